Source: an optimization exercise on an open RTL-to-GDS flow (aim: small area). Production flows keep margins and buffers that such runs may drop. In this exercise RTL edits were held to simulation tests only and were not proved equivalent to the original. Order is by start time. A run may have started before the one above it ended, and the first run may already hold edits. Some runs may be left out. An edit can pass the tests and still lose a function that they never use. Power figures rest on the tool's default switching activity, not on a simulated workload.

## design/flow/design.v

```verilog
`timescale 1ns / 1ps
module argminmax4(
    input wire signed [31:0] q0, q1, q2, q3,
    output wire [1:0] amax, amin
    );
    wire l01 = q0 < q1, l02 = q0 < q2, l03 = q0 < q3;
    wire l12 = q1 < q2, l13 = q1 < q3, l23 = q2 < q3;
    wire g01 = q0 > q1, g02 = q0 > q2, g03 = q0 > q3;
    wire g12 = q1 > q2, g13 = q1 > q3, g23 = q2 > q3;
    wire mx1 =  l01 & ~l12 & ~l13;
    wire mx2 =  l02 &  l12 & ~l23;
    wire mx3 =  l03 &  l13 &  l23;
    assign amax = {mx2 | mx3, mx1 | mx3};
    wire mn1 =  g01 & ~g12 & ~g13;
    wire mn2 =  g02 &  g12 & ~g23;
    wire mn3 =  g03 &  g13 &  g23;
    assign amin = {mn2 | mn3, mn1 | mn3};
endmodule
`timescale 1ns / 1ps
module PG(
    input wire clk, rst,
    input wire [31:0] Q0_A, Q1_A, Q2_A, Q3_A,
    input wire [31:0] Q0_B, Q1_B, Q2_B, Q3_B,
    input wire [1:0] Arand_A, Arand_B,
    input wire Asel_A, Asel_B,
    input wire learning,
    output wire [1:0] Amax_A, Amax_B,
    output wire [1:0] Amin_A, Amin_B,
    output wire [1:0] A_A, A_B
    );
    wire [1:0] amax_A, amin_A, amax_B, amin_B;
    argminmax4 amm0(.q0(Q0_A), .q1(Q1_A), .q2(Q2_A), .q3(Q3_A), .amax(amax_A), .amin(amin_A));
    argminmax4 amm1(.q0(Q0_B), .q1(Q1_B), .q2(Q2_B), .q3(Q3_B), .amax(amax_B), .amin(amin_B));
    reg [1:0] Amax_reg_A, Amin_reg_A, Agreed_A, Arand_reg_A;
    reg [1:0] Amax_reg_B, Amin_reg_B, Agreed_B, Arand_reg_B;
    reg Asel_reg_A, Asel_reg_B;
    always @(posedge clk) begin
        if (rst) begin
            Amax_reg_A <= 2'd0;
            Amin_reg_A <= 2'd0;
            Agreed_A   <= 2'd0;
            Amax_reg_B <= 2'd0;
            Amin_reg_B <= 2'd0;
            Agreed_B   <= 2'd0;
        end else begin
            Amax_reg_A <= amax_A;
            Amin_reg_A <= amin_A;
            Agreed_A   <= Amax_reg_A;
            Amax_reg_B <= amax_B;
            Amin_reg_B <= amin_B;
            Agreed_B   <= Amax_reg_B;
        end
        Asel_reg_A  <= Asel_A;
        Asel_reg_B  <= Asel_B;
        Arand_reg_A <= Arand_A;
        Arand_reg_B <= Arand_B;
    end
    assign Amax_A = Amax_reg_A;
    assign Amin_A = Amin_reg_A;
    assign Amax_B = Amax_reg_B;
    assign Amin_B = Amin_reg_B;
    assign A_A = (Asel_reg_A & learning) ? Agreed_A : Arand_reg_A;
    assign A_B = (Asel_reg_B & learning) ? Agreed_B : Arand_reg_B;
endmodule
```

## design/flow/run.sh

```bash
#!/bin/bash
# synth_recipe.tcl (not shown) runs the flow's synth.tcl, then flattens the netlist and writes it again
# the make line also repeats each setting of config.mk as NAME=value (left out here)
make -C /OpenROAD-flow-scripts/flow DESIGN_CONFIG=/design/flow/config.mk WORK_HOME=/design/flow/orfs CLKGATE_MAP_FILE= SYNTH_SCRIPT=/design/flow/synth_recipe.tcl finish
```

## design/flow/config.mk

```make
export PLATFORM = sky130hd
export DESIGN_NAME = PG
export DESIGN_NICKNAME = PG
export VERILOG_FILES = /design/flow/design.v
export SDC_FILE = /design/flow/constraint.sdc
export NUM_CORES = 4
export LEC_CHECK = 0
export CAP_MARGIN = 20
export CORE_MARGIN = 2
export CORE_UTILIZATION = 40
export SLEW_MARGIN = 20
```

## design/flow/constraint.sdc

```tcl
create_clock -name core_clock -period 9.0 [get_ports {clk}]
set_input_delay 1.8000 -clock core_clock [delete_from_list [all_inputs] [get_ports {clk}]]
set_output_delay 1.8000 -clock core_clock [all_outputs]
set_load 0.01 [all_outputs]
```

==> impl_results.md, run 1 <==
- Syn Inst Count: approximately 1.2k
- Antenna Violating Nets Remaining: 0
- Most frequent cells after synthesis: 384 x sky130_fd_sc_hd__ha_1, 209 x sky130_fd_sc_hd__inv_1, 136 x sky130_fd_sc_hd__a21oi_1
- Tot Pwr: ~770 µW
- Synthesized flop and latch total: 18
- Pleak: 6.64 nW
- Max-cap check violation count: 0
- Clock tree from TritonCTS: done
- Path class of the lowest-slack min-delay path: reg2reg
- Endpoints failing hold: 0
- Class of the most critical setup path: in2out
- Max Fanout on Critical Path: 2
- Largest buffer count on any clock path: 2
- Minimum clock period: 4.97 ns
- Post-synthesis average cell area: 7.86 µm²
- Most frequent cell after synthesis: sky130_fd_sc_hd__ha_1
- Die height: ~160 µm
- Status: complete, no violations
- HPWL after detailed placement: 30700 µm
- Detailed Route Iter0 Violations: between 500 and 600
- Initial antenna violation count: 2
- First drt pass iteration count: 5
- Number of nets in the finished design: 2163
- Die Span X: ~160 µm
- Number of placed instances, taps included: around 1.8k
- Final period utilization: about 55%
- Category of the worst setup path capture point: output pin
- Total wire length: approximately 34000 µm
- Pre-CTS setup slack: 4.04 ns
- First-pass GRT wire length: between 50000 and 60000 µm
- I/O pins: approximately 280
- Total congestion overflow: 0
- H-tree level count: 1
- Met2 GRT Util: 45.7%
- Post-CTS setup buffer count: 0
- Cell types with the largest area share after synthesis: sky130_fd_sc_hd__ha_1 50%, sky130_fd_sc_hd__inv_1 8.1%, sky130_fd_sc_hd__a21oi_1 7.0%
- Met1 routing resource usage after global routing: between 30% and 40%
- Setup repair after global routing missed its margin: no
- Sinks on the clock net: 18
- Standard-cell rows: 56
- Cell at the root of the clock tree: sky130_fd_sc_hd__clkbuf_16
- Number of enable-type register cells in the synthesized netlist: 0
- CTS Hold Bufs: 0
- Starting utilization of the core area: around 41%
- Vias per Instance: between 5 and 6
- Routed via count: ~10k
- Placed inst area: 12900 µm²
- Sequential fraction of the synthesis area: roughly 3.7%
- Final-layout worst hold slack: 0.461 ns
- Count of pins over their slew limit: 0
- Post-layout worst setup margin: 4.03 ns
- Final non-filler cell total: ~1.8k
- TNS Setup: 0 ns
- Routability cong.: 0.932
- Setup-failing EPs final: 0
- Area inside the core boundary: roughly 24000 µm²
- Ys flop type: sky130_fd_sc_hd__dfxtp_1
- Number of distinct standard cells referenced by the synthesized netlist: 70
- Count of warnings emitted by yosys: 1
- Area added between synthesis and finish: 33.5%
- Slew headroom: 39.9%
- Worst skew pair latency: 0.26 ns
- Worst path arrival time: 3.17 ns
- Max VDD drop: a little under 60 µV
- Fraction of layout instances using a drive strength above 1: 1.19%
- Final routed wire length divided by cell count: about 18 µm
- PwrDens: roughly 60 nW/µm²
- Finished layout cell area: roughly 13000 µm²
- Number of antenna diodes: 0
- CTS Buf Count: 3
- Highest clock rate: between 200 and 250 MHz
- Utilization after layout: 54.8%
- Number of nets in the synthesized netlist: ~1.9k
- Vias in the first global route: a little over 10k
- Worst Skew: between 0.006 and 0.007 ns
- All-Layer GR Usage: between 20% and 30%
- Resize count post-CTS: 0
- DRC violations left: 0
- Slew at the pin with the worst max-slew slack: between 0.8 and 0.9 ns
- Clock transition at path regs: about 0.05 ns
- Pin count of the biggest net entering global routing: 16
- Fraction of post-synthesis cell area in the top cell type by area: just under 50%
- Area of the die: between 20000 and 30000 µm²
- Mapped cell area: between 9000 and 10000 µm²
- Most used routing layer in global routing: met2
- Cell type with the highest aggregate area in the netlist: sky130_fd_sc_hd__ha_1
- FFs w/ async S/R, synth: 0%
- Filler cell count in the final layout: between 2k and 2.5k
- Met3 global-route usage: 3.92%
- Critical path launch point type: primary input
- CP required: 7.20 ns
- Buffers on Ports: approximately 280
layout make-up:
| cell class | instances | area [µm²] | area share, % |
|---|---|---|---|
| clock buffer | 4 | 88.8 | 0.686 |
| timing repair buffer | 276 | 2760 | 21.3 |
| sequential | 18 | 360 | 2.78 |
| multi-input combinational | 1006 | 8550 | 66.1 |
| inverter | 209 | 785 | 6.06 |
| tap | 319 | 399 | 3.08 |
logic make-up after synthesis:
kind of cell               count (synthesis)  synth area share, %
DFF                                       18                 3.71
buffers and inverters                    210                 8.12
muxes                                      8                0.903
and+or+nand+nor                          291                 16.5
adders and majority gates                384                 49.5
AOI/OAI and AO/OA                        323                 21.3
cells in the final DEF, fill, tap and decap left out, drive strengths merged, types with 8 or more instances in the layout:
cell           synthesis  routed
nor3                  11      11
nand4                 82      82
a211oi                13      13
a21o                  50      50
nor4                  16      16
ha                   384     384
nand2                 65      65
nor2                  28      28
o21ai                 36      36
nor2b                 16      16
and4                   8       8
inv                  209     209
a21oi                137     137
clkdlybuf4s50          0     276
o211ai                16      16
dfxtp                 18      18
nand2b                12      12
nand3                 32      32
layer usage:
layer  vias to the layer above  wire (µm)
li1                       5193          -
met1                      4592      15100
met2                       318      15900
met3                        44       2030
met4                         4        661
met5                         -         26
state kept, by name, summed over array words and instances, names as in the netlist:
register	cells
Agreed_B	2
Amax_reg_A	2
Arand_reg_A	2
Asel_reg_A	1
Asel_reg_B	1
Agreed_A	2
Amin_reg_B	2
Arand_reg_B	2
Amin_reg_A	2
Amax_reg_B	2
worst max-delay path: stages:
cell                              delay [ns]
sky130_fd_sc_hd__clkdlybuf4s50_1        0.43
sky130_fd_sc_hd__nand2_1                0.11
sky130_fd_sc_hd__mux2_2                 0.34
sky130_fd_sc_hd__clkdlybuf4s50_1        0.48
power by group:
| group | switching, mW | leakage, nW | internal, mW | total [mW] |
|---|---|---|---|---|
| logic | 0.292 | 6.44 | 0.288 | 0.580 |
| registers | 0.00378 | 0.149 | 0.0864 | 0.0901 |
| clock network | 0.0338 | 0.0442 | 0.0678 | 0.102 |
worst paths after layout:
check | from | endpoint | slack [ns] | depth (start not counted)
hold / removal | Amax_reg_A[0]$_SDFF_PP0_ | Agreed_A[0]$_SDFF_PP0_ | 0.46 | 1
setup reg to reg | Amax_reg_B[0]$_SDFF_PP0_ | Agreed_B[0]$_SDFF_PP0_ | 8.39 | 1
hold reg to reg | Amax_reg_A[0]$_SDFF_PP0_ | Agreed_A[0]$_SDFF_PP0_ | 0.46 | 1
setup / recovery | learning | A_A[0] | 4.03 | 4
==> run 2, diff against run 1 <==
--- a/design/flow/design.v
+++ b/design/flow/design.v
@@ -1,11 +1,49 @@
 `timescale 1ns / 1ps
+module cmp3_32(
+    input wire [31:0] a, b,
+    output wire lt, gt
+    );
+    wire [31:0] x = {~a[31], a[30:0]};
+    wire [31:0] y = {~b[31], b[30:0]};
+    wire [31:0] l0 = ~x & y;
+    wire [31:0] e0 = ~(x ^ y);
+    wire [15:0] l1, e1;
+    wire [7:0]  l2, e2;
+    wire [3:0]  l3, e3;
+    wire [1:0]  l4, e4;
+    genvar k;
+    generate
+        for (k = 0; k < 16; k = k + 1) begin : s1
+            assign l1[k] = l0[2*k+1] | (e0[2*k+1] & l0[2*k]);
+            assign e1[k] = e0[2*k+1] & e0[2*k];
+        end
+        for (k = 0; k < 8; k = k + 1) begin : s2
+            assign l2[k] = l1[2*k+1] | (e1[2*k+1] & l1[2*k]);
+            assign e2[k] = e1[2*k+1] & e1[2*k];
+        end
+        for (k = 0; k < 4; k = k + 1) begin : s3
+            assign l3[k] = l2[2*k+1] | (e2[2*k+1] & l2[2*k]);
+            assign e3[k] = e2[2*k+1] & e2[2*k];
+        end
+        for (k = 0; k < 2; k = k + 1) begin : s4
+            assign l4[k] = l3[2*k+1] | (e3[2*k+1] & l3[2*k]);
+            assign e4[k] = e3[2*k+1] & e3[2*k];
+        end
+    endgenerate
+    assign lt = l4[1] | (e4[1] & l4[0]);
+    assign gt = ~lt & ~(e4[1] & e4[0]);
+endmodule
 module argminmax4(
-    input wire signed [31:0] q0, q1, q2, q3,
+    input wire [31:0] q0, q1, q2, q3,
     output wire [1:0] amax, amin
     );
-    wire l01 = q0 < q1, l02 = q0 < q2, l03 = q0 < q3;
-    wire l12 = q1 < q2, l13 = q1 < q3, l23 = q2 < q3;
-    wire g01 = q0 > q1, g02 = q0 > q2, g03 = q0 > q3;
-    wire g12 = q1 > q2, g13 = q1 > q3, g23 = q2 > q3;
+    wire l01, l02, l03, l12, l13, l23;
+    wire g01, g02, g03, g12, g13, g23;
+    cmp3_32 c01(.a(q0), .b(q1), .lt(l01), .gt(g01));
+    cmp3_32 c02(.a(q0), .b(q2), .lt(l02), .gt(g02));
+    cmp3_32 c03(.a(q0), .b(q3), .lt(l03), .gt(g03));
+    cmp3_32 c12(.a(q1), .b(q2), .lt(l12), .gt(g12));
+    cmp3_32 c13(.a(q1), .b(q3), .lt(l13), .gt(g13));
+    cmp3_32 c23(.a(q2), .b(q3), .lt(l23), .gt(g23));
     wire mx1 =  l01 & ~l12 & ~l13;
     wire mx2 =  l02 &  l12 & ~l23;
==> design/flow/flow/run.sh (new file) <==
#!/bin/bash
# Own layout flow. The standard synthesis runs first, unchanged. Then remap.tcl synthesizes the
# same RTL again with an area-oriented ABC script (the comparator module on its own), keeping the
# standard synthesis's register names and cells; its netlist replaces the standard one and the
# standard layout runs on it, with sky130_fd_sc_hd__buf_1 as the port buffers.
set -euo pipefail
W=$(pwd)
R=$W/orfs/results/$FLOW_PLATFORM/PG/base
export LIB=$FLOW_HOME/platforms/$FLOW_PLATFORM/lib/sky130_fd_sc_hd__tt_025C_1v80.lib
export DEEPSYN_T=${DEEPSYN_T:-60}
export DONT_USE_CELLS=$(sed -n '/^export DONT_USE_CELLS/,/^[^ ]/p' $FLOW_HOME/platforms/$FLOW_PLATFORM/config.mk | grep -o 'sky130_fd_sc_hd__[a-z0-9_]*' | tr '\n' ' ')

bash standard.sh synth > std_synth.log 2>&1
cp $R/1_2_yosys.v std_1_2_yosys.v

yosys -c flow/remap.tcl > remap.log 2>&1

grep -o 'sky130_fd_sc_hd__df[a-z0-9_]* [^ ]*' std_1_2_yosys.v | sort > regs_std.txt
grep -o 'sky130_fd_sc_hd__df[a-z0-9_]* [^ ]*' remap.v | sort > regs_remap.txt
if ! diff regs_std.txt regs_remap.txt > regs_diff.txt; then
  echo "register mismatch with the standard synthesis" >&2
  cat regs_diff.txt >&2
  exit 1
fi

cp remap.v $R/1_2_yosys.v
rm -f $R/1_synth.odb $R/1_synth.sdc
export BUFFER_PORTS_ARGS="-buffer_cell sky130_fd_sc_hd__buf_1"
bash standard.sh finish > layout.log 2>&1
==> design/flow/flow/remap.tcl (new file) <==
# Area-oriented synthesis of design.v: the same coarse synthesis as the standard flow, then the
# comparator module optimised on its own with ABC's deepsyn and mapped with amap.
set lib $::env(LIB)
set dont_use {}
foreach c $::env(DONT_USE_CELLS) { lappend dont_use -dont_use $c }
yosys read_liberty -lib $lib
yosys read_verilog -defer $::env(FLOW_DESIGN)
yosys hierarchy -check -top $::env(FLOW_TOP)
yosys setattr -mod -set keep_hierarchy 1 argminmax4
yosys synth -top $::env(FLOW_TOP) -flatten -nofsm -noshare
yosys rename -wire
yosys opt -purge
yosys dfflibmap -liberty $lib {*}$dont_use
yosys opt
yosys setundef -zero
yosys abc -script "+strash;&get -n;&deepsyn -T $::env(DEEPSYN_T);&put;amap;topo;stime -p" -liberty $lib {*}$dont_use
# left out here: clear keep_hierarchy, flatten
yosys splitnets
yosys opt_clean -purge
yosys hilomap -singleton -hicell sky130_fd_sc_hd__conb_1 HI -locell sky130_fd_sc_hd__conb_1 LO
yosys insbuf -buf sky130_fd_sc_hd__buf_4 A X
yosys stat -liberty $lib
yosys check -assert -mapped
yosys write_verilog -noattr -nohex -nodec remap.v
==> design/flow/standard.sh (new file) <==
#!/bin/bash
# synth_recipe.tcl (not shown) runs the flow's synth.tcl, then flattens the netlist and writes it again
# the make line also repeats each setting of config.mk as NAME=value (left out here)
make -C /OpenROAD-flow-scripts/flow DESIGN_CONFIG=/design/flow/config.mk WORK_HOME=/design/flow/orfs CLKGATE_MAP_FILE= SYNTH_SCRIPT=/design/flow/synth_recipe.tcl "${@:-finish}"
removed: design/flow/run.sh
==> run 2 against run 1 <==
Clock power decreased by 18%. Sequential share of layout area increased by 2.4 points. Die area decreased by 41%. Largest power group unchanged. Still clean on timing, DRC and antenna. Utilization decreased by 4.3 points. Final area decreased by 46%. Synthesized cell count decreased by 26%.
==> impl_results.md, run 2 <==
- Status: complete, no violations
- Count of warnings emitted by yosys: 1
- PwrDens: a little under 80 nW/µm²
- Minimum clock period: around 4.8 ns
- Setup-failing EPs final: 0
- HPWL after detailed placement: 22400 µm
- First drt pass iteration count: 7
- Standard-cell rows: 43
- First-pass GRT wire length: between 40000 and 50000 µm
- Pleak: slightly above 2 nW
- Antenna Violating Nets Remaining: 0
- Category of the worst setup path capture point: flop
- Met1 routed wirelength after detailed routing: between 10000 and 15000 µm
- Detailed Route Iter0 Violations: 1319
- Crit-path cells: buf_1 > clkinv_1 > o22ai_1 > nand2b_1 > o221ai_1 > nand2b_1 > o221ai_1 > nand2b_1 > o221ai_1 > a222oi_1 > nor2_1 > a211o_1 > nand2_1 > o221a_1 > or2_0 > o211ai_1 > and2_0 > a221oi_1 > o21ai_0 > o21ai_0 > nor2b_1
- Setup repair after global routing missed its margin: no
- Routability cong.: around 1
- Routed via count: 9052
- TNS Setup: 0 ns
- Cell at the root of the clock tree: sky130_fd_sc_hd__clkbuf_16
- Number of nets in the synthesized netlist: between 1k and 1.5k
- Clock transition at path regs: around 0.05 ns
- Worst path arrival time: 4.97 ns
- Die height: roughly 120 µm
- Highest clock rate: 208 MHz
- Worst Skew: 0.000493 ns
- CTS Hold Bufs: 0
- Die Span X: around 120 µm
- Number of antenna diodes: 0
- Endpoints failing hold: 0
- Class of the most critical setup path: in2reg
- Buffers on Ports: 276
- Max-cap check violation count: 0
- CTS Buf Count: 3
- Largest buffer count on any clock path: 2
- Slowest cell on crit path: sky130_fd_sc_hd__a222oi_1
- Vias in the first global route: ~8k
- Clock tree from TritonCTS: done
- Filler cell count in the final layout: approximately 1.6k
- Critical path launch point type: primary input
- Number of nets in the finished design: roughly 1.5k
- Total wire length: about 26000 µm
- Fraction of layout instances using a drive strength above 1: less than 1%
- Routed met2 length: 11000 µm
- Initial antenna violation count: 0
- I/O pins: between 200 and 300
- Commonest non-fill, non-tap cell in the layout: sky130_fd_sc_hd__buf_1
- Post-synthesis average cell area: about 6.2 µm²
- Starting utilization of the core area: slightly above 40%
- All-Layer GR Usage: 32.5%
- H-tree level count: 1
- Path class of the lowest-slack min-delay path: reg2reg
- Slew headroom: between 50% and 60%
- Final-layout worst hold slack: approximately 0.46 ns
- Sinks on the clock net: 18
- Pin count of the biggest net entering global routing: 13
- Syn Inst Count: approximately 900
- Commonest cells after routing, fill and taps aside: 276 x sky130_fd_sc_hd__buf_1, 240 x sky130_fd_sc_hd__clkinv_1, 136 x sky130_fd_sc_hd__o22ai_1, 66 x sky130_fd_sc_hd__o221ai_1, 58 x sky130_fd_sc_hd__a222oi_1
- Max VDD drop: 51.2 µV
- Area of the die: 15100 µm²
- Post-CTS setup buffer count: 0
- Utilization after layout: between 50% and 60%
- Max Fanout on Critical Path: 5
- Area added between synthesis and finish: 23.7%
- Resize count post-CTS: 0
- Total congestion overflow: 0
- CP required: 9.18 ns
- Slew at the pin with the worst max-slew slack: 0.667 ns
- Met3 Routed Length: about 3000 µm
- Largest delay contributor family on the critical path: compound AO/OA/AOI/OAI gates
- DRC violations left: 0
- Area inside the core boundary: 13800 µm²
- Largest stage delay on the critical path: roughly 0.3 ns
- Mapped cell area: between 5000 and 6000 µm²
- Vias per Instance: about 6.6
- Worst skew pair latency: ~0.24 ns
- Final period utilization: between 50% and 60%
- Sum of buffers and inverters on the critical path: 2
- Count of pins over their slew limit: 0
- Top layer reached by signal wires: met4
- Final routed wire length divided by cell count: between 15 and 20 µm
run 2: path summary, 6_finish.rpt:
kind / cells past startpoint / slack, ns / end / from
max: 21 / 4.20 / Amin_reg_A[0]$_SDFF_PP0_ / Q0_A[1]
min: 1 / 0.46 / Agreed_A[1]$_SDFF_PP0_ / Amax_reg_A[1]$_SDFF_PP0_
max reg2reg: 1 / 8.41 / Agreed_A[0]$_SDFF_PP0_ / Amax_reg_A[0]$_SDFF_PP0_
min reg2reg: 1 / 0.46 / Agreed_A[1]$_SDFF_PP0_ / Amax_reg_A[1]$_SDFF_PP0_
run 2: layer usage:
metal,up-vias,GRT usage (%)
met3,79,5.16
li1,4248,-
met5,-,0
met2,647,49.9
met4,0,9.91
met1,4078,46.5
run 2: cell type report:
| class | count | area [µm²] | area share, % |
|---|---|---|---|
| Multi-Input combinational cell | 650 | 4390 | 62.8 |
| Timing Repair Buffer | 276 | 1040 | 14.8 |
| Inverter | 240 | 901 | 12.9 |
| Sequential cell | 18 | 360 | 5.16 |
| Tap cell | 180 | 225 | 3.22 |
| Clock buffer | 3 | 75.1 | 1.07 |
run 2: stage by stage:
stage          instances  area [µm²]  setup slack (ns)  total power [mW]
2_1_floorplan        908        5650              4.77             0.304
3_3_place_gp        1364        6910              4.16             0.464
3_5_place_dp        1364        6910              4.08             0.459
4_1_cts             1367        6980              4.30             0.546
5_1_grt             1367        6980              3.90             0.597
6_report            1367        6980              4.20             0.555
run 2: power breakdown:
group / total, mW / switching, mW / internal (mW)
Combinational: 0.382 / 0.238 / 0.143
Sequential: 0.0894 / 0.00254 / 0.0869
Clock: 0.0841 / 0.0259 / 0.0582
Total: 0.555 / 0.267 / 0.289
==> run 3, diff against run 2 <==
==> design/flow/flow/run.sh (replaced) <==
#!/bin/bash
# Own layout flow. The standard synthesis runs first, unchanged. Then remap.tcl synthesizes the
# same RTL again with an area-oriented ABC script (the comparator module on its own, with deepsyn
# from a few random seeds in parallel; the smallest result is kept), keeping the standard
# synthesis's register names and cells. Its netlist replaces the standard one and the standard
# layout runs on it, with sky130_fd_sc_hd__buf_1 as the port buffers.
set -euo pipefail
W=$(pwd)
R=$W/orfs/results/$FLOW_PLATFORM/PG/base
export LIB=$FLOW_HOME/platforms/$FLOW_PLATFORM/lib/sky130_fd_sc_hd__tt_025C_1v80.lib
export DEEPSYN_T=${DEEPSYN_T:-90}
export DONT_USE_CELLS=$(sed -n '/^export DONT_USE_CELLS/,/^[^ ]/p' $FLOW_HOME/platforms/$FLOW_PLATFORM/config.mk | grep -o 'sky130_fd_sc_hd__[a-z0-9_]*' | tr '\n' ' ')

bash standard.sh synth > std_synth.log 2>&1
cp $R/1_2_yosys.v std_1_2_yosys.v

pids=()
for s in 1 2 3 4; do
  DEEPSYN_S=$s REMAP_OUT=remap_$s.v yosys -c flow/remap.tcl > remap_$s.log 2>&1 &
  pids+=($!)
done
for p in "${pids[@]}"; do wait $p; done
best=
best_area=
for s in 1 2 3 4; do
  a=$(grep "Chip area for module '\\\\PG'" remap_$s.log | tail -1 | awk '{print $NF}')
  echo "seed $s area $a" >> remap_choice.log
  if [[ -z "$best" ]] || awk -v a="$a" -v b="$best_area" 'BEGIN{exit !(a < b)}'; then
    best=$s; best_area=$a
  fi
done
echo "kept seed $best" >> remap_choice.log
cp remap_$best.v remap.v

grep -o 'sky130_fd_sc_hd__df[a-z0-9_]* [^ ]*' std_1_2_yosys.v | sort > regs_std.txt
grep -o 'sky130_fd_sc_hd__df[a-z0-9_]* [^ ]*' remap.v | sort > regs_remap.txt
if ! diff regs_std.txt regs_remap.txt > regs_diff.txt; then
  echo "register mismatch with the standard synthesis" >&2
  cat regs_diff.txt >&2
  exit 1
fi

cp remap.v $R/1_2_yosys.v
rm -f $R/1_synth.odb $R/1_synth.sdc
export BUFFER_PORTS_ARGS="-buffer_cell sky130_fd_sc_hd__buf_1"
bash standard.sh finish > layout.log 2>&1
--- a/design/flow/flow/remap.tcl
+++ b/design/flow/flow/remap.tcl
@@ -14,5 +14,6 @@
 yosys opt
 yosys setundef -zero
-yosys abc -script "+strash;&get -n;&deepsyn -T $::env(DEEPSYN_T);&put;amap;topo;stime -p" -liberty $lib {*}$dont_use
+yosys abc -script "+strash;&get -n;&deepsyn -T $::env(DEEPSYN_T) -S $::env(DEEPSYN_S);&put;amap;topo;stime -p" -liberty $lib {*}$dont_use argminmax4
+yosys abc -script "+strash;dch;amap;topo;stime -p" -liberty $lib {*}$dont_use $::env(FLOW_TOP)
 # left out here: clear keep_hierarchy, flatten
 yosys splitnets
@@ -22,3 +23,3 @@
 yosys stat -liberty $lib
 yosys check -assert -mapped
-yosys write_verilog -noattr -nohex -nodec remap.v
+yosys write_verilog -noattr -nohex -nodec $::env(REMAP_OUT)
--- a/design/flow/config.mk
+++ b/design/flow/config.mk
@@ -9,3 +9,4 @@
 export CORE_MARGIN = 2
 export CORE_UTILIZATION = 40
+export CTS_BUF_LIST = sky130_fd_sc_hd__clkbuf_4
 export SLEW_MARGIN = 20
==> run 3 against run 2 <==
Final cell count decreased by 2.1%. Critical path depth decreased by 7. Final area decreased by 2.8%. Clock skew increased by 0.0062 ns. First-iteration DRC count increased by 11%. Fmax increased by 11%. Wire length increased by 6.2%. Clock-buffer cell count unchanged. Critical endpoint is now Amin_reg_B[0]$_SDFF_PP0_.
==> impl_results.md, run 3 <==
- Utilization after layout: between 50% and 60%
- First drt pass iteration count: 13
- Met3 Routed Length: approximately 3800 µm
- Initial antenna violation count: 0
- Finished layout cell area: ~6800 µm²
- TNS Setup: 0 ns
- Top layer reached by signal wires: met4
- Die Span X: 121 µm
- Buffers on Ports: 276
- Crit-path cells: buf_1 > clkinv_1 > o22ai_1 > clkinv_1 > a222oi_1 > o21ai_0 > a222oi_1 > o221ai_1 > a222oi_1 > clkinv_1 > a31oi_1 > clkinv_1 > a31o_1 > nor2b_1
- Worst path arrival time: around 4.5 ns
- Count of warnings emitted by yosys: 1
- Highest clock rate: 231 MHz
- Largest stage delay on the critical path: roughly 0.39 ns
- Slew at the pin with the worst max-slew slack: around 0.86 ns
- Critical register-to-register path endpoint: Agreed_B[1]$_SDFF_PP0_
- Pin count of the biggest net entering global routing: 13
- Class of the most critical setup path: in2reg
- Minimum setup slack among reg-to-reg paths: about 8.4 ns
- Minimum clock period: ~4.3 ns
- Number of antenna diodes: 0
- Total congestion overflow: 0
- Path class of the lowest-slack min-delay path: reg2reg
- Fraction of layout instances using a drive strength above 1: less than 1%
- Source of the worst hold timing path: Amax_reg_A[0]$_SDFF_PP0_
- Routed via count: 9104
- Final period utilization: between 40% and 50%
- Number of nets in the finished design: about 1.4k
- Standard-cell rows: 42
- Setup-failing EPs final: 0
- CTS Buf Count: 3
- Count of pins over their slew limit: 0
- Vias in the first global route: ~8.2k
- Routability cong.: approximately 1.0
- Cell occurring most often along the worst timing path: sky130_fd_sc_hd__clkinv_1
- Met1 routed wirelength after detailed routing: 11800 µm
- Max VDD drop: 33.2 µV
- Antenna Violating Nets Remaining: 0
- Sinks on the clock net: 18
- Syn Inst Count: 880
- Cell at the root of the clock tree: sky130_fd_sc_hd__clkbuf_4
- Max-cap check violation count: 0
- All-Layer GR Usage: between 30% and 40%
- Max Fanout on Critical Path: 4
- PwrDens: between 70 and 80 nW/µm²
- DRC violations left: 0
- Worst skew pair latency: about 0.29 ns
- Clock transition at path regs: 0.10 ns
- Slowest cell on crit path: sky130_fd_sc_hd__a222oi_1
- Post-synthesis average cell area: 6.24 µm²
- Detailed Route Iter0 Violations: around 1.5k
- Hold EP: Agreed_A[0]$_SDFF_PP0_
- Starting utilization of the core area: approximately two fifths
- CP required: between 9 and 10 ns
- I/O pins: ~280
- Largest buffer count on any clock path: 2
- R2r worst-path depth: 1
- CTS Hold Bufs: 0
- Worst Skew: about 0.0067 ns
- Die height: around 120 µm
- Mapped cell area: 5490 µm²
- Post-CTS setup buffer count: 0
- Commonest cells after routing, fill and taps aside: 276 x sky130_fd_sc_hd__buf_1, 251 x sky130_fd_sc_hd__clkinv_1, 128 x sky130_fd_sc_hd__o22ai_1, 84 x sky130_fd_sc_hd__o221ai_1, 74 x sky130_fd_sc_hd__a222oi_1
- Number of nets in the synthesized netlist: ~1.1k
- Final routed wire length divided by cell count: 20.6 µm
- Tot Pwr: ~510 µW
- Placed inst area: between 6000 and 7000 µm²
- Vias per Instance: 6.80
- Setup repair after global routing missed its margin: no
- Hold Path Cell Cnt: 1
- Category of the worst setup path capture point: flop
- Resize count post-CTS: 0
- H-tree level count: 1
- Total wire length: ~28000 µm
- Critical path launch point type: primary input
- HPWL after detailed placement: 23600 µm
- Area of the die: ~15000 µm²
- Area inside the core boundary: 13300 µm²
- Pleak: 1.94 nW
- Routed met2 length: ~12000 µm
- Area added between synthesis and finish: 23.6%
- Endpoints failing hold: 0
- R2r startpoint: Amax_reg_B[1]$_SDFF_PP0_
- Clock tree from TritonCTS: done
- Slew headroom: a little over two fifths
- Status: complete, no violations
- First-pass GRT wire length: ~43000 µm
- Commonest non-fill, non-tap cell in the layout: sky130_fd_sc_hd__buf_1
[run 3: cell types whose count changed in the layout (fill, tap and decap cells not counted), moves of 10 or more]
cell	previous run	this run
sky130_fd_sc_hd__a222oi_1	58	74
sky130_fd_sc_hd__clkinv_1	240	251
sky130_fd_sc_hd__nand2b_1	28	10
sky130_fd_sc_hd__nand3_1	14	4
sky130_fd_sc_hd__nor4_1	8	18
sky130_fd_sc_hd__o221ai_1	66	84
sky130_fd_sc_hd__o22a_1	12	0
sky130_fd_sc_hd__or4_1	14	2
[run 3: through the flow]
stage | std cells | hold slack (ns) | worst slack, ns
4_1_cts | 1338 | 0.499 | 4.71
6_report | 1338 | 0.490 | 4.66
3_3_place_gp | 1334 | 0.475 | 4.39
3_5_place_dp | 1334 | 0.483 | 4.39
2_1_floorplan | 880 | 0.488 | 4.99
5_1_grt | 1338 | 0.506 | 4.34
[run 3: layer usage]
metal / vias up / GRT usage, %
met5: - / 0
met1: 4122 / 50.9
met4: 0 / 5.24
met2: 731 / 54.6
li1: 4195 / -
met3: 56 / 8.18
[run 3: how the worst max path moves through the flow]
| stage | startpoint | to | cells after the start |
|---|---|---|---|
| 6_report | Q1_B[11] | Amin_reg_B[0]$_SDFF_PP0_ | 14 |
| 5_1_grt | Q1_B[11] | Amin_reg_B[0]$_SDFF_PP0_ | 14 |
| 4_1_cts | Q1_B[11] | Amin_reg_B[0]$_SDFF_PP0_ | 14 |
| 3_5_place_dp | Q1_B[11] | Amin_reg_B[0]$_SDFF_PP0_ | 14 |
| 3_3_place_gp | Q1_B[11] | Amin_reg_B[0]$_SDFF_PP0_ | 14 |
| 2_1_floorplan | learning | A_A[0] | 3 |
[run 3: power breakdown]
part           total (mW)  internal, mW  switching [mW]  leakage (nW)
Clock              0.0397        0.0161          0.0236        0.0154
Combinational       0.381         0.139           0.243          1.77
Sequential         0.0910        0.0867         0.00429         0.150
[run 3: critical path: cells and delay by family]
family	cells	cell delay, ns
AND/OR/NAND/NOR	1	0.12
AO/OA/AOI/OAI	8	1.89
buffers and inverters	5	0.67
[run 3: layout make-up]
| cell class | instances | area, µm² |
|---|---|---|
| Multi-Input combinational cell | 612 | 4190 |
| Sequential cell | 18 | 360 |
| Fill cell | 1507 | 6560 |
| Timing Repair Buffer | 278 | 1050 |
| Inverter | 250 | 938 |
| Clock buffer | 3 | 22.5 |
| Tap cell | 176 | 220 |
| Clock inverter | 1 | 3.75 |
==> run 4, diff against run 3 <==
--- a/design/flow/flow/run.sh
+++ b/design/flow/flow/run.sh
@@ -2,5 +2,5 @@
 # Own layout flow. The standard synthesis runs first, unchanged. Then remap.tcl synthesizes the
 # same RTL again with an area-oriented ABC script (the comparator module on its own, with deepsyn
-# from a few random seeds in parallel; the smallest result is kept), keeping the standard
+# from eight random seeds, four at a time; the smallest result is kept), keeping the standard
 # synthesis's register names and cells. Its netlist replaces the standard one and the standard
 # layout runs on it, with sky130_fd_sc_hd__buf_1 as the port buffers.
@@ -9,5 +9,5 @@
 R=$W/orfs/results/$FLOW_PLATFORM/PG/base
 export LIB=$FLOW_HOME/platforms/$FLOW_PLATFORM/lib/sky130_fd_sc_hd__tt_025C_1v80.lib
-export DEEPSYN_T=${DEEPSYN_T:-90}
+export DEEPSYN_T=${DEEPSYN_T:-45}
 export DONT_USE_CELLS=$(sed -n '/^export DONT_USE_CELLS/,/^[^ ]/p' $FLOW_HOME/platforms/$FLOW_PLATFORM/config.mk | grep -o 'sky130_fd_sc_hd__[a-z0-9_]*' | tr '\n' ' ')
 
@@ -15,13 +15,16 @@
 cp $R/1_2_yosys.v std_1_2_yosys.v
 
-pids=()
-for s in 1 2 3 4; do
-  DEEPSYN_S=$s REMAP_OUT=remap_$s.v yosys -c flow/remap.tcl > remap_$s.log 2>&1 &
-  pids+=($!)
+SEEDS="1 2 3 4 5 6 7 8"
+for round in "1 2 3 4" "5 6 7 8"; do
+  pids=()
+  for s in $round; do
+    DEEPSYN_S=$s REMAP_OUT=remap_$s.v yosys -c flow/remap.tcl > remap_$s.log 2>&1 &
+    pids+=($!)
+  done
+  for p in "${pids[@]}"; do wait $p; done
 done
-for p in "${pids[@]}"; do wait $p; done
 best=
 best_area=
-for s in 1 2 3 4; do
+for s in $SEEDS; do
   a=$(grep "Chip area for module '\\\\PG'" remap_$s.log | tail -1 | awk '{print $NF}')
   echo "seed $s area $a" >> remap_choice.log
==> run 4 against run 3 <==
Global-route usage decreased by 0.82 points. Largest cell class unchanged. Critical path depth down 2. Synthesized cell count shrank 0.68%. Combinational power decreased by 1%. Highest routed layer unchanged. Worst hold slack improved by 0.029 ns.
==> impl_results.md, run 4 <==
- Setup-failing EPs final: 0
- Largest buffer count on any clock path: 2
- Pin count of the biggest net entering global routing: 13
- Routed via count: 9087
- Internal power: 239 µW
- Slew headroom: 52.1%
- Setup repair after global routing missed its margin: no
- Class of the most critical setup path: in2reg
- HPWL after detailed placement: around 23000 µm
- Finished layout cell area: between 6000 and 7000 µm²
- Pre-CTS setup slack: 4.32 ns
- Top layer reached by signal wires: met4
- Final routed wire length divided by cell count: between 20 and 25 µm
- Number of nets in the synthesized netlist: ~1.1k
- Area added between synthesis and finish: 23.3%
- Highest clock rate: ~220 MHz
- Placed inst area: a little under 7000 µm²
- Worst skew pair latency: ~0.28 ns
- CTS Buf Count: 3
- Post-synthesis average cell area: about 6.3 µm²
- Slew at the pin with the worst max-slew slack: approximately 0.7 ns
- Buffers on Ports: between 200 and 300
- Minimum setup slack among reg-to-reg paths: around 8.4 ns
- Antenna Violating Nets Remaining: 0
- Minimum clock period: ~4.5 ns
- Logic depth of the worst path, buffers included: 12
- Count of pins over their slew limit: 0
- Mapped cell area: between 5000 and 6000 µm²
- All-Layer GR Usage: approximately 35%
- Starting utilization of the core area: roughly two fifths
- Number of nets in the finished design: 1420
- Utilization after layout: between 50% and 60%
- Category of the worst setup path capture point: flop
- Final period utilization: about half
- Largest stage delay on the critical path: 0.50 ns
- Vias in the first global route: slightly above 8k
- Post-layout worst setup margin: around 4.5 ns
- Met3 Routed Length: about 3700 µm
- Vias per Instance: between 6 and 7
- Filler cell count in the final layout: around 1.5k
- Fraction of power spent switching nets: 52.6%
- Final-layout worst hold slack: 0.519 ns
- H-tree level count: 1
- Path class of the lowest-slack min-delay path: reg2reg
- Met1 routed wirelength after detailed routing: 10900 µm
- CP required: about 9.2 ns
- Clock transition at path regs: 0.09 ns
- DRC violations left: 0
- Post-CTS setup buffer count: 0
- Max Fanout on Critical Path: 4
- Total wire length: between 20000 and 30000 µm
- PwrDens: between 70 and 80 nW/µm²
- Area of the die: 14700 µm²
- Proportion of power drawn by the clock network: approximately 7.5%
- Initial antenna violation count: 0
- I/O pins: about 280
- First drt pass iteration count: 9
- Clock tree from TritonCTS: done
- Hold Path Cell Cnt: 1
- Total congestion overflow: 0
- Syn Inst Count: slightly below 900
- Combinational group share of total power: between 70% and 80%
- Detailed Route Iter0 Violations: approximately 1.4k
- Die Span X: around 120 µm
- Worst Skew: 0.00492 ns
- Worst path arrival time: between 4 and 5 ns
- Final non-filler cell total: roughly 1.3k
- R2r worst-path depth: 1
- Max VDD drop: 32.4 µV
- Commonest cells after routing, fill and taps aside: 276 x sky130_fd_sc_hd__buf_1, 247 x sky130_fd_sc_hd__clkinv_1, 142 x sky130_fd_sc_hd__o22ai_1, 84 x sky130_fd_sc_hd__o221ai_1, 66 x sky130_fd_sc_hd__a222oi_1
- Die height: 121 µm
- First-pass GRT wire length: between 40000 and 50000 µm
- Fraction of layout instances using a drive strength above 1: less than 1%
- Count of warnings emitted by yosys: 1
- CTS Hold Bufs: 0
- Sinks on the clock net: 18
- Resize count post-CTS: 0
- Pleak: around 1.9 nW
- Number of placed instances, taps included: 1326
- Crit-path cells: buf_1 > clkinv_1 > a22oi_1 > o221ai_1 > nor4_1 > o221ai_1 > or4_1 > nor2_1 > nor2_1 > or3b_1 > o21ai_0 > nor2b_1
- Area inside the core boundary: 13300 µm²
- Cell at the root of the clock tree: sky130_fd_sc_hd__clkbuf_4
- Slowest cell on crit path: sky130_fd_sc_hd__or4_1
- Max-cap check violation count: 0
- Commonest non-fill, non-tap cell in the layout: sky130_fd_sc_hd__buf_1
- Endpoints failing hold: 0
- Critical path launch point type: primary input
- Seq pwr share: between 10% and 20%
- Sum of buffers and inverters on the critical path: 2
- Number of antenna diodes: 0
- Tot Pwr: between 500 and 600 µW
- Largest delay contributor family on the critical path: simple AND/OR/NAND/NOR gates
- TNS Setup: 0 ns
- Routability cong.: approximately 1.0
- Power dissipated by switching net loads: approximately 270 µW
- Status: complete, no violations
- Routed met2 length: approximately 12000 µm
- Standard-cell rows: 42
[run 4: final cells by class]
cell class	count	area [µm²]	area share, %
Sequential cell	18	360	5.32
Inverter	246	923	13.6
Multi-Input combinational cell	610	4210	62.1
Clock buffer	3	22.5	0.332
Tap cell	176	220	3.25
Timing Repair Buffer	276	1040	15.3
Clock inverter	1	3.75	0.0554
[run 4: power by group through the flow]
stage	registers [mW]	clock network (mW)	logic, mW
final	0.0909	0.0379	0.376
after global routing	0.0917	0.0455	0.406
after CTS	0.0909	0.0406	0.363
after detailed placement	0.0928	0	0.361
after global placement	0.0930	0	0.368
after floorplan	0.0925	0	0.202
[run 4: worst paths after layout]
check,from,end
worst max register to register,Amax_reg_B[0]$_SDFF_PP0_,Agreed_B[0]$_SDFF_PP0_
worst max-delay path,Q3_B[21],Amax_reg_B[0]$_SDFF_PP0_
worst min register to register,Amax_reg_A[0]$_SDFF_PP0_,Agreed_A[0]$_SDFF_PP0_
worst min-delay path,Amax_reg_A[0]$_SDFF_PP0_,Agreed_A[0]$_SDFF_PP0_
[run 4: routing by layer]
metal / vias to the layer above / GRT usage, %
met1: 4135 / 46.2
met4: 0 / 9.70
met3: 59 / 8.08
li1: 4174 / -
met2: 719 / 55.4
met5: - / 0
==> run 5, diff against run 4 <==
==> design/flow/design.v (replaced) <==
`timescale 1ns / 1ps
module argminmax4(q0, q1, q2, q3, amax, amin);
  input [31:0] q0;
  wire [31:0] q0;
  input [31:0] q1;
  wire [31:0] q1;
  input [31:0] q2;
  wire [31:0] q2;
  input [31:0] q3;
  wire [31:0] q3;
  output [1:0] amax;
  wire [1:0] amax;
  output [1:0] amin;
  wire [1:0] amin;
  wire _0000_;
  wire _0001_;
  wire _0002_;
  wire _0003_;
  wire _0004_;
  wire _0005_;
  wire _0006_;
  wire _0007_;
  wire _0008_;
  wire _0009_;
  wire _0010_;
  wire _0011_;
  wire _0012_;
  wire _0013_;
  wire _0014_;
  wire _0015_;
  wire _0016_;
  wire _0017_;
  wire _0018_;
  wire _0019_;
  wire _0020_;
  wire _0021_;
  wire _0022_;
  wire _0023_;
  wire _0024_;
  wire _0025_;
  wire _0026_;
  wire _0027_;
  wire _0028_;
  wire _0029_;
  wire _0030_;
  wire _0031_;
  wire _0032_;
  wire _0033_;
  wire _0034_;
  wire _0035_;
  wire _0036_;
  wire _0037_;
  wire _0038_;
  wire _0039_;
  wire _0040_;
  wire _0041_;
  wire _0042_;
  wire _0043_;
  wire _0044_;
  wire _0045_;
  wire _0046_;
  wire _0047_;
  wire _0048_;
  wire _0049_;
  wire _0050_;
  wire _0051_;
  wire _0052_;
  wire _0053_;
  wire _0054_;
  wire _0055_;
  wire _0056_;
  wire _0057_;
  wire _0058_;
  wire _0059_;
  wire _0060_;
  wire _0061_;
  wire _0062_;
  wire _0063_;
  wire _0064_;
  wire _0065_;
  wire _0066_;
  wire _0067_;
  wire _0068_;
  wire _0069_;
  wire _0070_;
  wire _0071_;
  wire _0072_;
  wire _0073_;
  wire _0074_;
  wire _0075_;
  wire _0076_;
  wire _0077_;
  wire _0078_;
  wire _0079_;
  wire _0080_;
  wire _0081_;
  wire _0082_;
  wire _0083_;
  wire _0084_;
  wire _0085_;
  wire _0086_;
  wire _0087_;
  wire _0088_;
  wire _0089_;
  wire _0090_;
  wire _0091_;
  wire _0092_;
  wire _0093_;
  wire _0094_;
  wire _0095_;
  wire _0096_;
  wire _0097_;
  wire _0098_;
  wire _0099_;
  wire _0100_;
  wire _0101_;
  wire _0102_;
  wire _0103_;
  wire _0104_;
  wire _0105_;
  wire _0106_;
  wire _0107_;
  wire _0108_;
  wire _0109_;
  wire _0110_;
  wire _0111_;
  wire _0112_;
  wire _0113_;
  wire _0114_;
  wire _0115_;
  wire _0116_;
  wire _0117_;
  wire _0118_;
  wire _0119_;
  wire _0120_;
  wire _0121_;
  wire _0122_;
  wire _0123_;
  wire _0124_;
  wire _0125_;
  wire _0126_;
  wire _0127_;
  wire _0128_;
  wire _0129_;
  wire _0130_;
  wire _0131_;
  wire _0132_;
  wire _0133_;
  wire _0134_;
  wire _0135_;
  wire _0136_;
  wire _0137_;
  wire _0138_;
  wire _0139_;
  wire _0140_;
  wire _0141_;
  wire _0142_;
  wire _0143_;
  wire _0144_;
  wire _0145_;
  wire _0146_;
  wire _0147_;
  wire _0148_;
  wire _0149_;
  wire _0150_;
  wire _0151_;
  wire _0152_;
  wire _0153_;
  wire _0154_;
  wire _0155_;
  wire _0156_;
  wire _0157_;
  wire _0158_;
  wire _0159_;
  wire _0160_;
  wire _0161_;
  wire _0162_;
  wire _0163_;
  wire _0164_;
  wire _0165_;
  wire _0166_;
  wire _0167_;
  wire _0168_;
  wire _0169_;
  wire _0170_;
  wire _0171_;
  wire _0172_;
  wire _0173_;
  wire _0174_;
  wire _0175_;
  wire _0176_;
  wire _0177_;
  wire _0178_;
  wire _0179_;
  wire _0180_;
  wire _0181_;
  wire _0182_;
  wire _0183_;
  wire _0184_;
  wire _0185_;
  wire _0186_;
  wire _0187_;
  wire _0188_;
  wire _0189_;
  wire _0190_;
  wire _0191_;
  wire _0192_;
  wire _0193_;
  wire _0194_;
  wire _0195_;
  wire _0196_;
  wire _0197_;
  wire _0198_;
  wire _0199_;
  wire _0200_;
  wire _0201_;
  wire _0202_;
  wire _0203_;
  wire _0204_;
  wire _0205_;
  wire _0206_;
  wire _0207_;
  wire _0208_;
  wire _0209_;
  wire _0210_;
  wire _0211_;
  wire _0212_;
  wire _0213_;
  wire _0214_;
  wire _0215_;
  wire _0216_;
  wire _0217_;
  wire _0218_;
  wire _0219_;
  wire _0220_;
  wire _0221_;
  wire _0222_;
  wire _0223_;
  wire _0224_;
  wire _0225_;
  wire _0226_;
  wire _0227_;
  wire _0228_;
  wire _0229_;
  wire _0230_;
  wire _0231_;
  wire _0232_;
  wire _0233_;
  wire _0234_;
  wire _0235_;
  wire _0236_;
  wire _0237_;
  wire _0238_;
  wire _0239_;
  wire _0240_;
  wire _0241_;
  wire _0242_;
  wire _0243_;
  wire _0244_;
  wire _0245_;
  wire _0246_;
  wire _0247_;
  wire _0248_;
  wire _0249_;
  wire _0250_;
  wire _0251_;
  wire _0252_;
  wire _0253_;
  wire _0254_;
  wire _0255_;
  wire _0256_;
  wire _0257_;
  wire _0258_;
  wire _0259_;
  wire _0260_;
  wire _0261_;
  wire _0262_;
  wire _0263_;
  wire _0264_;
  wire _0265_;
  wire _0266_;
  wire _0267_;
  wire _0268_;
  wire _0269_;
  wire _0270_;
  wire _0271_;
  wire _0272_;
  wire _0273_;
  wire _0274_;
  wire _0275_;
  wire _0276_;
  wire _0277_;
  wire _0278_;
  wire _0279_;
  wire _0280_;
  wire _0281_;
  wire _0282_;
  wire _0283_;
  wire _0284_;
  wire _0285_;
  wire _0286_;
  wire _0287_;
  wire _0288_;
  wire _0289_;
  wire _0290_;
  wire _0291_;
  wire _0292_;
  wire _0293_;
  wire _0294_;
  wire _0295_;
  wire _0296_;
  wire _0297_;
  wire _0298_;
  wire _0299_;
  wire _0300_;
  wire _0301_;
  wire _0302_;
  wire _0303_;
  wire _0304_;
  wire _0305_;
  wire _0306_;
  wire _0307_;
  wire _0308_;
  wire _0309_;
  wire _0310_;
  wire _0311_;
  wire _0312_;
  wire _0313_;
  wire _0314_;
  wire _0315_;
  wire _0316_;
  wire _0317_;
  wire _0318_;
  wire _0319_;
  wire _0320_;
  wire _0321_;
  wire _0322_;
  wire _0323_;
  wire _0324_;
  wire _0325_;
  wire _0326_;
  wire _0327_;
  wire _0328_;
  wire _0329_;
  wire _0330_;
  wire _0331_;
  wire _0332_;
  wire _0333_;
  wire _0334_;
  wire _0335_;
  wire _0336_;
  wire _0337_;
  wire _0338_;
  wire _0339_;
  wire _0340_;
  wire _0341_;
  wire _0342_;
  wire _0343_;
  wire _0344_;
  wire _0345_;
  wire _0346_;
  wire _0347_;
  wire _0348_;
  wire _0349_;
  wire _0350_;
  wire _0351_;
  wire _0352_;
  wire _0353_;
  wire _0354_;
  wire _0355_;
  wire _0356_;
  wire _0357_;
  wire _0358_;
  wire _0359_;
  wire _0360_;
  wire _0361_;
  wire _0362_;
  wire _0363_;
  wire _0364_;
  wire _0365_;
  wire _0366_;
  wire _0367_;
  wire _0368_;
  wire _0369_;
  wire _0370_;
  wire _0371_;
  wire _0372_;
  wire _0373_;
  wire _0374_;
  wire _0375_;
  wire _0376_;
  wire _0377_;
  wire _0378_;
  wire _0379_;
  wire _0380_;
  wire _0381_;
  wire _0382_;
  wire _0383_;
  wire _0384_;
  wire _0385_;
  wire _0386_;
  wire _0387_;
  wire _0388_;
  wire _0389_;
  wire _0390_;
  wire _0391_;
  wire _0392_;
  wire _0393_;
  wire _0394_;
  wire _0395_;
  wire _0396_;
  wire _0397_;
  wire _0398_;
  wire _0399_;
  wire _0400_;
  wire _0401_;
  wire _0402_;
  wire _0403_;
  wire _0404_;
  wire _0405_;
  wire _0406_;
  wire _0407_;
  wire _0408_;
  wire _0409_;
  wire _0410_;
  wire _0411_;
  wire _0412_;
  wire _0413_;
  wire _0414_;
  wire _0415_;
  wire _0416_;
  wire _0417_;
  wire _0418_;
  wire _0419_;
  wire _0420_;
  wire _0421_;
  wire _0422_;
  wire _0423_;
  wire _0424_;
  wire _0425_;
  wire _0426_;
  wire _0427_;
  wire _0428_;
  wire _0429_;
  wire _0430_;
  wire _0431_;
  wire _0432_;
  wire _0433_;
  wire _0434_;
  wire _0435_;
  wire _0436_;
  wire _0437_;
  wire _0438_;
  wire _0439_;
  wire _0440_;
  wire _0441_;
  wire _0442_;
  wire _0443_;
  wire _0444_;
  wire _0445_;
  wire _0446_;
  wire _0447_;
  wire _0448_;
  wire _0449_;
  wire _0450_;
  wire _0451_;
  wire _0452_;
  wire _0453_;
  wire _0454_;
  wire _0455_;
  wire _0456_;
  wire _0457_;
  wire _0458_;
  wire _0459_;
  wire _0460_;
  wire _0461_;
  wire _0462_;
  wire _0463_;
  wire _0464_;
  wire _0465_;
  wire _0466_;
  wire _0467_;
  wire _0468_;
  wire _0469_;
  wire _0470_;
  wire _0471_;
  wire _0472_;
  wire _0473_;
  wire _0474_;
  wire _0475_;
  wire _0476_;
  wire _0477_;
  wire _0478_;
  wire _0479_;
  wire _0480_;
  wire _0481_;
  wire _0482_;
  wire _0483_;
  wire _0484_;
  wire _0485_;
  wire _0486_;
  wire _0487_;
  wire _0488_;
  wire _0489_;
  wire _0490_;
  wire _0491_;
  wire _0492_;
  wire _0493_;
  wire _0494_;
  wire _0495_;
  wire _0496_;
  wire _0497_;
  wire _0498_;
  wire _0499_;
  wire _0500_;
  wire _0501_;
  wire _0502_;
  wire _0503_;
  wire _0504_;
  wire _0505_;
  wire _0506_;
  wire _0507_;
  wire _0508_;
  wire _0509_;
  wire _0510_;
  wire _0511_;
  wire _0512_;
  wire _0513_;
  wire _0514_;
  wire _0515_;
  wire _0516_;
  wire _0517_;
  wire _0518_;
  wire _0519_;
  wire _0520_;
  wire _0521_;
  wire _0522_;
  wire _0523_;
  wire _0524_;
  wire _0525_;
  wire _0526_;
  wire _0527_;
  wire _0528_;
  wire _0529_;
  wire _0530_;
  wire _0531_;
  wire _0532_;
  wire _0533_;
  wire _0534_;
  wire _0535_;
  wire _0536_;
  wire _0537_;
  wire _0538_;
  wire _0539_;
  wire _0540_;
  wire _0541_;
  wire _0542_;
  wire _0543_;
  wire _0544_;
  wire _0545_;
  wire _0546_;
  wire _0547_;
  wire _0548_;
  wire _0549_;
  wire _0550_;
  wire _0551_;
  wire _0552_;
  wire _0553_;
  wire _0554_;
  wire _0555_;
  wire _0556_;
  wire _0557_;
  wire _0558_;
  wire _0559_;
  wire _0560_;
  wire _0561_;
  wire _0562_;
  wire _0563_;
  wire _0564_;
  wire _0565_;
  wire _0566_;
  wire _0567_;
  wire _0568_;
  wire _0569_;
  wire _0570_;
  wire _0571_;
  wire _0572_;
  wire _0573_;
  wire _0574_;
  wire _0575_;
  wire _0576_;
  wire _0577_;
  wire _0578_;
  wire _0579_;
  wire _0580_;
  wire _0581_;
  wire _0582_;
  wire _0583_;
  wire _0584_;
  wire _0585_;
  wire _0586_;
  wire _0587_;
  wire _0588_;
  wire _0589_;
  wire _0590_;
  wire _0591_;
  wire _0592_;
  wire _0593_;
  wire _0594_;
  wire _0595_;
  wire _0596_;
  wire _0597_;
  wire _0598_;
  wire _0599_;
  wire _0600_;
  wire [31:0] \c01.a ;
  wire [31:0] \c01.b ;
  wire [31:0] \c01.x ;
  wire [31:0] \c01.y ;
  wire [31:0] \c02.a ;
  wire [31:0] \c02.b ;
  wire [31:0] \c02.x ;
  wire [31:0] \c02.y ;
  wire [31:0] \c03.a ;
  wire [31:0] \c03.b ;
  wire [31:0] \c03.x ;
  wire [31:0] \c03.y ;
  wire [31:0] \c12.a ;
  wire [31:0] \c12.b ;
  wire [31:0] \c12.x ;
  wire [31:0] \c12.y ;
  wire [31:0] \c13.a ;
  wire [31:0] \c13.b ;
  wire [31:0] \c13.x ;
  wire [31:0] \c13.y ;
  wire [31:0] \c23.a ;
  wire [31:0] \c23.b ;
  wire [31:0] \c23.x ;
  wire [31:0] \c23.y ;
  assign _0000_ = q3[31] & ~(q0[31]);
  assign _0001_ = ~_0000_;
  assign _0002_ = ~q0[30];
  assign _0003_ = ~q0[29];
  assign _0004_ = ~((q3[29] | _0003_) & (q3[30] | _0002_));
  assign _0005_ = _0001_ & ~(_0004_);
  assign _0006_ = ~q3[28];
  assign _0007_ = ~q3[27];
  assign _0008_ = ~((_0007_ & q0[27]) | (_0006_ & q0[28]));
  assign _0009_ = ~(_0008_ & _0005_);
  assign _0010_ = ~q3[26];
  assign _0011_ = ~q3[25];
  assign _0012_ = ~((_0011_ & q0[25]) | (_0010_ & q0[26]));
  assign _0013_ = ~q3[24];
  assign _0014_ = ~q3[23];
  assign _0015_ = ~((_0014_ & q0[23]) | (_0013_ & q0[24]));
  assign _0016_ = ~q3[22];
  assign _0017_ = ~q3[21];
  assign _0018_ = ~((_0017_ & q0[21]) | (_0016_ & q0[22]));
  assign _0019_ = ~(_0018_ & _0015_);
  assign _0020_ = ~q3[20];
  assign _0021_ = ~q3[19];
  assign _0022_ = ~((_0021_ & q0[19]) | (_0020_ & q0[20]));
  assign _0023_ = ~q0[18];
  assign _0024_ = ~q0[17];
  assign _0025_ = ~((q3[17] | _0024_) & (q3[18] | _0023_));
  assign _0026_ = _0022_ & ~(_0025_);
  assign _0027_ = ~q0[16];
  assign _0028_ = ~q0[15];
  assign _0029_ = ~((q3[15] | _0028_) & (q3[16] | _0027_));
  assign _0030_ = ~q0[14];
  assign _0031_ = ~((q3[14] & _0030_) | (q3[15] & _0028_));
  assign _0032_ = ~((q3[16] & _0027_) | (q3[17] & _0024_));
  assign _0033_ = ~((_0031_ | _0029_) & _0032_);
  assign _0034_ = ~q0[13];
  assign _0035_ = ~((q3[13] | _0034_) & (q3[14] | _0030_));
  assign _0036_ = _0035_ | _0029_;
  assign _0037_ = _0026_ & ~(_0036_);
  assign _0038_ = ~q0[12];
  assign _0039_ = ~((q3[12] & _0038_) | (q3[13] & _0034_));
  assign _0040_ = _0039_ | ~(_0037_);
  assign _0041_ = ~q3[18];
  assign _0042_ = ~((_0041_ | q0[18]) & (_0021_ | q0[19]));
  assign _0043_ = ~((_0020_ | q0[20]) & (_0017_ | q0[21]));
  assign _0044_ = ~((_0042_ & _0022_) | _0043_);
  assign _0045_ = ~(_0044_ & _0040_);
  assign _0046_ = ~((_0033_ & _0026_) | _0045_);
  assign _0047_ = ~((_0016_ | q0[22]) & (_0014_ | q0[23]));
  assign _0048_ = ~((_0013_ | q0[24]) & (_0011_ | q0[25]));
  assign _0049_ = ~((_0047_ & _0015_) | _0048_);
  assign _0050_ = ~((_0046_ | _0019_) & _0049_);
  assign _0051_ = ~q3[12];
  assign _0052_ = ~q3[11];
  assign _0053_ = ~((_0052_ & q0[11]) | (_0051_ & q0[12]));
  assign _0054_ = ~(_0053_ & _0012_);
  assign _0055_ = _0054_ | _0019_;
  assign _0056_ = _0037_ & ~(_0055_);
  assign _0057_ = ~_0056_;
  assign _0058_ = ~q3[10];
  assign _0059_ = ~q3[9];
  assign _0060_ = ~((_0059_ & q0[9]) | (_0058_ & q0[10]));
  assign _0061_ = ~q0[8];
  assign _0062_ = ~q0[7];
  assign _0063_ = ~((q3[7] | _0062_) & (q3[8] | _0061_));
  assign _0064_ = _0060_ & ~(_0063_);
  assign _0065_ = ~q0[6];
  assign _0066_ = ~q0[5];
  assign _0067_ = ~((q3[5] | _0066_) & (q3[6] | _0065_));
  assign _0068_ = _0064_ & ~(_0067_);
  assign _0069_ = ~q3[4];
  assign _0070_ = ~q3[3];
  assign _0071_ = ~((_0070_ & q0[3]) | (_0069_ & q0[4]));
  assign _0072_ = ~_0071_;
  assign _0073_ = ~q3[1];
  assign _0074_ = ~q3[0];
  assign _0075_ = ~((_0074_ | q0[0]) & (_0073_ | q0[1]));
  assign _0076_ = ~q3[2];
  assign _0077_ = ~((_0073_ & q0[1]) | (_0076_ & q0[2]));
  assign _0078_ = ~((_0076_ | q0[2]) & (_0070_ | q0[3]));
  assign _0079_ = ~((_0077_ & _0075_) | _0078_);
  assign _0080_ = ~q0[4];
  assign _0081_ = ~((q3[4] & _0080_) | (q3[5] & _0066_));
  assign _0082_ = ~((_0079_ | _0072_) & _0081_);
  assign _0083_ = ~((q3[6] & _0065_) | (q3[7] & _0062_));
  assign _0084_ = _0083_ | ~(_0064_);
  assign _0085_ = ~q3[8];
  assign _0086_ = ~((_0085_ | q0[8]) & (_0059_ | q0[9]));
  assign _0087_ = ~((_0058_ | q0[10]) & (_0052_ | q0[11]));
  assign _0088_ = ~((_0086_ & _0060_) | _0087_);
  assign _0089_ = ~(_0088_ & _0084_);
  assign _0090_ = ~((_0082_ & _0068_) | _0089_);
  assign _0091_ = ~q0[27];
  assign _0092_ = ~q0[26];
  assign _0093_ = ~((q3[26] & _0092_) | (q3[27] & _0091_));
  assign _0094_ = ~((_0090_ | _0057_) & _0093_);
  assign _0095_ = ~((_0050_ & _0012_) | _0094_);
  assign _0096_ = ~q3[29];
  assign _0097_ = ~((_0006_ | q0[28]) & (_0096_ | q0[29]));
  assign _0098_ = ~q0[31];
  assign _0099_ = ~q3[30];
  assign _0100_ = ~((_0099_ | q0[30]) & (q3[31] | _0098_));
  assign _0101_ = ~((_0100_ & _0001_) | (_0097_ & _0005_));
  assign _0102_ = ~((_0095_ | _0009_) & _0101_);
  assign _0103_ = ~q2[31];
  assign _0104_ = ~((_0099_ & q2[30]) | (q3[31] & _0103_));
  assign _0105_ = ~q2[29];
  assign _0106_ = ~q2[28];
  assign _0107_ = ~((q3[28] | _0106_) & (q3[29] | _0105_));
  assign _0108_ = _0104_ & ~(_0107_);
  assign _0109_ = ~_0108_;
  assign _0110_ = ~q3[17];
  assign _0111_ = ~((_0110_ & q2[17]) | (_0041_ & q2[18]));
  assign _0112_ = ~q2[15];
  assign _0113_ = q2[27] & ~(q3[27]);
  assign _0114_ = q3[16] | ~(q2[16]);
  assign _0115_ = _0114_ & ~(_0113_);
  assign _0116_ = ~((q3[15] | _0112_) & _0115_);
  assign _0117_ = _0111_ & ~(_0116_);
  assign _0118_ = ~((_0011_ & q2[25]) | (_0010_ & q2[26]));
  assign _0119_ = ~q2[24];
  assign _0120_ = ~q2[23];
  assign _0121_ = ~((q3[23] | _0120_) & (q3[24] | _0119_));
  assign _0122_ = _0118_ & ~(_0121_);
  assign _0123_ = ~((_0017_ & q2[21]) | (_0016_ & q2[22]));
  assign _0124_ = ~q2[20];
  assign _0125_ = ~q2[19];
  assign _0126_ = ~((q3[19] | _0125_) & (q3[20] | _0124_));
  assign _0127_ = _0123_ & ~(_0126_);
  assign _0128_ = ~(_0127_ & _0122_);
  assign _0129_ = _0117_ & ~(_0128_);
  assign _0130_ = ~_0129_;
  assign _0131_ = ~q3[14];
  assign _0132_ = ~q3[13];
  assign _0133_ = ~((_0132_ & q2[13]) | (_0131_ & q2[14]));
  assign _0134_ = ~q2[12];
  assign _0135_ = ~q2[11];
  assign _0136_ = ~((q3[11] | _0135_) & (q3[12] | _0134_));
  assign _0137_ = _0133_ & ~(_0136_);
  assign _0138_ = ~((_0059_ & q2[9]) | (_0058_ & q2[10]));
  assign _0139_ = ~q3[7];
  assign _0140_ = ~((_0139_ & q2[7]) | (_0085_ & q2[8]));
  assign _0141_ = ~(_0140_ & _0138_);
  assign _0142_ = _0137_ & ~(_0141_);
  assign _0143_ = ~q3[6];
  assign _0144_ = ~q3[5];
  assign _0145_ = ~((_0144_ & q2[5]) | (_0143_ & q2[6]));
  assign _0146_ = ~((_0070_ & q2[3]) | (_0069_ & q2[4]));
  assign _0147_ = ~q2[2];
  assign _0148_ = ~q2[1];
  assign _0149_ = ~((q3[1] | _0148_) & (q3[2] | _0147_));
  assign _0150_ = _0146_ & ~(_0149_);
  assign _0151_ = ~_0150_;
  assign _0152_ = ~q2[0];
  assign _0153_ = ~((q3[0] & _0152_) | (q3[1] & _0148_));
  assign _0154_ = ~q2[3];
  assign _0155_ = ~((q3[2] & _0147_) | (q3[3] & _0154_));
  assign _0156_ = _0146_ & ~(_0155_);
  assign _0157_ = ~q2[5];
  assign _0158_ = ~q2[4];
  assign _0159_ = ~((q3[4] & _0158_) | (q3[5] & _0157_));
  assign _0160_ = _0159_ & ~(_0156_);
  assign _0161_ = ~((_0153_ | _0151_) & _0160_);
  assign _0162_ = ~q2[7];
  assign _0163_ = ~q2[6];
  assign _0164_ = ~((q3[6] & _0163_) | (q3[7] & _0162_));
  assign _0165_ = ~_0164_;
  assign _0166_ = ~((_0161_ & _0145_) | _0165_);
  assign _0167_ = _0166_ | ~(_0142_);
  assign _0168_ = ~q2[9];
  assign _0169_ = ~q2[8];
  assign _0170_ = ~((q3[8] & _0169_) | (q3[9] & _0168_));
  assign _0171_ = _0138_ & ~(_0170_);
  assign _0172_ = ~q2[10];
  assign _0173_ = ~((q3[10] & _0172_) | (q3[11] & _0135_));
  assign _0174_ = _0173_ & ~(_0171_);
  assign _0175_ = _0137_ & ~(_0174_);
  assign _0176_ = ~q2[13];
  assign _0177_ = ~((q3[12] & _0134_) | (q3[13] & _0176_));
  assign _0178_ = _0133_ & ~(_0177_);
  assign _0179_ = ~q2[14];
  assign _0180_ = ~((q3[14] & _0179_) | (q3[15] & _0112_));
  assign _0181_ = _0180_ & ~(_0178_);
  assign _0182_ = _0181_ & ~(_0175_);
  assign _0183_ = ~((_0182_ & _0167_) | _0130_);
  assign _0184_ = ~_0122_;
  assign _0185_ = ~q2[17];
  assign _0186_ = ~q2[16];
  assign _0187_ = ~((q3[16] & _0186_) | (q3[17] & _0185_));
  assign _0188_ = _0111_ & ~(_0187_);
  assign _0189_ = ~q2[18];
  assign _0190_ = ~((q3[18] & _0189_) | (q3[19] & _0125_));
  assign _0191_ = _0190_ & ~(_0188_);
  assign _0192_ = _0191_ | ~(_0127_);
  assign _0193_ = ~q2[21];
  assign _0194_ = ~((q3[20] & _0124_) | (q3[21] & _0193_));
  assign _0195_ = _0123_ & ~(_0194_);
  assign _0196_ = ~q2[22];
  assign _0197_ = ~((q3[22] & _0196_) | (q3[23] & _0120_));
  assign _0198_ = _0197_ & ~(_0195_);
  assign _0199_ = ~((_0198_ & _0192_) | _0184_);
  assign _0200_ = ~q2[26];
  assign _0201_ = ~q2[25];
  assign _0202_ = ~((q3[24] & _0119_) | (q3[25] & _0201_));
  assign _0203_ = ~_0202_;
  assign _0204_ = ~((_0203_ & _0118_) | (q3[26] & _0200_));
  assign _0205_ = _0204_ & ~(_0199_);
  assign _0206_ = ~q2[27];
  assign _0207_ = ~((q3[27] & _0206_) | (q3[28] & _0106_));
  assign _0208_ = ~((_0205_ | _0113_) & _0207_);
  assign _0209_ = ~(_0208_ | _0183_);
  assign _0210_ = ~q3[31];
  assign _0211_ = ~q2[30];
  assign _0212_ = ~((q3[29] & _0105_) | (q3[30] & _0211_));
  assign _0213_ = ~_0212_;
  assign _0214_ = ~((_0213_ & _0104_) | (_0210_ & q2[31]));
  assign _0215_ = ~((_0209_ | _0109_) & _0214_);
  assign _0216_ = ~q1[31];
  assign _0217_ = ~((_0099_ & q1[30]) | (q3[31] & _0216_));
  assign _0218_ = ~q1[29];
  assign _0219_ = ~q1[28];
  assign _0220_ = ~((q3[28] | _0219_) & (q3[29] | _0218_));
  assign _0221_ = _0217_ & ~(_0220_);
  assign _0222_ = ~((_0010_ & q1[26]) | (_0007_ & q1[27]));
  assign _0223_ = ~_0222_;
  assign _0224_ = ~q1[24];
  assign _0225_ = q1[25] & ~(q3[25]);
  assign _0226_ = ~((_0014_ & q1[23]) | _0225_);
  assign _0227_ = ~((q3[24] | _0224_) & _0226_);
  assign _0228_ = _0227_ | _0223_;
  assign _0229_ = _0221_ & ~(_0228_);
  assign _0230_ = ~((_0017_ & q1[21]) | (_0016_ & q1[22]));
  assign _0231_ = ~q1[16];
  assign _0232_ = ~q1[15];
  assign _0233_ = ~((q3[15] | _0232_) & (q3[16] | _0231_));
  assign _0234_ = _0230_ & ~(_0233_);
  assign _0235_ = ~((_0021_ & q1[19]) | (_0020_ & q1[20]));
  assign _0236_ = ~((_0110_ & q1[17]) | (_0041_ & q1[18]));
  assign _0237_ = ~(_0236_ & _0235_);
  assign _0238_ = _0234_ & ~(_0237_);
  assign _0239_ = ~((_0052_ & q1[11]) | (_0051_ & q1[12]));
  assign _0240_ = ~((_0132_ & q1[13]) | (_0131_ & q1[14]));
  assign _0241_ = ~((_0059_ & q1[9]) | (_0058_ & q1[10]));
  assign _0242_ = ~(_0241_ & _0240_);
  assign _0243_ = _0239_ & ~(_0242_);
  assign _0244_ = ~(_0243_ & _0238_);
  assign _0245_ = _0229_ & ~(_0244_);
  assign _0246_ = ~_0245_;
  assign _0247_ = ~((_0139_ & q1[7]) | (_0085_ & q1[8]));
  assign _0248_ = ~((_0144_ & q1[5]) | (_0143_ & q1[6]));
  assign _0249_ = ~_0248_;
  assign _0250_ = ~((_0070_ & q1[3]) | (_0069_ & q1[4]));
  assign _0251_ = ~((_0073_ & q1[1]) | (_0076_ & q1[2]));
  assign _0252_ = ~_0251_;
  assign _0253_ = ~q1[1];
  assign _0254_ = ~q1[0];
  assign _0255_ = ~((q3[0] & _0254_) | (q3[1] & _0253_));
  assign _0256_ = ~q1[3];
  assign _0257_ = ~q1[2];
  assign _0258_ = ~((q3[2] & _0257_) | (q3[3] & _0256_));
  assign _0259_ = ~((_0255_ | _0252_) & _0258_);
  assign _0260_ = ~q1[5];
  assign _0261_ = ~q1[4];
  assign _0262_ = ~((q3[4] & _0261_) | (q3[5] & _0260_));
  assign _0263_ = ~_0262_;
  assign _0264_ = ~((_0259_ & _0250_) | _0263_);
  assign _0265_ = ~q1[7];
  assign _0266_ = ~q1[6];
  assign _0267_ = ~((q3[6] & _0266_) | (q3[7] & _0265_));
  assign _0268_ = ~((_0264_ | _0249_) & _0267_);
  assign _0269_ = ~q1[9];
  assign _0270_ = ~q1[8];
  assign _0271_ = ~((q3[8] & _0270_) | (q3[9] & _0269_));
  assign _0272_ = ~_0271_;
  assign _0273_ = ~((_0268_ & _0247_) | _0272_);
  assign _0274_ = ~_0229_;
  assign _0275_ = ~_0240_;
  assign _0276_ = ~q1[11];
  assign _0277_ = ~q1[10];
  assign _0278_ = ~((q3[10] & _0277_) | (q3[11] & _0276_));
  assign _0279_ = _0278_ | ~(_0239_);
  assign _0280_ = ~q1[13];
  assign _0281_ = ~q1[12];
  assign _0282_ = ~((q3[12] & _0281_) | (q3[13] & _0280_));
  assign _0283_ = ~((_0282_ & _0279_) | _0275_);
  assign _0284_ = ~q1[14];
  assign _0285_ = ~((q3[14] & _0284_) | (q3[15] & _0232_));
  assign _0286_ = _0285_ & ~(_0283_);
  assign _0287_ = _0286_ | ~(_0238_);
  assign _0288_ = ~_0235_;
  assign _0289_ = ~q1[17];
  assign _0290_ = ~((q3[16] & _0231_) | (q3[17] & _0289_));
  assign _0291_ = _0290_ | ~(_0236_);
  assign _0292_ = ~q1[19];
  assign _0293_ = ~q1[18];
  assign _0294_ = ~((q3[18] & _0293_) | (q3[19] & _0292_));
  assign _0295_ = ~((_0294_ & _0291_) | _0288_);
  assign _0296_ = ~q1[21];
  assign _0297_ = ~q1[20];
  assign _0298_ = ~((q3[20] & _0297_) | (q3[21] & _0296_));
  assign _0299_ = _0298_ & ~(_0295_);
  assign _0300_ = _0230_ & ~(_0299_);
  assign _0301_ = ~q1[23];
  assign _0302_ = ~q1[22];
  assign _0303_ = ~((q3[22] & _0302_) | (q3[23] & _0301_));
  assign _0304_ = _0303_ & ~(_0300_);
  assign _0305_ = ~((_0304_ & _0287_) | _0274_);
  assign _0306_ = q3[24] & ~(q1[24]);
  assign _0307_ = _0225_ | ~(_0306_);
  assign _0308_ = ~q1[26];
  assign _0309_ = ~q1[25];
  assign _0310_ = ~((q3[25] & _0309_) | (q3[26] & _0308_));
  assign _0311_ = _0310_ & _0307_;
  assign _0312_ = ~q1[27];
  assign _0313_ = ~((q3[27] & _0312_) | (q3[28] & _0219_));
  assign _0314_ = ~((_0311_ | _0223_) & _0313_);
  assign _0315_ = ~(_0314_ & _0221_);
  assign _0316_ = ~q1[30];
  assign _0317_ = ~((q3[29] & _0218_) | (q3[30] & _0316_));
  assign _0318_ = ~_0317_;
  assign _0319_ = ~((_0318_ & _0217_) | (_0210_ & q1[31]));
  assign _0320_ = _0319_ & _0315_;
  assign _0321_ = _0320_ & ~(_0305_);
  assign _0322_ = ~((_0273_ | _0246_) & _0321_);
  assign _0323_ = ~((q3[0] | _0254_) & _0247_);
  assign _0324_ = ~(_0250_ & _0248_);
  assign _0325_ = _0324_ | _0252_;
  assign _0326_ = _0325_ | _0323_;
  assign _0327_ = ~q0[0];
  assign _0328_ = ~((q3[0] | _0327_) & _0071_);
  assign _0329_ = _0328_ | ~(_0077_);
  assign _0330_ = _0329_ | _0009_;
  assign _0331_ = _0068_ & ~(_0330_);
  assign _0332_ = ~((q3[0] | _0152_) & _0145_);
  assign _0333_ = _0332_ | ~(_0108_);
  assign _0334_ = _0333_ | _0151_;
  assign _0335_ = _0142_ & ~(_0334_);
  assign _0336_ = ~((_0335_ & _0129_) | (_0331_ & _0056_));
  assign _0337_ = ~((_0326_ | _0246_) & _0336_);
  assign _0338_ = _0337_ | _0322_;
  assign _0339_ = _0338_ | _0215_;
  assign _0340_ = _0339_ | _0102_;
  assign _0341_ = ~((_0105_ & q0[29]) | (_0211_ & q0[30]));
  assign _0342_ = ~q0[24];
  assign _0343_ = ~q0[23];
  assign _0344_ = ~((q2[23] | _0343_) & (q2[24] | _0342_));
  assign _0345_ = _0341_ & ~(_0344_);
  assign _0346_ = ~((_0201_ & q0[25]) | (_0200_ & q0[26]));
  assign _0347_ = ~((_0206_ & q0[27]) | (_0106_ & q0[28]));
  assign _0348_ = ~(_0347_ & _0346_);
  assign _0349_ = _0345_ & ~(_0348_);
  assign _0350_ = ~_0349_;
  assign _0351_ = ~((_0193_ & q0[21]) | (_0196_ & q0[22]));
  assign _0352_ = ~((_0125_ & q0[19]) | (q0[20] & _0124_));
  assign _0353_ = ~((_0185_ & q0[17]) | (_0189_ & q0[18]));
  assign _0354_ = ~((_0112_ & q0[15]) | (_0186_ & q0[16]));
  assign _0355_ = ~(_0354_ & _0353_);
  assign _0356_ = _0352_ & ~(_0355_);
  assign _0357_ = ~((_0176_ & q0[13]) | (_0179_ & q0[14]));
  assign _0358_ = ~((_0135_ & q0[11]) | (q0[12] & _0134_));
  assign _0359_ = ~((_0168_ & q0[9]) | (_0172_ & q0[10]));
  assign _0360_ = ~(_0359_ & _0358_);
  assign _0361_ = ~q0[9];
  assign _0362_ = ~((_0061_ & q2[8]) | (q2[9] & _0361_));
  assign _0363_ = ~((_0172_ | q0[10]) & (_0135_ | q0[11]));
  assign _0364_ = ~((q0[12] | _0134_) & (_0176_ | q0[13]));
  assign _0365_ = ~((_0363_ & _0358_) | _0364_);
  assign _0366_ = ~((_0362_ | _0360_) & _0365_);
  assign _0367_ = ~((_0179_ | q0[14]) & (_0112_ | q0[15]));
  assign _0368_ = ~((_0366_ & _0357_) | _0367_);
  assign _0369_ = _0356_ & ~(_0368_);
  assign _0370_ = ~((_0162_ & q0[7]) | (q0[8] & _0169_));
  assign _0371_ = ~(_0370_ & _0357_);
  assign _0372_ = _0371_ | _0360_;
  assign _0373_ = _0356_ & ~(_0372_);
  assign _0374_ = ~_0373_;
  assign _0375_ = ~((_0157_ & q0[5]) | (_0163_ & q0[6]));
  assign _0376_ = ~q0[3];
  assign _0377_ = ~((q2[3] | _0376_) & (_0080_ | q2[4]));
  assign _0378_ = _0375_ & ~(_0377_);
  assign _0379_ = ~_0378_;
  assign _0380_ = ~((_0148_ & q0[1]) | (_0147_ & q0[2]));
  assign _0381_ = ~_0380_;
  assign _0382_ = ~q0[1];
  assign _0383_ = ~((q2[0] & _0327_) | (q2[1] & _0382_));
  assign _0384_ = ~q0[2];
  assign _0385_ = ~((q2[2] & _0384_) | (q2[3] & _0376_));
  assign _0386_ = ~((_0383_ | _0381_) & _0385_);
  assign _0387_ = _0386_ & ~(_0379_);
  assign _0388_ = ~((_0080_ & q2[4]) | (q2[5] & _0066_));
  assign _0389_ = _0375_ & ~(_0388_);
  assign _0390_ = ~((q2[6] & _0065_) | (q2[7] & _0062_));
  assign _0391_ = _0390_ & ~(_0389_);
  assign _0392_ = _0391_ & ~(_0387_);
  assign _0393_ = ~_0352_;
  assign _0394_ = ~((q2[16] & _0027_) | (q2[17] & _0024_));
  assign _0395_ = _0394_ | ~(_0353_);
  assign _0396_ = ~q0[19];
  assign _0397_ = ~((q2[18] & _0023_) | (q2[19] & _0396_));
  assign _0398_ = ~((_0397_ & _0395_) | _0393_);
  assign _0399_ = ~q0[21];
  assign _0400_ = ~q0[20];
  assign _0401_ = ~((_0400_ & q2[20]) | (q2[21] & _0399_));
  assign _0402_ = _0401_ & ~(_0398_);
  assign _0403_ = ~((_0392_ | _0374_) & _0402_);
  assign _0404_ = ~((_0403_ | _0369_) & _0351_);
  assign _0405_ = ~q0[22];
  assign _0406_ = ~((q2[22] & _0405_) | (q2[23] & _0343_));
  assign _0407_ = ~((_0406_ & _0404_) | _0350_);
  assign _0408_ = ~_0407_;
  assign _0409_ = ~_0347_;
  assign _0410_ = ~q0[25];
  assign _0411_ = ~((q2[24] & _0342_) | (q2[25] & _0410_));
  assign _0412_ = _0411_ | ~(_0346_);
  assign _0413_ = ~((q2[26] & _0092_) | (q2[27] & _0091_));
  assign _0414_ = ~((_0413_ & _0412_) | _0409_);
  assign _0415_ = ~q0[28];
  assign _0416_ = ~((q2[28] & _0415_) | (q2[29] & _0003_));
  assign _0417_ = _0416_ & ~(_0414_);
  assign _0418_ = _0341_ & ~(_0417_);
  assign _0419_ = ~((q2[30] & _0002_) | (_0103_ & q0[31]));
  assign _0420_ = _0419_ & ~(_0418_);
  assign _0421_ = ~((_0420_ & _0408_) | (q2[31] & _0098_));
  assign _0422_ = ~((q1[30] & _0211_) | (_0216_ & q2[31]));
  assign _0423_ = ~((_0219_ | q2[28]) & (_0218_ | q2[29]));
  assign _0424_ = _0422_ & ~(_0423_);
  assign _0425_ = ~((q1[26] & _0200_) | (q1[27] & _0206_));
  assign _0426_ = ~_0425_;
  assign _0427_ = q1[25] & ~(q2[25]);
  assign _0428_ = ~((_0301_ | q2[23]) & (_0224_ | q2[24]));
  assign _0429_ = _0428_ | _0427_;
  assign _0430_ = _0429_ | _0426_;
  assign _0431_ = _0424_ & ~(_0430_);
  assign _0432_ = ~((q1[19] & _0125_) | (q1[20] & _0124_));
  assign _0433_ = q1[18] & ~(q2[18]);
  assign _0434_ = ~((_0231_ | q2[16]) & (_0289_ | q2[17]));
  assign _0435_ = _0434_ | _0433_;
  assign _0436_ = _0432_ & ~(_0435_);
  assign _0437_ = q1[15] & ~(q2[15]);
  assign _0438_ = ~((q1[13] & _0176_) | _0437_);
  assign _0439_ = ~((_0284_ | q2[14]) & _0438_);
  assign _0440_ = ~((q1[21] & _0193_) | (q1[22] & _0196_));
  assign _0441_ = ~((q1[11] & _0135_) | (q1[12] & _0134_));
  assign _0442_ = ~(_0441_ & _0440_);
  assign _0443_ = ~(_0442_ | _0439_);
  assign _0444_ = ~(_0443_ & _0436_);
  assign _0445_ = _0431_ & ~(_0444_);
  assign _0446_ = ~((_0269_ | q2[9]) & (_0277_ | q2[10]));
  assign _0447_ = _0445_ & ~(_0446_);
  assign _0448_ = ~((q1[7] & _0162_) | (q1[8] & _0169_));
  assign _0449_ = ~((q1[5] & _0157_) | (q1[6] & _0163_));
  assign _0450_ = ~_0449_;
  assign _0451_ = ~((q1[3] & _0154_) | (q1[4] & _0158_));
  assign _0452_ = ~((q1[1] & _0148_) | (q1[2] & _0147_));
  assign _0453_ = ~_0452_;
  assign _0454_ = ~((_0254_ & q2[0]) | (_0253_ & q2[1]));
  assign _0455_ = ~((_0257_ & q2[2]) | (_0256_ & q2[3]));
  assign _0456_ = ~((_0454_ | _0453_) & _0455_);
  assign _0457_ = ~((_0261_ & q2[4]) | (_0260_ & q2[5]));
  assign _0458_ = ~_0457_;
  assign _0459_ = ~((_0456_ & _0451_) | _0458_);
  assign _0460_ = ~((_0266_ & q2[6]) | (_0265_ & q2[7]));
  assign _0461_ = ~((_0459_ | _0450_) & _0460_);
  assign _0462_ = ~((_0270_ & q2[8]) | (_0269_ & q2[9]));
  assign _0463_ = ~_0462_;
  assign _0464_ = ~((_0461_ & _0448_) | _0463_);
  assign _0465_ = _0447_ & ~(_0464_);
  assign _0466_ = ~_0440_;
  assign _0467_ = ~((_0281_ & q2[12]) | (_0280_ & q2[13]));
  assign _0468_ = q2[14] & ~(q1[14]);
  assign _0469_ = _0437_ | ~(_0468_);
  assign _0470_ = ~((_0232_ & q2[15]) | (_0231_ & q2[16]));
  assign _0471_ = _0470_ & _0469_;
  assign _0472_ = ~((_0467_ | _0439_) & _0471_);
  assign _0473_ = ~(_0472_ & _0436_);
  assign _0474_ = q2[17] & ~(q1[17]);
  assign _0475_ = _0433_ | ~(_0474_);
  assign _0476_ = ~((_0293_ & q2[18]) | (_0292_ & q2[19]));
  assign _0477_ = _0476_ & _0475_;
  assign _0478_ = _0432_ & ~(_0477_);
  assign _0479_ = ~((_0297_ & q2[20]) | (_0296_ & q2[21]));
  assign _0480_ = _0479_ & ~(_0478_);
  assign _0481_ = ~((_0480_ & _0473_) | _0466_);
  assign _0482_ = ~((_0302_ & q2[22]) | (_0301_ & q2[23]));
  assign _0483_ = _0482_ & ~(_0481_);
  assign _0484_ = _0431_ & ~(_0483_);
  assign _0485_ = ~((_0277_ & q2[10]) | (_0276_ & q2[11]));
  assign _0486_ = _0445_ & ~(_0485_);
  assign _0487_ = q2[24] & ~(q1[24]);
  assign _0488_ = _0427_ | ~(_0487_);
  assign _0489_ = ~((_0309_ & q2[25]) | (_0308_ & q2[26]));
  assign _0490_ = _0489_ & _0488_;
  assign _0491_ = ~((_0312_ & q2[27]) | (_0219_ & q2[28]));
  assign _0492_ = ~((_0490_ | _0426_) & _0491_);
  assign _0493_ = ~(_0492_ & _0424_);
  assign _0494_ = ~((_0218_ & q2[29]) | (_0316_ & q2[30]));
  assign _0495_ = ~_0494_;
  assign _0496_ = ~((_0495_ & _0422_) | (q1[31] & _0103_));
  assign _0497_ = _0496_ & _0493_;
  assign _0498_ = _0497_ & ~(_0486_);
  assign _0499_ = _0498_ & ~(_0484_);
  assign _0500_ = _0499_ & ~(_0465_);
  assign _0501_ = ~_0500_;
  assign _0502_ = q1[0] & ~(q2[0]);
  assign _0503_ = _0448_ & ~(_0502_);
  assign _0504_ = ~(_0451_ & _0449_);
  assign _0505_ = _0504_ | _0453_;
  assign _0506_ = _0503_ & ~(_0505_);
  assign _0507_ = ~((_0506_ & _0447_) | _0501_);
  assign _0508_ = ~((_0152_ & q0[0]) | (q2[31] & _0098_));
  assign _0509_ = ~(_0508_ & _0351_);
  assign _0510_ = _0509_ | _0381_;
  assign _0511_ = _0510_ | _0379_;
  assign _0512_ = _0511_ | _0350_;
  assign _0513_ = ~((_0512_ | _0374_) & _0507_);
  assign amin[1] = ~((_0513_ | _0421_) & _0340_);
  assign _0514_ = ~((_0316_ & q0[30]) | (q1[31] & _0098_));
  assign _0515_ = ~((q1[28] | _0415_) & (q1[29] | _0003_));
  assign _0516_ = _0514_ & ~(_0515_);
  assign _0517_ = ~((_0308_ & q0[26]) | (_0312_ & q0[27]));
  assign _0518_ = ~_0517_;
  assign _0519_ = q0[25] & ~(q1[25]);
  assign _0520_ = ~((q1[23] | _0343_) & (q1[24] | _0342_));
  assign _0521_ = _0520_ | _0519_;
  assign _0522_ = _0521_ | _0518_;
  assign _0523_ = _0516_ & ~(_0522_);
  assign _0524_ = ~_0523_;
  assign _0525_ = ~((_0296_ & q0[21]) | (_0302_ & q0[22]));
  assign _0526_ = ~((q1[19] | _0396_) & (q1[20] | _0400_));
  assign _0527_ = _0525_ & ~(_0526_);
  assign _0528_ = ~((_0232_ & q0[15]) | (_0231_ & q0[16]));
  assign _0529_ = ~((_0276_ & q0[11]) | (_0281_ & q0[12]));
  assign _0530_ = _0529_ & _0528_;
  assign _0531_ = ~((_0280_ & q0[13]) | (_0284_ & q0[14]));
  assign _0532_ = ~((_0289_ & q0[17]) | (_0293_ & q0[18]));
  assign _0533_ = ~(_0532_ & _0531_);
  assign _0534_ = _0530_ & ~(_0533_);
  assign _0535_ = ~_0534_;
  assign _0536_ = ~((_0269_ & q0[9]) | (_0277_ & q0[10]));
  assign _0537_ = ~((_0265_ & q0[7]) | (_0270_ & q0[8]));
  assign _0538_ = ~((q1[5] | _0066_) & (q1[6] | _0065_));
  assign _0539_ = _0537_ & ~(_0538_);
  assign _0540_ = ~((_0256_ & q0[3]) | (_0261_ & q0[4]));
  assign _0541_ = ~((_0253_ & q0[1]) | (_0257_ & q0[2]));
  assign _0542_ = ~(_0541_ & _0540_);
  assign _0543_ = _0539_ & ~(_0542_);
  assign _0544_ = ~_0543_;
  assign _0545_ = q1[0] & ~(q0[0]);
  assign _0546_ = ~((q1[1] & _0382_) | _0545_);
  assign _0547_ = ~((q1[2] & _0384_) | (q1[3] & _0376_));
  assign _0548_ = _0540_ & ~(_0547_);
  assign _0549_ = ~((q1[4] & _0080_) | (q1[5] & _0066_));
  assign _0550_ = _0549_ & ~(_0548_);
  assign _0551_ = _0539_ & ~(_0550_);
  assign _0552_ = ~((q1[6] & _0065_) | (q1[7] & _0062_));
  assign _0553_ = _0537_ & ~(_0552_);
  assign _0554_ = ~((q1[8] & _0061_) | (q1[9] & _0361_));
  assign _0555_ = _0554_ & ~(_0553_);
  assign _0556_ = _0555_ & ~(_0551_);
  assign _0557_ = ~((_0546_ | _0544_) & _0556_);
  assign _0558_ = ~((_0277_ | q0[10]) & (_0276_ | q0[11]));
  assign _0559_ = ~((_0557_ & _0536_) | _0558_);
  assign _0560_ = ~_0528_;
  assign _0561_ = ~((q1[12] & _0038_) | (q1[13] & _0034_));
  assign _0562_ = _0561_ | ~(_0531_);
  assign _0563_ = ~((q1[14] & _0030_) | (q1[15] & _0028_));
  assign _0564_ = ~((_0563_ & _0562_) | _0560_);
  assign _0565_ = ~((q1[16] & _0027_) | (q1[17] & _0024_));
  assign _0566_ = _0565_ & ~(_0564_);
  assign _0567_ = _0532_ & ~(_0566_);
  assign _0568_ = ~((q1[18] & _0023_) | (q1[19] & _0396_));
  assign _0569_ = _0568_ & ~(_0567_);
  assign _0570_ = ~((_0559_ | _0535_) & _0569_);
  assign _0571_ = ~((q1[20] & _0400_) | (q1[21] & _0399_));
  assign _0572_ = _0525_ & ~(_0571_);
  assign _0573_ = ~((q1[22] & _0405_) | (q1[23] & _0343_));
  assign _0574_ = _0573_ & ~(_0572_);
  assign _0575_ = ~_0574_;
  assign _0576_ = ~((_0570_ & _0527_) | _0575_);
  assign _0577_ = q1[24] & ~(q0[24]);
  assign _0578_ = _0519_ | ~(_0577_);
  assign _0579_ = ~((q1[25] & _0410_) | (q1[26] & _0092_));
  assign _0580_ = _0579_ & _0578_;
  assign _0581_ = ~((q1[27] & _0091_) | (q1[28] & _0415_));
  assign _0582_ = ~((_0580_ | _0518_) & _0581_);
  assign _0583_ = ~(_0582_ & _0516_);
  assign _0584_ = ~((q1[29] & _0003_) | (q1[30] & _0002_));
  assign _0585_ = ~_0584_;
  assign _0586_ = ~((_0585_ & _0514_) | (_0216_ & q0[31]));
  assign _0587_ = _0586_ & _0583_;
  assign _0588_ = ~((_0576_ | _0524_) & _0587_);
  assign _0589_ = q0[0] & ~(q1[0]);
  assign _0590_ = ~(_0589_ | _0545_);
  assign _0591_ = _0590_ & _0536_;
  assign _0592_ = _0591_ & _0527_;
  assign _0593_ = ~(_0592_ & _0534_);
  assign _0594_ = _0593_ | _0544_;
  assign _0595_ = ~(_0594_ | _0524_);
  assign _0596_ = _0595_ | _0507_;
  assign amin[0] = ~((_0596_ | _0588_) & _0340_);
  assign _0597_ = ~(_0322_ & _0215_);
  assign _0598_ = _0597_ | ~(_0102_);
  assign _0599_ = ~(_0501_ & _0421_);
  assign amax[1] = ~(_0599_ & _0598_);
  assign _0600_ = ~(_0588_ & _0500_);
  assign amax[0] = ~(_0600_ & _0598_);
  assign \c12.b  = q2;
  assign \c12.a  = q1;
  assign \c02.a  = q0;
  assign \c02.b  = q2;
  assign \c02.x  = { \c01.x [31], q0[30:0] };
  assign \c02.y [30:0] = q2[30:0];
  assign \c13.y  = { \c03.y [31], q3[30:0] };
  assign \c13.x  = { \c01.y [31], q1[30:0] };
  assign \c13.b  = q3;
  assign \c13.a  = q1;
  assign \c03.a  = q0;
  assign \c03.b  = q3;
  assign \c03.x  = { \c01.x [31], q0[30:0] };
  assign \c03.y [30:0] = q3[30:0];
  assign \c01.a  = q0;
  assign \c01.b  = q1;
  assign \c01.x [30:0] = q0[30:0];
  assign \c01.y [30:0] = q1[30:0];
  assign \c12.y  = { \c02.y [31], q2[30:0] };
  assign \c12.x  = { \c01.y [31], q1[30:0] };
  assign \c23.y  = { \c03.y [31], q3[30:0] };
  assign \c23.x  = { \c02.y [31], q2[30:0] };
  assign \c23.b  = q3;
  assign \c23.a  = q2;
endmodule
`timescale 1ns / 1ps
module PG(
    input wire clk, rst,
    input wire [31:0] Q0_A, Q1_A, Q2_A, Q3_A,
    input wire [31:0] Q0_B, Q1_B, Q2_B, Q3_B,
    input wire [1:0] Arand_A, Arand_B,
    input wire Asel_A, Asel_B,
    input wire learning,
    output wire [1:0] Amax_A, Amax_B,
    output wire [1:0] Amin_A, Amin_B,
    output wire [1:0] A_A, A_B
    );
    wire [1:0] amax_A, amin_A, amax_B, amin_B;
    argminmax4 amm0(.q0(Q0_A), .q1(Q1_A), .q2(Q2_A), .q3(Q3_A), .amax(amax_A), .amin(amin_A));
    argminmax4 amm1(.q0(Q0_B), .q1(Q1_B), .q2(Q2_B), .q3(Q3_B), .amax(amax_B), .amin(amin_B));
    reg [1:0] Amax_reg_A, Amin_reg_A, Agreed_A, Arand_reg_A;
    reg [1:0] Amax_reg_B, Amin_reg_B, Agreed_B, Arand_reg_B;
    reg Asel_reg_A, Asel_reg_B;
    always @(posedge clk) begin
        if (rst) begin
            Amax_reg_A <= 2'd0;
            Amin_reg_A <= 2'd0;
            Agreed_A   <= 2'd0;
            Amax_reg_B <= 2'd0;
            Amin_reg_B <= 2'd0;
            Agreed_B   <= 2'd0;
        end else begin
            Amax_reg_A <= amax_A;
            Amin_reg_A <= amin_A;
            Agreed_A   <= Amax_reg_A;
            Amax_reg_B <= amax_B;
            Amin_reg_B <= amin_B;
            Agreed_B   <= Amax_reg_B;
        end
        Asel_reg_A  <= Asel_A;
        Asel_reg_B  <= Asel_B;
        Arand_reg_A <= Arand_A;
        Arand_reg_B <= Arand_B;
    end
    assign Amax_A = Amax_reg_A;
    assign Amin_A = Amin_reg_A;
    assign Amax_B = Amax_reg_B;
    assign Amin_B = Amin_reg_B;
    assign A_A = (Asel_reg_A & learning) ? Agreed_A : Arand_reg_A;
    assign A_B = (Asel_reg_B & learning) ? Agreed_B : Arand_reg_B;
endmodule
==> design/flow/run.sh (new file) <==
#!/bin/bash
# synth_recipe.tcl (not shown) runs the flow's synth.tcl, then flattens the netlist and writes it again
# the make line also repeats each setting of config.mk as NAME=value (left out here)
make -C /OpenROAD-flow-scripts/flow DESIGN_CONFIG=/design/flow/config.mk WORK_HOME=/design/flow/orfs CLKGATE_MAP_FILE= SYNTH_SCRIPT=/design/flow/synth_recipe.tcl finish
--- a/design/flow/config.mk
+++ b/design/flow/config.mk
@@ -9,4 +9,3 @@
 export CORE_MARGIN = 2
 export CORE_UTILIZATION = 40
-export CTS_BUF_LIST = sky130_fd_sc_hd__clkbuf_4
 export SLEW_MARGIN = 20
removed: design/flow/flow/run.sh
removed: design/flow/flow/remap.tcl
removed: design/flow/standard.sh
==> run 5 against run 4 <==
Power up 35%. First-iteration DRC count is 24% lower. Critical path depth fell by 8. Final area up 51%. Via count is 8.9% higher. Global-route usage decreased by 1.7 points. Area after synthesis up 29%. Register-to-register slack about the same. Sequential cell count unchanged. Non-clock buffer count increased by 1. Largest power group unchanged.
==> impl_results.md, run 5 <==
- Met3 global-route usage: 3.56%
- Max VDD drop: a little under 80 µV
- Ys flop type: sky130_fd_sc_hd__dfxtp_1
- Max-cap check violation count: 0
- Max Fanout on Critical Path: 2
- Endpoints failing hold: 0
- CTS Buf Count: 3
- Vias per Instance: 6.26
- Largest stage delay on the critical path: ~0.47 ns
- Clock tree from TritonCTS: done
- Slew headroom: 35.4%
- Total wire length: between 30000 and 40000 µm
- Clock transition at path regs: ~0.050 ns
- Fraction of layout instances using a drive strength above 1: roughly 1.8%
- Met1 routing resource usage after global routing: roughly half
- CTS Hold Bufs: 0
- Class of the most critical setup path: in2out
- Count of pins over their slew limit: 0
- Routability cong.: approximately 1
- Vias in the first global route: a little over 9k
- Cell types with the largest area share after synthesis: sky130_fd_sc_hd__maj3_1 12%, sky130_fd_sc_hd__nand2b_1 11%, sky130_fd_sc_hd__inv_1 9.5%
- Starting utilization of the core area: approximately two fifths
- Highest clock rate: between 200 and 250 MHz
- FFs w/ async S/R, synth: 0%
- Crit-path cells: clkdlybuf4s50_1 > nand2_1 > mux2_2 > clkdlybuf4s50_1
- Standard-cell rows: between 40 and 50
- All-Layer GR Usage: around 33%
- Largest delay contributor family on the critical path: buffers and inverters
- Syn Inst Count: ~1.1k
- Final period utilization: around 55%
- H-tree level count: 1
- Number of antenna diodes: 0
- Pleak: about 4 nW
- Sinks on the clock net: 18
- Initial antenna violation count: 0
- Synthesized flop and latch total: 18
- Met2 GRT Util: roughly 51%
- Area added between synthesis and finish: 44.1%
- Commonest non-fill, non-tap cell in the layout: sky130_fd_sc_hd__clkdlybuf4s50_1
- Cell at the root of the clock tree: sky130_fd_sc_hd__clkbuf_16
- Final routed wire length divided by cell count: 20.4 µm
- Pin count of the biggest net entering global routing: 14
- Largest buffer count on any clock path: 2
- Number of nets in the synthesized netlist: around 1.3k
- Worst skew pair latency: ~0.24 ns
- HPWL after detailed placement: between 20000 and 30000 µm
- Fraction of post-synthesis cell area in the top cell type by area: about an eighth
- Post-synthesis average cell area: approximately 6.6 µm²
- Slew at the pin with the worst max-slew slack: 0.944 ns
- Critical path launch point type: primary input
- Slowest cell on crit path: sky130_fd_sc_hd__clkdlybuf4s50_1
- Routed via count: 9893
- Antenna Violating Nets Remaining: 0
- PwrDens: around 67 nW/µm²
- Area inside the core boundary: approximately 17000 µm²
- Number of enable-type register cells in the synthesized netlist: 0
- Most used routing layer in global routing: met2
- Count of warnings emitted by yosys: 1
- Total congestion overflow: 0
- Mapped cell area: around 7000 µm²
- Sequential fraction of the synthesis area: 5.09%
- DRC violations left: 0
- Category of the worst setup path capture point: output pin
- Commonest cells after routing, fill and taps aside: 276 x sky130_fd_sc_hd__clkdlybuf4s50_1, 179 x sky130_fd_sc_hd__inv_1, 123 x sky130_fd_sc_hd__nand2b_1, 97 x sky130_fd_sc_hd__nor2b_1, 83 x sky130_fd_sc_hd__maj3_1
- Worst path arrival time: between 3 and 4 ns
- First-pass GRT wire length: around 50000 µm
- Cell occurring most often along the worst timing path: sky130_fd_sc_hd__clkdlybuf4s50_1
- Buffers on Ports: ~280
- Most frequent cells after synthesis: 179 x sky130_fd_sc_hd__inv_1, 123 x sky130_fd_sc_hd__nand2b_1, 97 x sky130_fd_sc_hd__nor2b_1
- Area of the die: 18800 µm²
- Status: complete, no violations
- Post-CTS setup buffer count: 0
- I/O pins: roughly 280
- Most frequent cell after synthesis: sky130_fd_sc_hd__inv_1
- Resize count post-CTS: 0
- Setup repair after global routing missed its margin: no
- Die height: ~140 µm
- Die Span X: 137 µm
- Cell type with the highest aggregate area in the netlist: sky130_fd_sc_hd__maj3_1
- Path class of the lowest-slack min-delay path: reg2reg
- Number of nets in the finished design: approximately 1.6k
- Minimum clock period: between 4 and 5 ns
- Detailed Route Iter0 Violations: ~1.1k
- Tot Pwr: about 680 µW
- First drt pass iteration count: 8
- TNS Setup: 0 ns
- Worst Skew: between 0.001 and 0.0015 ns
- Setup-failing EPs final: 0
- CP required: about 7.2 ns
- Sum of buffers and inverters on the critical path: 2
- Number of distinct standard cells referenced by the synthesized netlist: 74
[run 5: cell count changes in the layout (fill, tap and decap cells not counted), sizes merged, moves of 68 or more]
| cell | change |
|---|---|
| inv | +185 |
| nor2b | +86 |
| o221ai | -68 |
| clkinv | -247 |
| nand2b | +111 |
| clkdlybuf4s50 | +276 |
| buf | -275 |
| o22ai | -68 |
| maj3 | +87 |
[run 5: cells by family after synthesis]
logic type	after synthesis	share of synthesized area [%]
adders and majority gates	89	12.7
and+or+nand+nor	404	32.6
DFF	18	5.09
buffers and inverters	187	9.92
AOI/OAI and AO/OA	375	39.1
muxes	4	0.636
[run 5: area by class of cell]
class,count,area (µm²)
fillers,1706,7100
multi-input cells,872,6020
repair buffers,277,2770
inverters,185,694
flip-flops and latches,18,360
well taps,225,282
clock buffers,3,75.1
[run 5: metrics by stage]
step           cells  hold slack (ns)  setup WS [ns]  util, %  area, µm²
6_report        1580            0.517           4.05     59.0      10200
5_1_grt         1580            0.523           3.98     59.0      10200
4_1_cts         1580            0.512           4.05     59.0      10200
3_5_place_dp    1577            0.502           4.04     58.5      10100
3_3_place_gp    1577            0.501           4.07     58.5      10100
2_1_floorplan   1077            0.492           4.81        -       7080
[run 5: worst paths after layout]
kind	endpoint	slack, ns	cells past startpoint	from
setup / recovery	A_B[0]	4.05	4	learning
setup reg to reg	Agreed_A[1]$_SDFF_PP0_	8.38	1	Amax_reg_A[1]$_SDFF_PP0_
hold reg to reg	Agreed_B[1]$_SDFF_PP0_	0.52	1	Amax_reg_B[1]$_SDFF_PP0_
hold / removal	Agreed_B[1]$_SDFF_PP0_	0.52	1	Amax_reg_B[1]$_SDFF_PP0_
[run 5: layer usage]
metal / vias up / part of all wire (%)
met1: 4602 / 46
li1: 4649 / -
met3: 53 / 9.8
met4: 0 / 1.7
met2: 589 / 43
met5: - / 0
[run 5: where the power goes]
part	leakage, nW	switching, mW	internal, mW	total, mW
sequential	0.150	0.00577	0.0876	0.0933
clock	0.0370	0.0270	0.0583	0.0853
combinational	3.81	0.255	0.246	0.501
total	4.00	0.287	0.392	0.680
==> run 6, diff against run 5 <==
==> design/flow/design.v: back to that of run 2 <==
==> design/flow/flow/run.sh (new file) <==
#!/bin/bash
# Own layout flow. The standard synthesis runs first, unchanged. Then remap.tcl synthesizes the
# same RTL again with an area-oriented ABC script (the comparator module on its own, with deepsyn
# from four random seeds, each from the RTL as written and after a dc2 rewrite, four jobs at a time; the smallest result is kept), keeping the standard
# synthesis's register names and cells. Its netlist replaces the standard one and the standard
# layout runs on it, with sky130_fd_sc_hd__buf_1 as the port buffers.
set -euo pipefail
W=$(pwd)
R=$W/orfs/results/$FLOW_PLATFORM/PG/base
export LIB=$FLOW_HOME/platforms/$FLOW_PLATFORM/lib/sky130_fd_sc_hd__tt_025C_1v80.lib
export DEEPSYN_T=${DEEPSYN_T:-45}
export DONT_USE_CELLS=$(sed -n '/^export DONT_USE_CELLS/,/^[^ ]/p' $FLOW_HOME/platforms/$FLOW_PLATFORM/config.mk | grep -o 'sky130_fd_sc_hd__[a-z0-9_]*' | tr '\n' ' ')

bash standard.sh synth > std_synth.log 2>&1
cp $R/1_2_yosys.v std_1_2_yosys.v

# jobs 1-4 start deepsyn from the RTL's own structure, jobs 5-8 after a dc2 rewrite of it
SEEDS="1 2 3 4 5 6 7 8"
for round in "1 2 3 4" "5 6 7 8"; do
  pids=()
  for s in $round; do
    if (( s <= 4 )); then pre=strash; else pre=dc2; fi
    PRE_OPT=$pre DEEPSYN_S=$(( (s - 1) % 4 + 1 )) REMAP_OUT=remap_$s.v yosys -c flow/remap.tcl > remap_$s.log 2>&1 &
    pids+=($!)
  done
  for p in "${pids[@]}"; do wait $p; done
done
best=
best_area=
for s in $SEEDS; do
  a=$(grep "Chip area for module '\\\\PG'" remap_$s.log | tail -1 | awk '{print $NF}')
  echo "seed $s area $a" >> remap_choice.log
  if [[ -z "$best" ]] || awk -v a="$a" -v b="$best_area" 'BEGIN{exit !(a < b)}'; then
    best=$s; best_area=$a
  fi
done
echo "kept seed $best" >> remap_choice.log
cp remap_$best.v remap.v

grep -o 'sky130_fd_sc_hd__df[a-z0-9_]* [^ ]*' std_1_2_yosys.v | sort > regs_std.txt
grep -o 'sky130_fd_sc_hd__df[a-z0-9_]* [^ ]*' remap.v | sort > regs_remap.txt
if ! diff regs_std.txt regs_remap.txt > regs_diff.txt; then
  echo "register mismatch with the standard synthesis" >&2
  cat regs_diff.txt >&2
  exit 1
fi

cp remap.v $R/1_2_yosys.v
rm -f $R/1_synth.odb $R/1_synth.sdc
export BUFFER_PORTS_ARGS="-buffer_cell sky130_fd_sc_hd__buf_1"
bash standard.sh finish > layout.log 2>&1
==> design/flow/flow/remap.tcl (new file) <==
# Area-oriented synthesis of design.v: the same coarse synthesis as the standard flow, then the
# comparator module optimised on its own with ABC's deepsyn and mapped with amap.
set lib $::env(LIB)
set dont_use {}
foreach c $::env(DONT_USE_CELLS) { lappend dont_use -dont_use $c }
yosys read_liberty -lib $lib
yosys read_verilog -defer $::env(FLOW_DESIGN)
yosys hierarchy -check -top $::env(FLOW_TOP)
yosys setattr -mod -set keep_hierarchy 1 argminmax4
yosys synth -top $::env(FLOW_TOP) -flatten -nofsm -noshare
yosys rename -wire
yosys opt -purge
yosys dfflibmap -liberty $lib {*}$dont_use
yosys opt
yosys setundef -zero
yosys abc -script "+strash;$::env(PRE_OPT);&get -n;&deepsyn -T $::env(DEEPSYN_T) -S $::env(DEEPSYN_S);&put;amap;topo;stime -p" -liberty $lib {*}$dont_use argminmax4
yosys abc -script "+strash;dch;amap;topo;stime -p" -liberty $lib {*}$dont_use $::env(FLOW_TOP)
# left out here: clear keep_hierarchy, flatten
yosys splitnets
yosys opt_clean -purge
yosys hilomap -singleton -hicell sky130_fd_sc_hd__conb_1 HI -locell sky130_fd_sc_hd__conb_1 LO
yosys insbuf -buf sky130_fd_sc_hd__buf_4 A X
yosys stat -liberty $lib
yosys check -assert -mapped
yosys write_verilog -noattr -nohex -nodec $::env(REMAP_OUT)
==> design/flow/standard.sh (new file) <==
#!/bin/bash
# synth_recipe.tcl (not shown) runs the flow's synth.tcl, then flattens the netlist and writes it again
# the make line also repeats each setting of config.mk as NAME=value (left out here)
make -C /OpenROAD-flow-scripts/flow DESIGN_CONFIG=/design/flow/config.mk WORK_HOME=/design/flow/orfs CLKGATE_MAP_FILE= SYNTH_SCRIPT=/design/flow/synth_recipe.tcl "${@:-finish}"
--- a/design/flow/config.mk
+++ b/design/flow/config.mk
@@ -9,3 +9,4 @@
 export CORE_MARGIN = 2
 export CORE_UTILIZATION = 40
+export CTS_BUF_LIST = sky130_fd_sc_hd__clkbuf_4
 export SLEW_MARGIN = 20
removed: design/flow/run.sh
==> run 6 against run 5 <==
Non-clock buffer count down 1. Die area down 22%. Global-route usage up 1.7 points. Critical path depth up 8. Register-to-register slack about the same. Synthesized cell count down 19%. Final cell count down 16%. Wire length down 16%. Fmax up 10%. Setup slack better by 0.46 ns. Clock power down 56%.
==> impl_results.md, run 6 <==
- Count of pins over their slew limit: 0
- Max VDD drop: about 32 µV
- Highest clock rate: 223 MHz
- Initial antenna violation count: 0
- Setup repair after global routing missed its margin: no
- Pin count of the biggest net entering global routing: 13
- Routed via count: 9087
- Area inside the core boundary: roughly 13000 µm²
- Sinks on the clock net: 18
- Number of nets in the synthesized netlist: 1139
- Largest buffer count on any clock path: 2
- Mapped cell area: around 5500 µm²
- Status: complete, no violations
- DRC violations left: 0
- Worst path arrival time: between 4 and 5 ns
- Die height: approximately 120 µm
- Post-synthesis average cell area: approximately 6.3 µm²
- I/O pins: between 200 and 300
- Clock transition at path regs: 0.09 ns
- Vias per Instance: just under 7
- Post-layout worst setup margin: between 4 and 5 ns
- Worst skew pair latency: 0.28 ns
- PwrDens: ~75 nW/µm²
- Minimum clock period: 4.49 ns
- Slew headroom: a little over half
- Buffers on Ports: 276
- Utilization after layout: between 50% and 60%
- Pleak: 1.94 nW
- Area of the die: approximately 15000 µm²
- Starting utilization of the core area: 41.2%
- Pre-CTS setup slack: approximately 4.3 ns
- Final-layout worst hold slack: 0.519 ns
- Routability cong.: between 1 and 1.5
- Setup-failing EPs final: 0
- Antenna Violating Nets Remaining: 0
- CP required: 9.22 ns
- Path class of the lowest-slack min-delay path: reg2reg
- All-Layer GR Usage: roughly a third
- TNS Setup: 0 ns
- Number of nets in the finished design: about 1.4k
- Count of warnings emitted by yosys: 1
- Syn Inst Count: between 800 and 900
- Die Span X: 121 µm
- Critical path launch point type: primary input
- Resize count post-CTS: 0
- Tot Pwr: between 500 and 600 µW
- Number of antenna diodes: 0
- Class of the most critical setup path: in2reg
- Standard-cell rows: 42
- Total congestion overflow: 0
- Detailed Route Iter0 Violations: roughly 1.4k
- Slew at the pin with the worst max-slew slack: approximately 0.7 ns
- Final period utilization: 49.9%
- CTS Buf Count: 3
- Max-cap check violation count: 0
- Category of the worst setup path capture point: flop
- HPWL after detailed placement: 23400 µm
- Commonest cells after routing, fill and taps aside: 276 x sky130_fd_sc_hd__buf_1, 247 x sky130_fd_sc_hd__clkinv_1, 142 x sky130_fd_sc_hd__o22ai_1, 84 x sky130_fd_sc_hd__o221ai_1, 66 x sky130_fd_sc_hd__a222oi_1
- Fraction of layout instances using a drive strength above 1: less than 1%
- H-tree level count: 1
- Post-CTS setup buffer count: 0
- CTS Hold Bufs: 0
- Endpoints failing hold: 0
- First drt pass iteration count: 9
- Max Fanout on Critical Path: 4
- Clock tree from TritonCTS: done
- Final routed wire length divided by cell count: just over 20 µm
- Area added between synthesis and finish: 23.3%
- First-pass GRT wire length: roughly 41000 µm
- Worst Skew: between 0.004 and 0.005 ns
- Vias in the first global route: 8259
- Commonest non-fill, non-tap cell in the layout: sky130_fd_sc_hd__buf_1
- Cell at the root of the clock tree: sky130_fd_sc_hd__clkbuf_4
- Total wire length: roughly 27000 µm
-- run 6: layer usage --
metal  vias up  part of all wire (%)  track usage [%]
met2       719                    44             55.4
met1      4135                    40             46.2
li1       4174                     -                -
met4         0                   2.7             9.70
met3        59                    14             8.08
met5         -                     0                0
-- run 6: worst max-delay path: stages --
cell and delay (ns):
sky130_fd_sc_hd__buf_1 0.16, sky130_fd_sc_hd__clkinv_1 0.14, sky130_fd_sc_hd__a22oi_1 0.31, sky130_fd_sc_hd__o221ai_1 0.18, sky130_fd_sc_hd__nor4_1 0.45, sky130_fd_sc_hd__o221ai_1 0.35
sky130_fd_sc_hd__or4_1 0.50, sky130_fd_sc_hd__nor2_1 0.15, sky130_fd_sc_hd__nor2_1 0.07, sky130_fd_sc_hd__or3b_1 0.39, sky130_fd_sc_hd__o21ai_0 0.08, sky130_fd_sc_hd__nor2b_1 0.13
-- run 6: final timing paths --
| check | start | cells past startpoint | end | slack, ns |
|---|---|---|---|---|
| worst max-delay path | Q3_B[21] | 12 | Amax_reg_B[0]$_SDFF_PP0_ | 4.51 |
| worst min-delay path | Amax_reg_A[0]$_SDFF_PP0_ | 1 | Agreed_A[0]$_SDFF_PP0_ | 0.52 |
| worst max register to register | Amax_reg_B[0]$_SDFF_PP0_ | 1 | Agreed_B[0]$_SDFF_PP0_ | 8.38 |
| worst min register to register | Amax_reg_A[0]$_SDFF_PP0_ | 1 | Agreed_A[0]$_SDFF_PP0_ | 0.52 |
-- run 6: cell type report --
cell class              instances  area (µm²)
fillers                      1465        6570
inverters                     246         923
well taps                     176         220
multi-input cells             610        4210
clock buffers                   3        22.5
repair buffers                276        1040
flip-flops and latches         18         360
clock inverters                 1        3.75
-- run 6: stage by stage --
| stage | std cells | instance area [µm²] |
|---|---|---|
| finish | 1330 | 6780 |
| global route | 1330 | 6780 |
| CTS | 1330 | 6780 |
| detailed placement | 1326 | 6750 |
| global placement | 1326 | 6750 |
| floorplan | 874 | 5490 |
-- run 6: report_power, final --
group / switching, mW / leakage, nW / total (mW) / internal, mW
clock: 0.0218 / 0.0154 / 0.0379 / 0.0161
combinational: 0.240 / 1.77 / 0.376 / 0.137
sequential: 0.00431 / 0.150 / 0.0909 / 0.0866
total: 0.266 / 1.94 / 0.505 / 0.239

what the ideal ports hide:
How much do the figures lean on ideal ports? The routed layouts below were timed once more, with nothing changed but the port constraints. Step 1, drivers: a clkbuf_16 drives clk and a buf_2 each remaining input, both assumed. Step 2 times the ports against the registers' clock, not the clock port: input delays grow and output delays shrink by t, the midpoint of the rising clock arrivals with the driver on. Three values: ideal ports, drivers, drivers and shift; two values: the first two.
| run | shift t [ns] | setup WS [ns] | worst slew at a driven data input, ns |
|---|---|---|---|
| run 1 | 0.289 | 4.033 / 4.005 / 4.005 | 0.10 |
| run 2 | 0.269 | 4.203 / 4.200 / 3.931 | 0.08 |
| run 3 | 0.308 | 4.663 / 4.662 / 4.354 | 0.07 |
| run 4 | 0.302 | 4.510 / 4.506 / 4.204 | 0.06 |
| run 5 | 0.269 | 4.053 / 4.029 / 4.029 | 0.07 |
| run 6 | 0.302 | 4.510 / 4.506 / 4.204 | 0.06 |
After both steps every run listed still meets setup and hold. For run 3, which loses most, drivers alone change the setup slack by -0.001 ns; drivers and shift together by -0.309 ns.
